Source: an optimization exercise on an open RTL-to-GDS flow (aim: small area). Production flows keep margins and buffers that such runs may drop.
Function was checked by simulation only, so behaviour that the tests miss may differ from the original.
Order is by start time. A run may have started before the one above it ended, and the first run may already hold edits.
Not every run is shown, and edits may drop behaviour that the tests do not exercise.
No activity file was given, so power comes from the tool's default toggle rates.

===== flow/design.v =====
`timescale 1ns / 1ps
module VGA_800x600at60HZ(
    input  clk,
    input  rst,
    output Hsync, Vsync,
    output reg [11:0] HorizontalCounter, VerticalCounter
    );
    always@(posedge clk)begin
        if(rst)begin
            HorizontalCounter <= 'h0;
            VerticalCounter <= 'h0;
        end
        else if(HorizontalCounter == 'd1056)begin
            HorizontalCounter <= 'h0;
            if(VerticalCounter == 'd628)begin
                VerticalCounter <= 'h0;
            end
            else VerticalCounter <= VerticalCounter + 1;
        end
        else HorizontalCounter <= HorizontalCounter + 1;
    end
    assign Hsync = (HorizontalCounter <= 'd840) | (HorizontalCounter >= 'd968);
    assign Vsync = (VerticalCounter <= 'd601) | (VerticalCounter >= 'd605);
endmodule
	module image_logic(
    input clk,
    input rst,
    input [11:0] Hindex, Vindex,
    input btnU, btnD, btnR, btnL,
    output reg [11:0] pixel_data,
    output [6:0] seg,
    output reg [3:0] an
    );
    localparam [11:0] left_paddle_horizontal_index = 12'd10;
    reg [11:0] left_paddle_vertical_index;
    localparam left_param_width = 12'd10;
    localparam left_param_lenght = 12'd50;
    localparam [11:0] right_paddle_horizontal_index = 12'd730;
    reg [11:0] right_paddle_vertical_index;
    localparam right_param_width = 12'd10;
    localparam right_param_lenght = 12'd50;
    reg [11:0] ball_hi;
    reg [11:0] ball_vi;
    localparam ball_w = 12'd5;
    localparam ball_h = 12'd5;
	reg [3:0] ball_dir;
    wire ball_active = (Hindex >= ball_hi & Hindex < (ball_hi + ball_w)) & (Vindex >= ball_vi & Vindex < (ball_vi + ball_h));
    wire left_paddle_active = (Hindex >= left_paddle_horizontal_index & Hindex <= (left_paddle_horizontal_index + left_param_width)) & (Vindex >= left_paddle_vertical_index & Vindex <= left_paddle_vertical_index + left_param_lenght);
    wire right_paddle_active = (Hindex >= right_paddle_horizontal_index & (Hindex < right_paddle_horizontal_index + right_param_width) & (Vindex >= right_paddle_vertical_index & Vindex <= (right_paddle_vertical_index + right_param_lenght)));
    wire top_hit = ball_vi == 12'd0;
    wire bottom_hit = (ball_vi + ball_h) >= 12'd600;
	wire left_paddle_hit = (((left_paddle_horizontal_index + left_param_width) >= ball_hi) & ((left_paddle_vertical_index <= ball_vi) & ((left_paddle_vertical_index + left_param_lenght) >= ball_vi)));
    wire right_paddle_hit = ((right_paddle_horizontal_index <= ball_hi) & ((right_paddle_vertical_index <= ball_vi) & ((right_paddle_vertical_index + right_param_lenght) >= ball_vi)));     
    wire left_hit = ball_hi == 12'd0;
    wire right_hit = ball_hi == 12'd800;
    always@(*)begin 
        if(left_paddle_active | right_paddle_active | ball_active)begin
            pixel_data = 12'hfff;
        end
        else begin
            pixel_data = 12'h000;
        end
    end
    localparam TICK_BITS = 10;
    reg [TICK_BITS-1:0] tick_div;
    always@(posedge clk)begin
        if(rst) tick_div <= 0;
        else tick_div <= tick_div + 1;
    end
    wire tick = tick_div == {1'b0, {(TICK_BITS-1){1'b1}}};
always@(posedge clk)begin
    if(rst)begin
        left_paddle_vertical_index <= 12'd10;
        right_paddle_vertical_index <= 12'd10;
    end else if(tick)begin
        if(btnU)begin
            if(left_paddle_vertical_index != 0)begin
                left_paddle_vertical_index <= left_paddle_vertical_index - 1;
            end
        end
        else if(btnL)begin
            if(left_paddle_vertical_index <= 12'd550)begin
                left_paddle_vertical_index <= left_paddle_vertical_index + 1;
            end
        end
        if(btnR)begin
            if(right_paddle_vertical_index != 0)begin
                right_paddle_vertical_index <= right_paddle_vertical_index - 1;
            end
        end
        else if(btnD)begin
            if(right_paddle_vertical_index <= 12'd550)begin
                right_paddle_vertical_index <= right_paddle_vertical_index + 1;
            end
        end
    end
end
reg reset;
reg [3:0] score_left;
reg [3:0] score_right;
reg [11:0] ball_hi_mv, ball_vi_mv;
always@(*)begin
    ball_hi_mv = ball_hi;
    ball_vi_mv = ball_vi;
    if (ball_dir[0])
       ball_hi_mv = ball_hi_mv + 1;
    if (ball_dir[1])
       ball_hi_mv = ball_hi_mv - 1;
    if (ball_dir[2])
       ball_vi_mv = ball_vi_mv + 1;
    if (ball_dir[3])
       ball_vi_mv = ball_vi_mv - 1;
end
always@(posedge clk)begin
    if(rst)begin
        ball_hi <= 12'd400;
        ball_vi <= 12'd300;
        ball_dir <= 4'b1010;
        reset <= 0;
        score_left <= 0;
        score_right <= 0;
    end else if(tick)begin
    if(reset)begin
        ball_hi <= 12'd400;
        ball_vi <= 12'd300;
        reset <= 0;
    end else
    begin
        ball_hi <= ball_hi_mv;
        ball_vi <= ball_vi_mv;
        if(left_paddle_hit)begin
            ball_dir[0] <= 1;
            ball_dir[1] <= 0;
            ball_hi <= ball_hi_mv + 1;
       end else
        if(right_paddle_hit)begin
            ball_dir[0] <= 0;
            ball_dir[1] <= 1;
            ball_hi <= ball_hi_mv - 1;
        end else
        if(top_hit)begin
            ball_dir[2] <= 1;
            ball_dir[3] <= 0;
            ball_vi <= ball_vi_mv + 1;
         end else
        if(bottom_hit)begin
            ball_dir[2] <= 0;
            ball_dir[3] <= 1;
            ball_vi <= ball_vi_mv - 1;
         end else
        if(left_hit)begin
            reset <= 1;
            ball_dir[0] <= 1;
            ball_dir[1] <= 0;
            score_right <= score_right + 1;
        end else
        if(right_hit)begin
            reset <= 1;
            ball_dir[0] <= 0;
            ball_dir[1] <= 1;
            score_left <= score_left + 1;
        end
    end
    end
end
reg [9:0] counter;
reg [3:0] sw;
wire [6:0] dekoder [15:0];
assign dekoder[0]  = 7'b1000000;  
assign dekoder[1]  = 7'b1111001;  
assign dekoder[2]  = 7'b0100100;  
assign dekoder[3]  = 7'b0110000;  
assign dekoder[4]  = 7'b0011001;  
assign dekoder[5]  = 7'b0010010;  
assign dekoder[6]  = 7'b0000010;  
assign dekoder[7]  = 7'b1111000;  
assign dekoder[8]  = 7'b0000000;  
assign dekoder[9]  = 7'b0010000;  
assign dekoder[10] = 7'b0001000;  
assign dekoder[11] = 7'b0000011;  
assign dekoder[12] = 7'b0100111;  
assign dekoder[13] = 7'b0100001;  
assign dekoder[14] = 7'b0000110;  
assign dekoder[15] = 7'b0001110;  
assign seg = dekoder[sw];
reg [3:0] sel;
always@(posedge clk)begin
    if(rst)begin
        counter <= 0;
        sel <= 4'b0001;
        sw <= 4'd0;
        an <= 4'b1111;
    end else if(tick)begin
    counter <= counter + 1;
    if (counter[9:8] == 1)begin
       sel <= {sel[2:0], sel[3]};
       if(sel[0])begin
            sw <= score_right;
            an <= 4'b0111;
       end
       if(sel[3])begin
            sw <= score_left;
            an <= 4'b1101;
       end
    end
    end
end
endmodule
`timescale 1ns / 1ps
module vga_top(
    input clk,
    input rst,
    input btnU, btnD, btnL, btnR,
    output [3:0] vgaRed, vgaGreen, vgaBlue,
    output Hsync, Vsync,
    output [6:0] seg,
    output [3:0] an
    );
    wire [11:0] Hindex, Vindex;
    VGA_800x600at60HZ vga_inst(.clk(clk), .rst(rst), .Hsync(Hsync), .Vsync(Vsync), .HorizontalCounter(Hindex), .VerticalCounter(Vindex));
    image_logic image_inst(.seg(seg), .an(an), .clk(clk), .rst(rst), .Hindex(Hindex), .Vindex(Vindex), .btnU(btnU), .btnD(btnD), .btnL(btnL), .btnR(btnR), .pixel_data({vgaBlue, vgaGreen ,vgaRed}));
endmodule

===== flow/run.sh =====
#!/bin/bash
# synth_recipe.tcl (not shown) runs the flow's synth.tcl, then flattens the netlist and writes it again
# the make line also repeats each setting of config.mk as NAME=value (left out here)
make -C /OpenROAD-flow-scripts/flow DESIGN_CONFIG=/design/flow/config.mk WORK_HOME=/design/flow/orfs CLKGATE_MAP_FILE= SYNTH_SCRIPT=/design/flow/synth_recipe.tcl finish

===== flow/config.mk =====
export PLATFORM = sky130hd
export DESIGN_NAME = vga_top
export DESIGN_NICKNAME = vga_top
export VERILOG_FILES = /design/flow/design.v
export SDC_FILE = /design/flow/constraint.sdc
export NUM_CORES = 4
export LEC_CHECK = 0
export CAP_MARGIN = 20
export CORE_MARGIN = 2
export CORE_UTILIZATION = 40
export SLEW_MARGIN = 20

===== flow/constraint.sdc =====
create_clock -name core_clock -period 25.0 [get_ports {clk}]
set_input_delay 5.0000 -clock core_clock [delete_from_list [all_inputs] [get_ports {clk}]]
set_output_delay 5.0000 -clock core_clock [all_outputs]
set_load 0.01 [all_outputs]

==> results of run 1 <==
-- layout make-up --
class	count	area, um^2
fill	3007	16610
multi-input combinational	1273	9027
sequential	115	2302
tap	390	488.0
clock buffer	18	439.2
inverter	112	420.4
timing repair buffer	35	327.8
clock inverter	13	98.84
-- power by group through the flow --
stage / combinational [mW] / clock [mW] / sequential [mW]
after floorplan: 0.0145 / 0 / 0.189
after global placement: 0.0200 / 0 / 0.190
after detailed placement: 0.0202 / 0 / 0.190
after CTS: 0.0203 / 0.238 / 0.186
after global routing: 0.0227 / 0.246 / 0.186
final: 0.0202 / 0.235 / 0.186
-- kinds of logic (layout without fill, tap and decap cells) --
family,count (synthesis),in the layout,synth area share
adder cells (fa/ha/maj),185,185,0.1924
AO/OA/AOI/OAI,371,371,0.2009
multiplexers,14,14,0.01189
AND/OR/NAND/NOR,560,560,0.2363
buffers and inverters,188,178,0.06542
flip-flops,115,115,0.1902
other,1,2,0.0003097
XOR/XNOR,141,141,0.1026
-- sequential cells by signal, summed over array words and instances (netlist names) --
| register | cells |
|---|---|
| image_inst.score_right | 4 |
| image_inst.score_left | 4 |
| image_inst.reset | 1 |
| image_inst.an | 2 |
| image_inst.tick_div | 10 |
| vga_inst.VerticalCounter | 12 |
| image_inst.sw | 4 |
| image_inst.left_paddle_vertical_index | 12 |
| image_inst.right_paddle_vertical_index | 12 |
| image_inst.ball_vi | 12 |
| image_inst.ball_dir | 4 |
| image_inst.counter | 10 |
| vga_inst.HorizontalCounter | 12 |
| image_inst.sel | 4 |
| image_inst.ball_hi | 12 |
-- routing by layer --
layer  GRT usage  vias up
met3     0.02749       34
met4     0.06011        0
met1      0.2983     5243
met5           0        -
met2      0.3543      235
li1            -     5668
-- cells in the mapped netlist (all sizes together), types with 36 or more instances --
library cell	count	area share
a21oi	100	0.042
nor3	53	0.023
clkbuf	40	0.012
xor2	38	0.027
nand4	39	0.020
nand2	104	0.032
nand3	61	0.026
dfxtp	115	0.19
xnor2	103	0.075
buf	36	0.018
ha	183	0.19
o21ai	82	0.034
inv	109	0.034
nor2	149	0.046
-- final timing paths --
kind / startpoint / slack, ps / end / depth (start not counted)
worst max-delay path: image_inst.ball_vi[0]$_SDFFE_PP0P_ / 15190 / vgaRed[3] / 11
worst min register to register: image_inst.an[3]$_SDFFE_PP1P_ / 450 / image_inst.an[3]$_SDFFE_PP1P_ / 2
worst max register to register: image_inst.right_paddle_vertical_index[1]$_SDFFE_PP1P_ / 20880 / image_inst.score_left[3]$_SDFFE_PP0P_ / 14
worst min-delay path: image_inst.an[3]$_SDFFE_PP1P_ / 450 / image_inst.an[3]$_SDFFE_PP1P_ / 2
-- worst max-delay path, cell delays in order, from the launching register on --
cell,delay [ps]
dfxtp_1,660
ha_1,410
o211a_1,260
or3b_1,430
xnor2_1,160
ha_1,200
a211oi_1,260
nand2_1,80
o41ai_1,350
nand3_1,140
o221ai_1,740
clkdlybuf4s50_1,690
==> impl_metrics.ini, run 1 <==
[route]
drt-met1-wl_mm = 16.55
avgViaCountPerCell = 5.716
routed_wl_mm = 33.58
wl_met2_mm = 15.18
drt-initial-drc-count = 958
firstDrtPassIters = 5
wl_met3_mm = 1.365
antenna_left = 0
drc = 0
routed.top_layer = met4
wire_per_inst_um = 17.17
vias = 11180

[clock_tree]
ctsResizeCount = 0
clk_latency_ps = 440
cts-htree-levels = 4
cts_tree = built
clock-root-buffer = clkbuf_16
cts.sinks = 115
numCtsBuffers = 17
cts_setup_buffers = 0
path_clk_slew_ps = 60
cts.hold.buffers_added = 0
cts.path.max_buffers = 2

[final_layout]
stdcell_count = 1956
diodes = 0
synthToLayoutAreaGrowth_pct = 8.237
final_cell_mix = ha_1 (183), nor2_1 (149), dfxtp_1 (115)
drive_above_1_share = 0.04342
finish.utilization = 0.4410
final_area_mm2 = 0.01310
final_common_cell = ha_1
finish.net_count = 1745

[placed_design]
dpl_cell_area_mm2 = 0.01256
port_buffers = 28
routabilityCongestion = 0.8702
dp_cells = 1925
hpwl_mm = 24.91
pre_cts_ws_ps = 15630

[synthesis]
yosys_warnings = 2
synth-edff-count = 0
postSynth.asyncResetShare = 0
ys.flop_type = dfxtp_1
seq_area_frac_synth = 0.1902
avgSynthCellArea_um2 = 7.687
yosys.cell_types.count = 77
ys_ff_latch = 115
netlist_instances = 1575
synth_area_mm2 = 0.01211

[power_and_ir_drop]
peakVddDrop_mv = 0.04038
p_seq_frac = 0.421
swShare = 0.2707
p_per_area_mw_per_mm2 = 33.64
clock_power_share = 0.533
netSwitchingPower_uw = 119.3
power.leakage_nw = 5.251
internal-power_uw = 321.5
p_total_uw = 440.8
p_comb_frac = 0.046

[timing]
slew-limit-headroom = 0.3645
holdWs_ps = 450.8
worst_slack_ps = 15190
setup_violations = 0
hold_violations = 0
worstMarginPinSlew_ps = 944.5
rsz0062_at_grt = no
max_freq_ghz = 0.1019
setup_tns_ps = 0
slew_viol_final = 0
post-route-min-period_ps = 9813
min_period_over_period = 0.3925
skew_ps = 10.70

[grt]
grt_pass1_wl_mm = 54.64
grt_overflow = 0
antenna_found_initial = 0
grt_max_degree = 57
grt_pass1_vias = 10530
globalRouteTotalUtil = 0.2165

[run]
cap_viol_max_count = 0

[floorplanning]
start_util = 0.4074
die_x_um = 178.0
dieArea_mm2 = 0.03167
rows = 63
ioPinCount = 31
core_area_mm2 = 0.02972
die_height_um = 178.0

[critical_path]
cp_max_fo = 16
crit_arrival_ps = 4810
crit_path_end_kind = output port
cp-start-kind = flip-flop
crit_required_ps = 20000
worstSetupPathType = reg2out

[hold_path]
hp-class = reg2reg

[outcome]
status = complete, no violations
==> run 2: changes to the inputs <==
==> flow/design.v (replaced) <==
`timescale 1ns / 1ps
module VGA_800x600at60HZ(
    input  clk,
    input  rst,
    output Hsync, Vsync,
    output reg [10:0] HorizontalCounter,
    output reg [9:0]  VerticalCounter
    );
    function ge12(input [11:0] a, input [11:0] b);
        integer i;
        reg g;
        begin
            g = 1'b1;
            for (i = 0; i < 12; i = i + 1)
                g = (a[i] & ~b[i]) | (~(a[i] ^ b[i]) & g);
            ge12 = g;
        end
    endfunction
    function [11:0] inc12(input [11:0] a);
        integer i;
        reg c;
        begin
            c = 1'b1;
            for (i = 0; i < 12; i = i + 1) begin
                inc12[i] = a[i] ^ c;
                c = c & a[i];
            end
        end
    endfunction
    wire [10:0] H = HorizontalCounter;
    wire [9:0] V = VerticalCounter;
    wire h_end = H[10] & H[5];
    wire v_end = V[9] & V[6] & V[5] & V[4] & V[2];
    wire [11:0] h_inc = inc12({1'b0, H});
    wire [11:0] v_inc = inc12({2'b0, V});
    always@(posedge clk)begin
        if(rst)begin
            HorizontalCounter <= 11'd0;
            VerticalCounter <= 10'd0;
        end
        else if(h_end)begin
            HorizontalCounter <= 11'd0;
            if(v_end)
                VerticalCounter <= 10'd0;
            else
                VerticalCounter <= v_inc[9:0];
        end
        else HorizontalCounter <= h_inc[10:0];
    end
    assign Hsync = ~ge12({1'b0, H}, 12'd841) | ge12({1'b0, H}, 12'd968);
    assign Vsync = ~ge12({2'b0, V}, 12'd602) | ge12({2'b0, V}, 12'd605);
endmodule
module image_logic(
    input clk,
    input rst,
    input [10:0] Hindex,
    input [9:0] Vindex,
    input btnU, btnD, btnR, btnL,
    output pixel,
    output [6:0] seg,
    output [3:0] an
    );
    function ge12(input [11:0] a, input [11:0] b);
        integer i;
        reg g;
        begin
            g = 1'b1;
            for (i = 0; i < 12; i = i + 1)
                g = (a[i] & ~b[i]) | (~(a[i] ^ b[i]) & g);
            ge12 = g;
        end
    endfunction
    function [12:0] sub12(input [11:0] a, input [11:0] b);
        integer i;
        reg br;
        begin
            br = 1'b0;
            for (i = 0; i < 12; i = i + 1) begin
                sub12[i] = a[i] ^ b[i] ^ br;
                br = (~a[i] & b[i]) | (~(a[i] ^ b[i]) & br);
            end
            sub12[12] = br;
        end
    endfunction
    function [11:0] add12(input [11:0] a, input [11:0] b, input ci);
        integer i;
        reg c;
        begin
            c = ci;
            for (i = 0; i < 12; i = i + 1) begin
                add12[i] = a[i] ^ b[i] ^ c;
                c = (a[i] & b[i]) | ((a[i] ^ b[i]) & c);
            end
        end
    endfunction
    function [11:0] step12(input [11:0] a, input up);
        integer i;
        reg c;
        begin
            c = 1'b1;
            for (i = 0; i < 12; i = i + 1) begin
                step12[i] = a[i] ^ c;
                c = c & (a[i] ~^ up);
            end
        end
    endfunction
    reg [19:0] tcnt;
    reg [19:0] tcnt_inc;
    integer k;
    reg tc_c;
    always@(*)begin
        tc_c = 1'b1;
        for (k = 0; k < 20; k = k + 1) begin
            tcnt_inc[k] = tcnt[k] ^ tc_c;
            tc_c = tc_c & tcnt[k];
        end
    end
    always@(posedge clk)begin
        if(rst) tcnt <= 20'd512;
        else tcnt <= tcnt_inc;
    end
    wire tick = &tcnt[9:0];
    wire [9:0] counter = tcnt[19:10];
    reg [9:0] lpad, rpad;
    wire [11:0] lpad_step = step12({2'b0, lpad}, ~btnU);
    wire [11:0] rpad_step = step12({2'b0, rpad}, ~btnR);
    wire lpad_move = btnU ? (lpad != 10'd0) : (btnL & ~ge12({2'b0, lpad}, 12'd551));
    wire rpad_move = btnR ? (rpad != 10'd0) : (btnD & ~ge12({2'b0, rpad}, 12'd551));
    always@(posedge clk)begin
        if(rst)begin
            lpad <= 10'd10;
            rpad <= 10'd10;
        end else if(tick)begin
            if(lpad_move) lpad <= lpad_step[9:0];
            if(rpad_move) rpad <= rpad_step[9:0];
        end
    end
    reg [11:0] ball_hi, ball_vi;
    reg dir_r, dir_d, pend;
    reg [3:0] score_left, score_right;
    wire lwin = ge12({1'b0, Hindex}, 12'd10) & ~ge12({1'b0, Hindex}, 12'd21);
    wire rwin = ge12({1'b0, Hindex}, 12'd730) & ~ge12({1'b0, Hindex}, 12'd740);
    wire pwin = lwin | rwin;
    wire psel = pwin ? Hindex[9] : Hindex[0];
    wire [9:0] pv = psel ? rpad : lpad;
    wire [9:0] xv = pwin ? Vindex : ball_vi[9:0];
    wire [12:0] pd = sub12({2'b0, xv}, {2'b0, pv});
    wire pin = ~pd[12] & ~ge12({2'b0, pd[9:0]}, 12'd51);
    reg lrow, rrow;
    always@(posedge clk)begin
        if(~pwin)begin
            if(Hindex[0]) rrow <= pin & (ball_vi[11:10] == 2'b00);
            else          lrow <= pin & (ball_vi[11:10] == 2'b00);
        end
    end
    wire lhit = ~ge12(ball_hi, 12'd21) & lrow;
    wire rhit = ge12(ball_hi, 12'd730) & rrow;
    wire top_hit = ball_vi == 12'd0;
    wire bottom_hit = ge12(ball_vi, 12'd595) & ~ge12(ball_vi, 12'd4091);
    wire left_hit = ball_hi == 12'd0;
    wire right_hit = ball_hi == 12'd800;
    reg [2:0] dx, dy;
    always@(*)begin
        if(lhit)       dx = dir_r ? 3'd2 : 3'd0;
        else if(rhit)  dx = dir_r ? 3'd0 : 3'b110;
        else           dx = dir_r ? 3'd1 : 3'b111;
        if(lhit | rhit)     dy = dir_d ? 3'd1 : 3'b111;
        else if(top_hit)    dy = dir_d ? 3'd2 : 3'd0;
        else if(bottom_hit) dy = dir_d ? 3'd0 : 3'b110;
        else                dy = dir_d ? 3'd1 : 3'b111;
    end
    wire [11:0] bx_next = add12(ball_hi, {{9{dx[2]}}, dx}, 1'b0);
    wire [11:0] by_next = add12(ball_vi, {{9{dy[2]}}, dy}, 1'b0);
    wire bounce = lhit | rhit | top_hit | bottom_hit;
    wire score = ~bounce & (left_hit | right_hit);
    reg [3:0] sl_inc, sr_inc;
    always@(*)begin
        sl_inc = {score_left[3] ^ (&score_left[2:0]), score_left[2] ^ (&score_left[1:0]),
                  score_left[1] ^ score_left[0], ~score_left[0]};
        sr_inc = {score_right[3] ^ (&score_right[2:0]), score_right[2] ^ (&score_right[1:0]),
                  score_right[1] ^ score_right[0], ~score_right[0]};
    end
    always@(posedge clk)begin
        if(rst)begin
            ball_hi <= 12'd400;
            ball_vi <= 12'd300;
            dir_r <= 1'b0;
            dir_d <= 1'b0;
            pend <= 1'b0;
            score_left <= 4'd0;
            score_right <= 4'd0;
        end else if(tick)begin
            if(pend)begin
                ball_hi <= 12'd400;
                ball_vi <= 12'd300;
                pend <= 1'b0;
            end else begin
                ball_hi <= bx_next;
                ball_vi <= by_next;
                if(lhit) dir_r <= 1'b1;
                else if(rhit) dir_r <= 1'b0;
                else if(score) dir_r <= left_hit;
                if(~lhit & ~rhit)begin
                    if(top_hit) dir_d <= 1'b1;
                    else if(bottom_hit) dir_d <= 1'b0;
                end
                pend <= score;
                if(score & left_hit) score_right <= sr_inc;
                if(score & ~left_hit) score_left <= sl_inc;
            end
        end
    end
    reg [3:0] sw;
    reg upd;
    wire cwin = (counter[9:8] == 2'b01);
    always@(posedge clk)begin
        if(rst)begin
            sw <= 4'd0;
            upd <= 1'b0;
        end else if(tick & cwin)begin
            upd <= 1'b1;
            if(counter[1:0] == 2'd0) sw <= score_right;
            if(counter[1:0] == 2'd3) sw <= score_left;
        end
    end
    wire an_mid = cwin & (counter[1:0] != 2'd0);
    assign an = {~(upd & an_mid), 1'b1, ~(upd & ~an_mid), 1'b1};
    reg [6:0] seg_r;
    always@(*)begin
        case(sw)
            4'h0: seg_r = 7'b1000000;
            4'h1: seg_r = 7'b1111001;
            4'h2: seg_r = 7'b0100100;
            4'h3: seg_r = 7'b0110000;
            4'h4: seg_r = 7'b0011001;
            4'h5: seg_r = 7'b0010010;
            4'h6: seg_r = 7'b0000010;
            4'h7: seg_r = 7'b1111000;
            4'h8: seg_r = 7'b0000000;
            4'h9: seg_r = 7'b0010000;
            4'ha: seg_r = 7'b0001000;
            4'hb: seg_r = 7'b0000011;
            4'hc: seg_r = 7'b0100111;
            4'hd: seg_r = 7'b0100001;
            4'he: seg_r = 7'b0000110;
            default: seg_r = 7'b0001110;
        endcase
    end
    assign seg = seg_r;
    wire [12:0] hb = sub12({1'b0, Hindex}, {1'b0, ball_hi[10:0]});
    wire [12:0] vb = sub12({2'b0, Vindex}, {2'b0, ball_vi[9:0]});
    wire ball_h = ~ball_hi[11] & ~hb[12] & (hb[10:3] == 8'd0) & ~(hb[2] & (hb[1] | hb[0]));
    wire ball_v = (ball_vi[11:10] == 2'b00) & ~vb[12] & (vb[9:3] == 7'd0) & ~(vb[2] & (vb[1] | vb[0]));
    assign pixel = (ball_h & ball_v) | (pwin & pin);
endmodule
`timescale 1ns / 1ps
module vga_top(
    input clk,
    input rst,
    input btnU, btnD, btnL, btnR,
    output [3:0] vgaRed, vgaGreen, vgaBlue,
    output Hsync, Vsync,
    output [6:0] seg,
    output [3:0] an
    );
    wire [10:0] Hindex;
    wire [9:0] Vindex;
    wire pixel;
    VGA_800x600at60HZ vga_inst(.clk(clk), .rst(rst), .Hsync(Hsync), .Vsync(Vsync),
        .HorizontalCounter(Hindex), .VerticalCounter(Vindex));
    image_logic image_inst(.clk(clk), .rst(rst), .Hindex(Hindex), .Vindex(Vindex),
        .btnU(btnU), .btnD(btnD), .btnL(btnL), .btnR(btnR),
        .pixel(pixel), .seg(seg), .an(an));
    assign vgaRed = {4{pixel}};
    assign vgaGreen = {4{pixel}};
    assign vgaBlue = {4{pixel}};
endmodule
==> run 2 against run 1 <==
Compared with the run above:
- clock-buffer cell count shrank 9
- cell count shrank 47%
- critical path type unchanged
- global-route usage shrank 5.1 points
- sequential power shrank 4%
- register-to-register slack lost 2400 ps
- combinational power shrank 35%
- sequential share of layout area grew 9.8 points
- final area shrank 38%
- non-clock buffer count shrank 3
- via count shrank 50%
- power shrank 24%
- core utilization shrank 0.35 points
==> impl_metrics.ini, run 2 <==
[synthesis]
avgSynthCellArea_um2 = 9.358
yosysTopAreaCell = dfxtp_1
netlist_instances = 804
ys_ff_latch = 110
postSynth.asyncResetShare = 0
ys.flop_type = dfxtp_1
synth_area_mm2 = 0.007523
yosysMostFrequentCell = dfxtp_1
yosys_warnings = 2
synthTopCellsByArea = dfxtp_1 (29%), fa_1 (13%), ha_1 (9.3%)
synth_top_cell_area_share = 0.2874
yosys.cell_types.count = 78
seq_area_frac_synth = 0.2954
synth.top_cells.by_count = dfxtp_1 (108), inv_1 (67), nor2_1 (60)
synth-edff-count = 2

[hold_path]
min-delay-start = image_inst.tcnt[0]$_SDFF_PP0_
min_to = image_inst.tcnt[0]$_SDFF_PP0_
hold_depth = 1
hp-class = reg2reg

[grt]
grt_max_degree = 50
antenna_found_initial = 0
grt_pass1_vias = 5494
grt_overflow = 0
grt_pass1_wl_mm = 27.03
globalRouteTotalUtil = 0.1651

[critical_path]
timing.rr.end = image_inst.lrow$_DFFE_PP_
crit_path_end_kind = output port
crit_arrival_ps = 7570
crit_required_ps = 20000
ff2ff_path_depth = 20
worstSetupPathType = reg2out
cp_max_fo = 18
timing.rr.start = vga_inst.HorizontalCounter[5]$_SDFF_PP0_
cp-start-kind = flip-flop
r2r_setup_slack_ps = 18470

[power_and_ir_drop]
p_per_area_mw_per_mm2 = 41.14
swShare = 0.2479
power.leakage_nw = 3.113
internal-power_uw = 251.5
netSwitchingPower_uw = 82.88
p_seq_frac = 0.533
p_comb_frac = 0.039
peakVddDrop_mv = 0.02975
clock_power_share = 0.428

[timing]
setup_tns_ps = 0
holdWs_ps = 441.0
min_period_over_period = 0.5029
post-route-min-period_ps = 12570
max_freq_ghz = 0.07953
worstMarginPinSlew_ps = 1014
skew_ps = 10.53
rsz0062_at_grt = no
slew_viol_final = 0
hold_violations = 0
slew-limit-headroom = 0.3234
setup_violations = 0

[floorplanning]
dieArea_mm2 = 0.01992
rows = 50
start_util = 0.4049
die_x_um = 141.1
core_area_mm2 = 0.01858
die_height_um = 141.1
ioPinCount = 31

[clock_tree]
ctsResizeCount = 0
cts_setup_buffers = 0
cts.sinks = 110
clock-root-buffer = clkbuf_16
cts-htree-levels = 3
cts.path.max_buffers = 2
cts_tree = built
clk_latency_ps = 360
cts.hold.buffers_added = 0
path_clk_slew_ps = 70
numCtsBuffers = 9

[route]
routed_wl_mm = 15.62
drt-initial-drc-count = 284
avgViaCountPerCell = 5.396
vias = 5590
wire_per_inst_um = 15.07
antenna_left = 0
drc = 0
firstDrtPassIters = 5

[final_layout]
reg_top3 = image_inst.tcnt (20), image_inst.ball_hi (12), image_inst.ball_vi (12)
largest_register_ffs = 20
synthToLayoutAreaGrowth_pct = 8.033
diodes = 0
finish.net_count = 907
final_cell_mix = dfxtp_1 (108), inv_1 (67), nor2_1 (60)
top_register = image_inst.tcnt
final_common_cell = dfxtp_1
drive_above_1_share = 0.08105
fillCellCount = 1825

[placed_design]
port_buffers = 28
routabilityCongestion = 0.8331
hpwl_mm = 11.38

[outcome]
status = complete, no violations

[run]
cap_viol_max_count = 0
run 2: worst max path at each step:
stage / startpoint / endpoint / cells past startpoint
final: vga_inst.HorizontalCounter[5]$_SDFF_PP0_ / vgaRed[3] / 21
after detailed placement: vga_inst.HorizontalCounter[5]$_SDFF_PP0_ / vgaRed[3] / 21
after global placement: vga_inst.HorizontalCounter[5]$_SDFF_PP0_ / vgaBlue[2] / 21
after floorplan: vga_inst.HorizontalCounter[0]$_SDFF_PP0_ / vgaBlue[0] / 26
after global routing: vga_inst.HorizontalCounter[5]$_SDFF_PP0_ / vgaBlue[3] / 23
after CTS: vga_inst.HorizontalCounter[5]$_SDFF_PP0_ / vgaRed[3] / 21
run 2: metal layers:
layer  share of wire  up-vias  track usage
met5               0        -            0
met4           0.017        0      0.04947
li1                -     2767            -
met3           0.043       22      0.03363
met1            0.49     2696       0.2280
met2            0.45      105       0.2616
run 2: kinds of logic (layout without fill, tap and decap cells):
group,Yosys count,in the layout,synth area share
AOI/OAI and AO/OA,151,151,0.1483
xor gates and xnor gates,25,25,0.02910
adders and majority gates,104,104,0.2209
buffers and inverters,120,117,0.07268
DFF,110,110,0.2954
muxes,31,31,0.04523
other,1,2,0.0004984
and+or+nand+nor,262,262,0.1879
run 2: power by group through the flow:
stage	Clock, mW	Sequential [mW]	Combinational [mW]
4_1_cts	0.148	0.178	0.0133
2_1_floorplan	0	0.182	0.0104
3_3_place_gp	0	0.182	0.0131
5_1_grt	0.155	0.178	0.0148
6_report	0.143	0.178	0.0131
3_5_place_dp	0	0.182	0.0132
run 2: cell type report:
type                       instances  area (um^2)  area share
tap                              234        292.8     0.03602
timing repair buffer              32        305.3     0.03756
inverter                          69        259.0     0.03187
sequential                       110         2222      0.2734
clock buffer                       9        225.2     0.02771
clock inverter                     7        65.06    0.008005
multi-input combinational        575         4758      0.5854
run 2: metrics by stage:
| step | setup WS [ps] | cells | power, mW | util | cell area, um^2 |
|---|---|---|---|---|---|
| floorplan | 14070 | 805 | 0.1921 | - | 7527 |
| global placement | 13020 | 1020 | 0.1953 | 0.4218 | 7838 |
| detailed placement | 12830 | 1020 | 0.1954 | 0.4218 | 7838 |
| CTS | 12430 | 1036 | 0.3398 | 0.4374 | 8128 |
| global route | 11860 | 1036 | 0.3486 | 0.4374 | 8128 |
| finish | 12430 | 1036 | 0.3344 | 0.4374 | 8128 |
run 2: critical path, cell delays in order, from the launching register on:
cell and delay [ps]:
dfxtp_1 520, inv_1 140, nor4_1 290, o2111ai_1 230
a211oi_4 760, mux2_2 430, fa_1 430, fa_1 370
inv_1 70, fa_1 180, fa_1 170, inv_1 50
fa_1 400, fa_1 410, fa_1 400, fa_1 400
fa_1 430, nor4_1 170, nand2_1 80, a31oi_1 250
a22o_1 410, clkdlybuf4s50_1 620
==> run 3: changes to the inputs <==
--- a/flow/design.v
+++ b/flow/design.v
@@ -7,45 +7,38 @@
     output reg [9:0]  VerticalCounter
     );
-    function ge12(input [11:0] a, input [11:0] b);
-        integer i;
-        reg g;
-        begin
-            g = 1'b1;
-            for (i = 0; i < 12; i = i + 1)
-                g = (a[i] & ~b[i]) | (~(a[i] ^ b[i]) & g);
-            ge12 = g;
-        end
-    endfunction
-    function [11:0] inc12(input [11:0] a);
-        integer i;
-        reg c;
-        begin
-            c = 1'b1;
-            for (i = 0; i < 12; i = i + 1) begin
-                inc12[i] = a[i] ^ c;
-                c = c & a[i];
-            end
-        end
-    endfunction
     wire [10:0] H = HorizontalCounter;
     wire [9:0] V = VerticalCounter;
     wire h_end = H[10] & H[5];
     wire v_end = V[9] & V[6] & V[5] & V[4] & V[2];
-    wire [11:0] h_inc = inc12({1'b0, H});
-    wire [11:0] v_inc = inc12({2'b0, V});
-    always@(posedge clk)begin
-        if(rst)begin
-            HorizontalCounter <= 11'd0;
-            VerticalCounter <= 10'd0;
-        end
-        else if(h_end)begin
-            HorizontalCounter <= 11'd0;
-            if(v_end)
-                VerticalCounter <= 10'd0;
-            else
-                VerticalCounter <= v_inc[9:0];
-        end
-        else HorizontalCounter <= h_inc[10:0];
-    end
+    reg [10:0] h_next;
+    reg [9:0] v_next;
+    reg hc, vc;
+    integer i;
+    always@(*)begin
+        hc = 1'b1;
+        for (i = 0; i < 11; i = i + 1) begin
+            h_next[i] = ~rst & ~h_end & (H[i] ^ hc);
+            hc = hc & H[i];
+        end
+        vc = h_end;
+        for (i = 0; i < 10; i = i + 1) begin
+            v_next[i] = ~rst & ~(h_end & v_end) & (V[i] ^ vc);
+            vc = vc & V[i];
+        end
+    end
+    always@(posedge clk)begin
+        HorizontalCounter <= h_next;
+        VerticalCounter <= v_next;
+    end
+    function ge12(input [11:0] a, input [11:0] b);
+        integer j;
+        reg g;
+        begin
+            g = 1'b1;
+            for (j = 0; j < 12; j = j + 1)
+                g = (a[j] & ~b[j]) | (~(a[j] ^ b[j]) & g);
+            ge12 = g;
+        end
+    endfunction
     assign Hsync = ~ge12({1'b0, H}, 12'd841) | ge12({1'b0, H}, 12'd968);
     assign Vsync = ~ge12({2'b0, V}, 12'd602) | ge12({2'b0, V}, 12'd605);
@@ -83,21 +76,11 @@
         end
     endfunction
-    function [11:0] add12(input [11:0] a, input [11:0] b, input ci);
+    function [11:0] step12(input [11:0] a, input up, input c1, input c2);
         integer i;
         reg c;
         begin
-            c = ci;
-            for (i = 0; i < 12; i = i + 1) begin
-                add12[i] = a[i] ^ b[i] ^ c;
-                c = (a[i] & b[i]) | ((a[i] ^ b[i]) & c);
-            end
-        end
-    endfunction
-    function [11:0] step12(input [11:0] a, input up);
-        integer i;
-        reg c;
-        begin
-            c = 1'b1;
-            for (i = 0; i < 12; i = i + 1) begin
+            step12[0] = a[0] ^ c1;
+            c = c2 | (c1 & (a[0] ~^ up));
+            for (i = 1; i < 12; i = i + 1) begin
                 step12[i] = a[i] ^ c;
                 c = c & (a[i] ~^ up);
@@ -105,33 +88,29 @@
         end
     endfunction
-    reg [19:0] tcnt;
-    reg [19:0] tcnt_inc;
-    integer k;
-    reg tc_c;
-    always@(*)begin
-        tc_c = 1'b1;
-        for (k = 0; k < 20; k = k + 1) begin
-            tcnt_inc[k] = tcnt[k] ^ tc_c;
-            tc_c = tc_c & tcnt[k];
-        end
-    end
-    always@(posedge clk)begin
-        if(rst) tcnt <= 20'd512;
-        else tcnt <= tcnt_inc;
-    end
-    wire tick = &tcnt[9:0];
-    wire [9:0] counter = tcnt[19:10];
+    reg [9:0] dsr;
+    wire dfb = dsr[9] ^ dsr[6] ^ (dsr[8:0] == 9'd0);
+    always@(posedge clk)begin
+        if(rst) dsr <= 10'd0;
+        else dsr <= {dsr[8:0], dfb};
+    end
+    wire tick = (dsr == 10'b0010000100);
+    reg [9:0] counter;
+    wire [11:0] counter_inc = step12({2'b0, counter}, 1'b1, tick, 1'b0);
+    always@(posedge clk)begin
+        if(rst) counter <= 10'd0;
+        else counter <= counter_inc[9:0];
+    end
     reg [9:0] lpad, rpad;
-    wire [11:0] lpad_step = step12({2'b0, lpad}, ~btnU);
-    wire [11:0] rpad_step = step12({2'b0, rpad}, ~btnR);
-    wire lpad_move = btnU ? (lpad != 10'd0) : (btnL & ~ge12({2'b0, lpad}, 12'd551));
-    wire rpad_move = btnR ? (rpad != 10'd0) : (btnD & ~ge12({2'b0, rpad}, 12'd551));
+    wire lpad_move = tick & (btnU ? (lpad != 10'd0) : (btnL & ~ge12({2'b0, lpad}, 12'd551)));
+    wire rpad_move = tick & (btnR ? (rpad != 10'd0) : (btnD & ~ge12({2'b0, rpad}, 12'd551)));
+    wire [11:0] lpad_next = step12({2'b0, lpad}, ~btnU, lpad_move, 1'b0);
+    wire [11:0] rpad_next = step12({2'b0, rpad}, ~btnR, rpad_move, 1'b0);
     always@(posedge clk)begin
         if(rst)begin
             lpad <= 10'd10;
             rpad <= 10'd10;
-        end else if(tick)begin
-            if(lpad_move) lpad <= lpad_step[9:0];
-            if(rpad_move) rpad <= rpad_step[9:0];
+        end else begin
+            lpad <= lpad_next[9:0];
+            rpad <= rpad_next[9:0];
         end
     end
@@ -160,25 +139,16 @@
     wire left_hit = ball_hi == 12'd0;
     wire right_hit = ball_hi == 12'd800;
-    reg [2:0] dx, dy;
-    always@(*)begin
-        if(lhit)       dx = dir_r ? 3'd2 : 3'd0;
-        else if(rhit)  dx = dir_r ? 3'd0 : 3'b110;
-        else           dx = dir_r ? 3'd1 : 3'b111;
-        if(lhit | rhit)     dy = dir_d ? 3'd1 : 3'b111;
-        else if(top_hit)    dy = dir_d ? 3'd2 : 3'd0;
-        else if(bottom_hit) dy = dir_d ? 3'd0 : 3'b110;
-        else                dy = dir_d ? 3'd1 : 3'b111;
-    end
-    wire [11:0] bx_next = add12(ball_hi, {{9{dx[2]}}, dx}, 1'b0);
-    wire [11:0] by_next = add12(ball_vi, {{9{dy[2]}}, dy}, 1'b0);
-    wire bounce = lhit | rhit | top_hit | bottom_hit;
-    wire score = ~bounce & (left_hit | right_hit);
-    reg [3:0] sl_inc, sr_inc;
-    always@(*)begin
-        sl_inc = {score_left[3] ^ (&score_left[2:0]), score_left[2] ^ (&score_left[1:0]),
-                  score_left[1] ^ score_left[0], ~score_left[0]};
-        sr_inc = {score_right[3] ^ (&score_right[2:0]), score_right[2] ^ (&score_right[1:0]),
-                  score_right[1] ^ score_right[0], ~score_right[0]};
-    end
+    wire play = tick & ~pend;
+    wire xhit = lhit | rhit;
+    wire x1 = play & ~xhit;
+    wire x2 = play & ((lhit & dir_r) | (rhit & ~dir_r));
+    wire yb = ~xhit & (top_hit | bottom_hit);
+    wire y1 = play & ~yb;
+    wire y2 = play & ~xhit & ((top_hit & dir_d) | (~top_hit & bottom_hit & ~dir_d));
+    wire [11:0] bx_next = step12(ball_hi, dir_r, x1, x2);
+    wire [11:0] by_next = step12(ball_vi, dir_d, y1, y2);
+    wire score = ~xhit & ~top_hit & ~bottom_hit & (left_hit | right_hit);
+    wire [11:0] sr_next = step12({8'd0, score_right}, 1'b1, play & score & left_hit, 1'b0);
+    wire [11:0] sl_next = step12({8'd0, score_left}, 1'b1, play & score & ~left_hit, 1'b0);
     always@(posedge clk)begin
         if(rst)begin
@@ -190,23 +160,24 @@
             score_left <= 4'd0;
             score_right <= 4'd0;
-        end else if(tick)begin
-            if(pend)begin
+        end else begin
+            if(tick & pend)begin
                 ball_hi <= 12'd400;
                 ball_vi <= 12'd300;
-                pend <= 1'b0;
             end else begin
                 ball_hi <= bx_next;
                 ball_vi <= by_next;
+            end
+            if(play)begin
                 if(lhit) dir_r <= 1'b1;
                 else if(rhit) dir_r <= 1'b0;
                 else if(score) dir_r <= left_hit;
-                if(~lhit & ~rhit)begin
+                if(~xhit)begin
                     if(top_hit) dir_d <= 1'b1;
                     else if(bottom_hit) dir_d <= 1'b0;
                 end
-                pend <= score;
-                if(score & left_hit) score_right <= sr_inc;
-                if(score & ~left_hit) score_left <= sl_inc;
-            end
+            end
+            if(tick) pend <= ~pend & score;
+            score_right <= sr_next[3:0];
+            score_left <= sl_next[3:0];
         end
     end
==> run 3 against run 2 <==
Compared with the run above:
- die area shrank 5.1%
- power decreased by 1.9%
- clock power down 3%
- cell count down 4.5%
- clock-buffer cell count increased by 1
- maximum frequency down 2.8%
- highest routed layer unchanged
==> impl_metrics.ini, run 3 <==
[critical_path]
ff2ff_path_depth = 22
cp-start-kind = flip-flop
crit_path_end_kind = output port
crit_arrival_ps = 7940
worstSetupPathType = reg2out
crit_required_ps = 20000
cp_max_fo = 13

[power_and_ir_drop]
p_per_area_mw_per_mm2 = 42.55
peakVddDrop_mv = 0.03011
p_total_uw = 328.2
power.leakage_nw = 3.013

[route]
avgViaCountPerCell = 5.268
antenna_left = 0
vias = 5210
firstDrtPassIters = 6
wire_per_inst_um = 14.60
routed_wl_mm = 14.44
drt-initial-drc-count = 220
drc = 0

[timing]
skew_ps = 6.495
setup_violations = 0
min_period_over_period = 0.5175
max_freq_ghz = 0.07729
hold_violations = 0
rsz0062_at_grt = no
post-route-min-period_ps = 12940
slew_viol_final = 0
slew-limit-headroom = 0.4055
worstMarginPinSlew_ps = 891.7
holdWs_ps = 485.7
setup_tns_ps = 0

[outcome]
status = complete, no violations

[grt]
globalRouteTotalUtil = 0.1670
grt_pass1_vias = 5207
antenna_found_initial = 0
grt_pass1_wl_mm = 25.18
grt_overflow = 0
grt_max_degree = 70

[synthesis]
synth_area_mm2 = 0.007128
yosys_warnings = 2
yosysMostFrequentCell = dfxtp_1
ys.flop_type = dfxtp_1
synth.top_cells.by_count = dfxtp_1 (108), nor2_1 (54), mux2i_1 (50)
seq_area_frac_synth = 0.3117
synthTopCellsByArea = dfxtp_1 (30%), ha_1 (7.9%), fa_1 (7.9%)
avgSynthCellArea_um2 = 9.269
postSynth.asyncResetShare = 0
netlist_instances = 769
yosysTopAreaCell = dfxtp_1
synth_top_cell_area_share = 0.3033
ys_ff_latch = 110
yosys.cell_types.count = 75
synth-edff-count = 2

[clock_tree]
numCtsBuffers = 9
cts.sinks = 110
ctsResizeCount = 0
cts.path.max_buffers = 2
cts_tree = built
path_clk_slew_ps = 80
cts_setup_buffers = 0
clk_latency_ps = 360
clock-root-buffer = clkbuf_16
cts-htree-levels = 3
cts.hold.buffers_added = 0

[floorplanning]
ioPinCount = 31
die_height_um = 137.5
die_x_um = 137.5
rows = 48
dieArea_mm2 = 0.01890
core_area_mm2 = 0.01736
start_util = 0.4107

[final_layout]
drive_above_1_share = 0.07592
finish.net_count = 838
final_common_cell = dfxtp_1
reg_top3 = image_inst.ball_hi (12), image_inst.ball_vi (12), vga_inst.HorizontalCounter (11)
finish.utilization = 0.4443
multi_input_area_mm2 = 0.004489
ff_latch_area_mm2 = 0.002222
final_cell_mix = dfxtp_1 (108), nor2_1 (54), mux2i_1 (50)
fillCellCount = 1639
synthToLayoutAreaGrowth_pct = 8.197
diodes = 0

[placed_design]
port_buffers = 28
hpwl_mm = 10.68
routabilityCongestion = 0.8257

[run]
cap_viol_max_count = 0

[hold_path]
hp-class = reg2reg
hold_depth = 1
run 3: critical path, cell delays in order (launching register included):
cell and delay [ps]:
dfxtp_1 350, inv_1 120, or3_1 380, a2111oi_0 680, or2_0 770, mux2i_1 300, ha_1 180, inv_1 50
fa_1 380, fa_1 370, inv_1 70, fa_1 180, fa_1 170, inv_1 50, fa_1 380, fa_1 400
fa_1 400, fa_1 390, fa_1 430, nor4_1 170, nand2_1 90, a31oi_1 260, a22o_1 400, clkdlybuf4s50_1 610
run 3: report_power, final:
group          leakage (nW)  switching (mW)  internal, mW
Sequential            0.892        0.000858         0.177
Combinational          1.98         0.00744       0.00402
Clock                 0.141          0.0680        0.0712
run 3: final cells by class:
cell class / instances / area share
Clock inverter: 6 / 0.005678
Tap cell: 225 / 0.03650
Multi-Input combinational cell: 569 / 0.5821
Inverter: 39 / 0.01898
Clock buffer: 10 / 0.03099
Timing Repair Buffer: 30 / 0.03764
Sequential cell: 110 / 0.2881
run 3: layer usage:
layer / GRT usage / wire length [um]
met3: 0.03679 / 353
met1: 0.2161 / 6912
met5: 0 / 0
met4: 0.03780 / 146
met2: 0.2844 / 7022
run 3: cell families after synthesis:
| family | Yosys count | share of synthesized area |
|---|---|---|
| AO/OA/AOI/OAI | 107 | 0.1029 |
| buffers and inverters | 91 | 0.05951 |
| adder cells (fa/ha/maj) | 73 | 0.1576 |
| other | 1 | 0.0005261 |
| flip-flops | 110 | 0.3117 |
| XOR/XNOR | 32 | 0.03932 |
| multiplexers | 67 | 0.09707 |
| AND/OR/NAND/NOR | 288 | 0.2314 |
run 3: worst paths after layout:
path / from / endpoint / slack (ps)
max: vga_inst.HorizontalCounter[4]$_DFF_P_ / vgaRed[2] / 12060
min: image_inst.dsr[1]$_SDFF_PP0_ / image_inst.dsr[2]$_SDFF_PP0_ / 490
max reg2reg: vga_inst.HorizontalCounter[4]$_DFF_P_ / image_inst.lrow$_DFFE_PP_ / 18100
min reg2reg: image_inst.dsr[1]$_SDFF_PP0_ / image_inst.dsr[2]$_SDFF_PP0_ / 490
run 3: through the flow:
stage | std cells | setup slack [ps] | area (um^2)
global route | 989 | 11600 | 7712
finish | 989 | 12060 | 7712
detailed placement | 973 | 12510 | 7426
global placement | 973 | 12790 | 7426
floorplan | 770 | 13960 | 7132
CTS | 989 | 12130 | 7709
==> run 4: changes to the inputs <==
==> flow/flow/run.sh (new file) <==
#!/bin/bash
# Standard synthesis, then an area-oriented re-mapping of the combinational
# logic (registers untouched), then the standard layout steps.
set -euo pipefail
W=$PWD
F=$W/flow
R=$W/orfs/results/$FLOW_PLATFORM/vga_top/base
export LIB=$FLOW_HOME/platforms/$FLOW_PLATFORM/lib/sky130_fd_sc_hd__tt_025C_1v80.lib

bash standard.sh synth > $W/log_synth.txt 2>&1

cp $R/1_2_yosys.v $W/netlist_std.v
export NET_IN=$W/netlist_std.v NET_OUT=$W/netlist_reopt.v STAT_OUT=$W/stat_reopt.txt
export ABC_SCRIPT=$F/reopt.abc
export DONT_USE="$(grep -oE 'sky130_fd_sc_hd__(lpflow_[a-z0-9_]+|probe_p_8|probec_p_8)' $LIB | sort -u | tr '\n' ' ')"
export FF_CELLS="$(grep -oE '^\s*sky130_fd_sc_hd__[a-z0-9_]+' $NET_IN | sort -u | grep -E '__(e?df|sdf|dl)' | tr -d ' ' | tr '\n' ' ')"
if timeout 900 yosys -c $F/reopt.tcl > $W/log_reopt.txt 2>&1 && [ -s $W/netlist_reopt.v ]; then
  cp $W/netlist_reopt.v $R/1_2_yosys.v
  rm -f $R/1_synth.odb $R/1_synth.sdc
  bash standard.sh synth > $W/log_synth2.txt 2>&1
else
  echo "re-mapping failed; keeping the standard netlist" >> $W/log_reopt.txt
fi

bash standard.sh > $W/log_layout.txt 2>&1
==> flow/flow/reopt.abc (new file) <==
strash
&get -n
&deepsyn -T 40
&put
dch -f
amap
topo
==> flow/flow/reopt.tcl (new file) <==
# Re-map the combinational logic of the standard synthesis netlist for area.
# Registers stay as they are: same instances, names and cell types.
yosys read_liberty -ignore_miss_func $::env(LIB)
yosys read_verilog $::env(NET_IN)
yosys hierarchy -top $::env(FLOW_TOP)
set ffs $::env(FF_CELLS)
puts "registers kept: $ffs"
yosys setattr -mod -set keep_hierarchy 1 {*}$ffs
yosys flatten
yosys opt_clean
set du {}
foreach c $::env(DONT_USE) { lappend du -dont_use $c }
yosys abc -liberty $::env(LIB) {*}$du -script $::env(ABC_SCRIPT)
yosys opt_clean -purge
yosys hilomap -singleton -hicell sky130_fd_sc_hd__conb_1 HI -locell sky130_fd_sc_hd__conb_1 LO
yosys insbuf -buf sky130_fd_sc_hd__buf_1 A X
yosys select $::env(FLOW_TOP)
yosys tee -o $::env(STAT_OUT) stat -liberty $::env(LIB)
yosys write_verilog -noattr -nohex -nodec -selected $::env(NET_OUT)
==> flow/standard.sh (new file) <==
#!/bin/bash
# synth_recipe.tcl (not shown) runs the flow's synth.tcl, then flattens the netlist and writes it again
# the make line also repeats each setting of config.mk as NAME=value (left out here)
make -C /OpenROAD-flow-scripts/flow DESIGN_CONFIG=/design/flow/config.mk WORK_HOME=/design/flow/orfs CLKGATE_MAP_FILE= SYNTH_SCRIPT=/design/flow/synth_recipe.tcl "${@:-finish}"
removed: flow/run.sh
==> run 4 against run 3 <==
Compared with the run above:
- still clean on timing, DRC and antenna
- die area down 21%
- critical path depth is 5 lower
- synthesized area is 21% lower
- setup slack better by 2200 ps
- global-route usage rose by 3.6 points
- non-clock buffer count stayed put
- final area decreased by 17%
- combinational power barely moved
- critical endpoint is now vgaRed[0]
- largest power group unchanged
- highest routed layer unchanged
==> impl_metrics.ini, run 4 <==
[floorplanning]
start_util = 0.4069
rows = 43
die_height_um = 122.4
dieArea_mm2 = 0.01497
ioPinCount = 31
core_area_mm2 = 0.01377
die_x_um = 122.4

[critical_path]
path_cells = nor2_1, or3_1, nor3_1, a31oi_1, clkinv_1, nor2_1, nor2_1, clkinv_1, o22ai_1, nand2_1, o21a_1, nand2_1, a21oi_1, a31o_1, o21ai_0, o2111ai_1, o32ai_2, clkdlybuf4s50_1
crit_path_frequent_cell = nor2_1
path_buf_inv = 3
crit_required_ps = 20000
worstSetupPathType = reg2out
crit_family = compound AO/OA/AOI/OAI gates
cp-start-kind = flip-flop
slowest_delay_ps = 670
crit_arrival_ps = 5710
cp_max_fo = 12
crit_path_top_delay_cell = clkdlybuf4s50_1
crit_path_end_kind = output port

[clock_tree]
cts.sinks = 110
cts_setup_buffers = 0
path_clk_slew_ps = 80
numCtsBuffers = 9
cts.hold.buffers_added = 0
clk_latency_ps = 360
clock-root-buffer = clkbuf_16
cts.path.max_buffers = 2
cts_tree = built
ctsResizeCount = 0
cts-htree-levels = 3

[timing]
setup_violations = 0
slew_viol_final = 0
rsz0062_at_grt = no
min_period_over_period = 0.4285
worstMarginPinSlew_ps = 1104
holdWs_ps = 417.2
setup_tns_ps = 0
hold_violations = 0
slew-limit-headroom = 0.2608
max_freq_ghz = 0.09335
post-route-min-period_ps = 10710
skew_ps = 11.00

[placed_design]
hpwl_mm = 11.00
port_buffers = 28
routabilityCongestion = 0.9229
dpl_cell_area_mm2 = 0.006075

[final_layout]
finish.net_count = 828
final_common_cell = nor2_1
final_cell_mix = nor2_1 (179), clkinv_1 (111), dfxtp_1 (108)
final_area_mm2 = 0.006387
synthToLayoutAreaGrowth_pct = 13.98
drive_above_1_share = 0.02418
reg_top3 = image_inst.ball_hi (12), image_inst.ball_vi (12), vga_inst.HorizontalCounter (11)
diodes = 0

[synthesis]
netlist_instances = 793
yosys_warnings = 2
synth_area_mm2 = 0.005604
avgSynthCellArea_um2 = 7.067

[grt]
grt_pass1_wl_mm = 24.15
gr-max-usage-layer = met2
grt_max_degree = 53
grt_overflow = 0
globalRouteTotalUtil = 0.2025
grt_use_met2 = 0.3243
use_met3 = 0.04926
antenna_found_initial = 0
met1_usage = 0.2634
grt_pass1_vias = 5045

[route]
wire_per_inst_um = 14.48
drt-initial-drc-count = 361
antenna_left = 0
vias = 5565
avgViaCountPerCell = 5.526
drc = 0
firstDrtPassIters = 5
routed_wl_mm = 14.58

[run]
cap_viol_max_count = 0

[power_and_ir_drop]
power.leakage_nw = 2.083
peakVddDrop_mv = 0.03700
p_per_area_mw_per_mm2 = 52.33

[hold_path]
hp-class = reg2reg

[outcome]
status = complete, no violations
==> run 4: area by class of cell <==
cell class | instances | area, um^2
clock inverters | 7 | 80.08
flip-flops and latches | 110 | 2222
multi-input cells | 560 | 2928
fillers | 1400 | 7386
clock buffers | 9 | 225.2
inverters | 111 | 416.7
well taps | 180 | 225.2
repair buffers | 30 | 290.3
==> run 4: routing by layer <==
metal	vias up	share of wire	wire, um
li1	2885	-	-
met1	2516	0.47	6866
met2	134	0.45	6630
met3	30	0.048	702
met4	0	0.026	379
met5	-	0	0
==> run 4: worst min-delay path: cells and delay by family (launching register included) <==
kind / cells / cell delay [ps]
buffers and inverters: 1 / 50
flip-flops: 1 / 310
AND/OR/NAND/NOR: 1 / 30
==> run 4: final timing paths <==
check | startpoint | to | slack [ps] | cells after the start
hold reg to reg | image_inst.dsr[4]$_SDFF_PP0_ | image_inst.dsr[5]$_SDFF_PP0_ | 420 | 2
setup / recovery | vga_inst.HorizontalCounter[4]$_DFF_P_ | vgaRed[0] | 14290 | 18
hold / removal | image_inst.dsr[4]$_SDFF_PP0_ | image_inst.dsr[5]$_SDFF_PP0_ | 420 | 2
setup reg to reg | vga_inst.HorizontalCounter[4]$_DFF_P_ | image_inst.lrow$_DFFE_PP_ | 20390 | 17
==> run 4: metrics by stage <==
step	setup WS (ps)	power, mW	instances	utilization
global placement	14790	0.1928	991	0.4410
CTS	14080	0.3392	1007	0.4632
finish	14290	0.3343	1007	0.4638
global route	13760	0.3471	1007	0.4638
detailed placement	14490	0.1931	991	0.4410
floorplan	16020	0.1882	794	-
==> run 4: report_power, final <==
group          total (mW)  switching (mW)  internal (mW)
registers           0.178        0.000907          0.177
clock network       0.145          0.0741         0.0712
logic              0.0113         0.00763        0.00365
total               0.334          0.0826          0.252
==> run 5: changes to the inputs <==
--- a/flow/design.v
+++ b/flow/design.v
@@ -197,26 +197,12 @@
     wire an_mid = cwin & (counter[1:0] != 2'd0);
     assign an = {~(upd & an_mid), 1'b1, ~(upd & ~an_mid), 1'b1};
-    reg [6:0] seg_r;
-    always@(*)begin
-        case(sw)
-            4'h0: seg_r = 7'b1000000;
-            4'h1: seg_r = 7'b1111001;
-            4'h2: seg_r = 7'b0100100;
-            4'h3: seg_r = 7'b0110000;
-            4'h4: seg_r = 7'b0011001;
-            4'h5: seg_r = 7'b0010010;
-            4'h6: seg_r = 7'b0000010;
-            4'h7: seg_r = 7'b1111000;
-            4'h8: seg_r = 7'b0000000;
-            4'h9: seg_r = 7'b0010000;
-            4'ha: seg_r = 7'b0001000;
-            4'hb: seg_r = 7'b0000011;
-            4'hc: seg_r = 7'b0100111;
-            4'hd: seg_r = 7'b0100001;
-            4'he: seg_r = 7'b0000110;
-            default: seg_r = 7'b0001110;
-        endcase
-    end
-    assign seg = seg_r;
+    wire [15:0] dec = 16'd1 << sw;
+    assign seg[0] = |(dec & 16'h3812);
+    assign seg[1] = |(dec & 16'hd860);
+    assign seg[2] = |(dec & 16'hd004);
+    assign seg[3] = |(dec & 16'h8492);
+    assign seg[4] = |(dec & 16'h02ba);
+    assign seg[5] = |(dec & 16'h308e);
+    assign seg[6] = |(dec & 16'h0083);
     wire [12:0] hb = sub12({1'b0, Hindex}, {1'b0, ball_hi[10:0]});
     wire [12:0] vb = sub12({2'b0, Vindex}, {2'b0, ball_vi[9:0]});
--- a/flow/flow/run.sh
+++ b/flow/flow/run.sh
@@ -23,3 +23,6 @@
 fi
 
+# Smallest buffer on each port; a clock tree of smaller buffers without dummy loads.
+export BUFFER_PORTS_ARGS="-buffer_cell sky130_fd_sc_hd__buf_1"
+export CTS_ARGS="-sink_clustering_enable -repair_clock_nets -dont_use_dummy_load -buf_list sky130_fd_sc_hd__clkbuf_4 -root_buf sky130_fd_sc_hd__clkbuf_8 -sink_clustering_size 8"
 bash standard.sh > $W/log_layout.txt 2>&1
==> run 5 against run 4 <==
Compared with the run above:
- still clean
- critical path type unchanged
- routed wire length is 0.21% lower
- setup slack better by 580 ps
- critical path depth is 1 lower
- cell count is 0.79% lower
- highest routed layer unchanged
- register-to-register slack worse by 130 ps
- sequential power is 7% lower
==> impl_metrics.ini, run 5 <==
[outcome]
status = complete, no violations

[grt]
grt_max_degree = 45
globalRouteTotalUtil = 0.2041
grt_pass1_vias = 4865
grt_overflow = 0
antenna_found_initial = 0
met1_usage = 0.2803
grt_pass1_wl_mm = 23.94
use_met3 = 0.04464
gr-max-usage-layer = met2
grt_use_met2 = 0.3251

[clock_tree]
cts-htree-levels = 3
numCtsBuffers = 9
cts.hold.buffers_added = 0
ctsResizeCount = 0
cts_setup_buffers = 0
cts_tree = built
cts.sinks = 103
clk_latency_ps = 390
cts.path.max_buffers = 2
path_clk_slew_ps = 100
clock-root-buffer = clkbuf_8

[critical_path]
worstSetupPathType = reg2out
crit_path_frequent_cell = clkinv_1
crit_path_top_delay_cell = o22ai_1
crit_arrival_ps = 5130
path_cells = clkinv_1, a21oi_1, a32oi_1, nor4_1, nor2_1, nor2_1, clkinv_1, o22ai_1, nor2b_1, clkinv_1, nand2_1, o32ai_1, nor3_1, a221oi_1, or4b_1, o22ai_1, buf_1
timing.rr.start = image_inst.dsr[8]$_SDFF_PP0_
crit_required_ps = 20000
crit_family = compound AO/OA/AOI/OAI gates
crit_path_end_kind = output port
r2r_setup_slack_ps = 20260
cp-start-kind = flip-flop
cp_max_fo = 12
slowest_delay_ps = 590
startpoint = vga_inst.HorizontalCounter[3]$_DFF_P_
path_buf_inv = 4

[timing]
post-route-min-period_ps = 10130
rsz0062_at_grt = no
worst_slack_ps = 14870
worstMarginPinSlew_ps = 857.7
slew-limit-headroom = 0.4261
max_freq_ghz = 0.09874
hold_violations = 0
skew_ps = 33.92
setup_tns_ps = 0
slew_viol_final = 0
holdWs_ps = 447.5
min_period_over_period = 0.4051
setup_violations = 0

[synthesis]
yosys_warnings = 2
synth_area_mm2 = 0.005519
netlist_instances = 796
avgSynthCellArea_um2 = 6.933

[final_layout]
synthToLayoutAreaGrowth_pct = 7.617
final_common_cell = nor2_1
diodes = 0
finish.net_count = 831
final_area_mm2 = 0.005939
stdcell_count = 999
final_cell_mix = nor2_1 (186), clkinv_1 (101), dfxtp_1 (101)
drive_above_1_share = 0.01458
reg_top3 = image_inst.ball_hi (12), image_inst.ball_vi (12), vga_inst.HorizontalCounter (11)
finish.utilization = 0.4450

[power_and_ir_drop]
peakVddDrop_mv = 0.02887
power.leakage_nw = 1.911
p_per_area_mw_per_mm2 = 44.20
p_total_uw = 262.5

[placed_design]
routabilityCongestion = 0.9252
dp_cells = 990
pre_cts_ws_ps = 15360
port_buffers = 28
hpwl_mm = 11.03
dpl_cell_area_mm2 = 0.005816

[floorplanning]
rows = 42
die_height_um = 121.5
dieArea_mm2 = 0.01475
die_x_um = 121.5
core_area_mm2 = 0.01335
start_util = 0.4135
ioPinCount = 31

[route]
firstDrtPassIters = 4
drc = 0
drt-initial-drc-count = 330
antenna_left = 0
routed_wl_mm = 14.55
wire_per_inst_um = 14.56
avgViaCountPerCell = 5.511
vias = 5505

[hold_path]
min-delay-start = image_inst.dsr[7]$_SDFF_PP0_
hp-class = reg2reg

[run]
cap_viol_max_count = 0
-- run 5: cell type report --
type / instances / area [um^2]
inverter: 101 / 379.1
tap: 176 / 220.2
sequential: 103 / 2082
clock buffer: 9 / 123.9
timing repair buffer: 30 / 121.4
fill: 1392 / 7408
multi-input combinational: 580 / 3013
-- run 5: path summary, 6_finish.rpt --
path | endpoint | cells past startpoint
worst max-delay path | vgaGreen[3] | 17
worst min-delay path | image_inst.dsr[8]$_SDFF_PP0_ | 2
worst max register to register | image_inst.ball_vi[11]$_SDFF_PP0_ | 20
worst min register to register | image_inst.dsr[8]$_SDFF_PP0_ | 2
-- run 5: worst register-to-register path, stage by stage, from the launching register on --
cell and delay [ps]:
dfxtp_1 320, or4_1 510, nor3_1 230, nand3_1 320, nor3_1 400, clkinv_1 170
nor2b_1 170, nor2_1 120, or3_1 370, or2_0 240, nand2_1 120, clkinv_1 100
nor3_1 240, nand2_1 120, o32ai_1 270, clkinv_1 170, a21oi_1 250, clkinv_1 120
nor2_1 130, nor2_1 50, a211oi_1 190
-- run 5: routing by layer --
layer	part of all wire	vias up
met4	0.014	0
met1	0.49	2491
met5	0	-
li1	-	2882
met3	0.044	17
met2	0.45	115
-- run 5: power breakdown --
part           total, mW  internal (mW)  switching [mW]  leakage, nW
registers          0.166          0.166        0.000670        0.836
logic             0.0107        0.00313         0.00756         1.01
clock network     0.0856         0.0324          0.0532       0.0647
total              0.263          0.201          0.0614         1.91
==> run 6: changes to the inputs <==
--- a/flow/flow/run.sh
+++ b/flow/flow/run.sh
@@ -25,4 +25,4 @@
 # Smallest buffer on each port; a clock tree of smaller buffers without dummy loads.
 export BUFFER_PORTS_ARGS="-buffer_cell sky130_fd_sc_hd__buf_1"
-export CTS_ARGS="-sink_clustering_enable -repair_clock_nets -dont_use_dummy_load -buf_list sky130_fd_sc_hd__clkbuf_4 -root_buf sky130_fd_sc_hd__clkbuf_8 -sink_clustering_size 8"
+export CTS_ARGS="-sink_clustering_enable -repair_clock_nets -dont_use_dummy_load -buf_list sky130_fd_sc_hd__clkbuf_8 -root_buf sky130_fd_sc_hd__clkbuf_8"
 bash standard.sh > $W/log_layout.txt 2>&1
==> run 6 against run 5 <==
Compared with the run above:
- sequential cell count is the same
- worst hold slack is the same
- critical path depth is the same
- setup slack is the same
- power is the same
- highest routed layer unchanged
==> impl_metrics.ini, run 6 <==
[route]
routed.top_layer = met4
drt-met1-wl_mm = 7.126
drt-initial-drc-count = 330
wire_per_inst_um = 14.56
vias = 5505
routed_wl_mm = 14.55
wl_met2_mm = 6.582
drc = 0
wl_met3_um = 637
avgViaCountPerCell = 5.511
antenna_left = 0
firstDrtPassIters = 4

[floorplanning]
die_x_um = 121.5
rows = 42
ioPinCount = 31
die_height_um = 121.5
start_util = 0.4135
dieArea_mm2 = 0.01475
core_area_mm2 = 0.01335

[final_layout]
final_area_mm2 = 0.005939
drive_above_1_share = 0.01458
diodes = 0
finish.net_count = 831
final_cell_mix = nor2_1 (186), clkinv_1 (101), dfxtp_1 (101)
final_common_cell = nor2_1
stdcell_count = 999
synthToLayoutAreaGrowth_pct = 7.617
reg_top3 = image_inst.ball_hi (12), image_inst.ball_vi (12), vga_inst.HorizontalCounter (11)

[placed_design]
port_buffers = 28
dpl_cell_area_mm2 = 0.005816
dp_cells = 990
hpwl_mm = 11.03
routabilityCongestion = 0.9252

[critical_path]
crit_path_end_kind = output port
cp_max_fo = 12
worstSetupPathType = reg2out
crit_arrival_ps = 5130
cp-start-kind = flip-flop
crit_required_ps = 20000

[grt]
grt_pass1_wl_mm = 23.94
grt_pass1_vias = 4865
grt_max_degree = 45
antenna_found_initial = 0
globalRouteTotalUtil = 0.2041
grt_overflow = 0

[power_and_ir_drop]
peakVddDrop_mv = 0.02887
p_per_area_mw_per_mm2 = 44.20
power.leakage_nw = 1.911
p_total_uw = 262.5

[clock_tree]
cts_tree = built
clk_latency_ps = 390
cts.sinks = 103
numCtsBuffers = 9
clock-root-buffer = clkbuf_8
cts-htree-levels = 3
path_clk_slew_ps = 100
cts.path.max_buffers = 2
cts_setup_buffers = 0
ctsResizeCount = 0
cts.hold.buffers_added = 0

[timing]
rsz0062_at_grt = no
slew_viol_final = 0
setup_violations = 0
holdWs_ps = 447.5
setup_tns_ps = 0
skew_ps = 33.92
worstMarginPinSlew_ps = 857.7
min_period_over_period = 0.4051
hold_violations = 0
max_freq_ghz = 0.09874
post-route-min-period_ps = 10130
slew-limit-headroom = 0.4261

[synthesis]
synth_area_mm2 = 0.005519
netlist_instances = 796
avgSynthCellArea_um2 = 6.933
yosys_warnings = 2

[run]
cap_viol_max_count = 0

[hold_path]
hp-class = reg2reg

[outcome]
status = complete, no violations
==> run 6: cell counts in the layout (fill, tap and decap cells not counted) <==
Identical to the previous run, type by type.
==> run 6: path summary, 6_finish.rpt <==
| path | from | end | slack, ps | cells past startpoint |
|---|---|---|---|---|
| setup / recovery | vga_inst.HorizontalCounter[3]$_DFF_P_ | vgaGreen[3] | 14870 | 17 |
| setup reg to reg | image_inst.dsr[8]$_SDFF_PP0_ | image_inst.ball_vi[11]$_SDFF_PP0_ | 20260 | 20 |
| hold reg to reg | image_inst.dsr[7]$_SDFF_PP0_ | image_inst.dsr[8]$_SDFF_PP0_ | 450 | 2 |
| hold / removal | image_inst.dsr[7]$_SDFF_PP0_ | image_inst.dsr[8]$_SDFF_PP0_ | 450 | 2 |
==> run 6: routing by layer <==
layer / vias to the layer above / global-route usage
met5: - / 0
met4: 0 / 0.05244
met3: 17 / 0.04464
met2: 115 / 0.3251
met1: 2491 / 0.2803
li1: 2882 / -
==> run 6: critical path, stage by stage (launching register included) <==
cell and delay, ps:
dfxtp_1 370, clkinv_1 200, a21oi_1 290, a32oi_1 90, nor4_1 310, nor2_1 70, nor2_1 570, clkinv_1 440
o22ai_1 250, nor2b_1 90, clkinv_1 60, nand2_1 50, o32ai_1 280, nor3_1 90, a221oi_1 240, or4b_1 540
o22ai_1 590, buf_1 210
==> run 6: per-stage QoR <==
stage | setup WS, ps | util
after detailed placement | 15360 | 0.4357
final | 14870 | 0.4450
after CTS | 14930 | 0.4450
after global routing | 14320 | 0.4450
after global placement | 15530 | 0.4357
after floorplan | 16070 | -
==> run 6: cell type report <==
class,count,area (um^2)
fill,1392,7408
multi-input combinational,580,3013
sequential,103,2082
inverter,101,379.1
tap,176,220.2
clock buffer,9,123.9
timing repair buffer,30,121.4
==> run 6: report_power, final <==
group / switching (mW) / leakage, nW / internal (mW) / total, mW
clock: 0.0532 / 0.0647 / 0.0324 / 0.0856
sequential: 0.000670 / 0.836 / 0.166 / 0.166
combinational: 0.00756 / 1.01 / 0.00313 / 0.0107
total: 0.0614 / 1.91 / 0.201 / 0.263
==> run 7: changes to the inputs <==
--- a/flow/design.v
+++ b/flow/design.v
@@ -102,6 +102,6 @@
     end
     reg [9:0] lpad, rpad;
-    wire lpad_move = tick & (btnU ? (lpad != 10'd0) : (btnL & ~ge12({2'b0, lpad}, 12'd551)));
-    wire rpad_move = tick & (btnR ? (rpad != 10'd0) : (btnD & ~ge12({2'b0, rpad}, 12'd551)));
+    wire lpad_move = tick & (btnU ? (lpad != 10'd0) : (btnL & (lpad != 10'd551)));
+    wire rpad_move = tick & (btnR ? (rpad != 10'd0) : (btnD & (rpad != 10'd551)));
     wire [11:0] lpad_next = step12({2'b0, lpad}, ~btnU, lpad_move, 1'b0);
     wire [11:0] rpad_next = step12({2'b0, rpad}, ~btnR, rpad_move, 1'b0);
==> run 7 against run 6 <==
Compared with the run above:
- sequential power about the same
- clock skew fell by 6.1 ps
- synthesized area down 0.32%
- global-route usage barely moved
- final area about the same
- sequential share of layout area is essentially flat
- cell count is 1.3% lower
- via count rose by 0.94%
- highest routed layer unchanged
==> impl_metrics.ini, run 7 <==
[critical_path]
slowest_delay_ps = 630
crit_path_frequent_cell = nor2_1
startpoint = vga_inst.HorizontalCounter[2]$_DFF_P_
path_cells = o21ai_0, nor2_1, o2111ai_1, o21ai_0, buf_4, o21ai_1, clkinv_1, o22ai_1, and2_0, a211oi_1, a21boi_0, or2_0, o21ai_0, nor2_1, nor2_1, nor2_1, or3b_1, o22ai_1, buf_1
timing.rr.start = vga_inst.HorizontalCounter[2]$_DFF_P_
worstSetupPathType = reg2out
crit_arrival_ps = 5490
cp-start-kind = flip-flop
crit_required_ps = 20000
crit_path_top_delay_cell = o21ai_1
cp_max_fo = 13
crit_path_end_kind = output port

[synthesis]
avgSynthCellArea_um2 = 7.044
synth_area_mm2 = 0.005502
netlist_instances = 781
yosys_warnings = 2

[timing]
worstMarginPinSlew_ps = 788.8
setup_tns_ps = 0
setup_violations = 0
slew_viol_final = 0
min_period_over_period = 0.4195
rsz0062_at_grt = no
post-route-min-period_ps = 10490
holdWs_ps = 422.0
hold_violations = 0
skew_ps = 27.83
slew-limit-headroom = 0.4706
max_freq_ghz = 0.09534

[floorplanning]
core_area_mm2 = 0.01335
rows = 42
dieArea_mm2 = 0.01471
ioPinCount = 31
die_height_um = 121.3
start_util = 0.4122
die_x_um = 121.3

[final_layout]
drive_above_1_share = 0.01728
synthToLayoutAreaGrowth_pct = 7.914
diodes = 0
final_cell_mix = nor2_1 (173), clkinv_1 (107), dfxtp_1 (101)
fillCellCount = 1350
finish.net_count = 818
final_common_cell = nor2_1
reg_top3 = image_inst.ball_hi (12), image_inst.ball_vi (12), vga_inst.HorizontalCounter (11)

[placed_design]
hpwl_mm = 10.91
routabilityCongestion = 0.9541
port_buffers = 28

[outcome]
status = complete, no violations

[route]
wire_per_inst_um = 14.67
antenna_left = 0
drt-initial-drc-count = 362
firstDrtPassIters = 5
routed_wl_mm = 14.46
drc = 0
avgViaCountPerCell = 5.636
vias = 5557

[grt]
antenna_found_initial = 0
grt_use_met2 = 0.3357
grt_overflow = 0
globalRouteTotalUtil = 0.2043
use_met3 = 0.04840
gr-max-usage-layer = met2
grt_max_degree = 47
grt_pass1_wl_mm = 24.00
met1_usage = 0.2519
grt_pass1_vias = 5137

[clock_tree]
cts.path.max_buffers = 2
cts_tree = built
clk_latency_ps = 390
path_clk_slew_ps = 100
cts.sinks = 103
cts_setup_buffers = 0
clock-root-buffer = clkbuf_8
cts.hold.buffers_added = 0
cts-htree-levels = 3
numCtsBuffers = 9
ctsResizeCount = 0

[power_and_ir_drop]
peakVddDrop_mv = 0.02655
p_per_area_mw_per_mm2 = 44.30
power.leakage_nw = 1.898

[run]
cap_viol_max_count = 0

[hold_path]
min-delay-start = image_inst.dsr[8]$_SDFF_PP0_
hp-class = reg2reg
run 7: final timing paths:
kind	to	slack [ps]	depth (start not counted)
worst max-delay path	vgaBlue[2]	14510	19
worst max register to register	image_inst.lrow$_DFFE_PP_	20280	18
worst min register to register	image_inst.dsr[9]$_SDFF_PP0_	420	2
worst min-delay path	image_inst.dsr[9]$_SDFF_PP0_	420	2
run 7: critical path, delay by kind of cell, from the launching register on:
family / cells / cell delay, ps
AOI/OAI and AO/OA: 9 / 2690
buffers and inverters: 3 / 870
and+or+nand+nor: 7 / 1180
DFF: 1 / 380
run 7: layout make-up:
class	count	area, um^2	share of cell area
clock buffer	9	123.9	0.02086
timing repair buffer	32	136.4	0.02297
inverter	107	401.6	0.06765
sequential	103	2082	0.3507
multi-input combinational	559	2973	0.5007
tap	176	220.2	0.03709
run 7: metrics by stage:
| step | std cells | util | setup slack, ps | total power, mW | area, um^2 |
|---|---|---|---|---|---|
| 2_1_floorplan | 782 | - | 15130 | 0.1778 | 5505 |
| 3_3_place_gp | 977 | 0.4355 | 14810 | 0.1819 | 5813 |
| 3_5_place_dp | 977 | 0.4355 | 14480 | 0.1823 | 5813 |
| 4_1_cts | 986 | 0.4448 | 14060 | 0.2669 | 5937 |
| 5_1_grt | 986 | 0.4448 | 13850 | 0.2743 | 5937 |
| 6_report | 986 | 0.4448 | 14510 | 0.2630 | 5937 |
run 7: power breakdown:
| group | internal [mW] | switching, mW |
|---|---|---|
| clock network | 0.0324 | 0.0519 |
| registers | 0.166 | 0.00100 |
| logic | 0.00364 | 0.00825 |
| total | 0.202 | 0.0611 |
run 7: layer usage:
metal,routed length [um],vias to the layer above
met5,0,-
met4,525,0
met3,629,45
met2,6758,160
met1,6551,2505
li1,-,2847
==> run 8: changes to the inputs <==
--- a/flow/flow/run.sh
+++ b/flow/flow/run.sh
@@ -15,5 +15,5 @@
 export DONT_USE="$(grep -oE 'sky130_fd_sc_hd__(lpflow_[a-z0-9_]+|probe_p_8|probec_p_8)' $LIB | sort -u | tr '\n' ' ')"
 export FF_CELLS="$(grep -oE '^\s*sky130_fd_sc_hd__[a-z0-9_]+' $NET_IN | sort -u | grep -E '__(e?df|sdf|dl)' | tr -d ' ' | tr '\n' ' ')"
-if timeout 900 yosys -c $F/reopt.tcl > $W/log_reopt.txt 2>&1 && [ -s $W/netlist_reopt.v ]; then
+if timeout 1500 yosys -c $F/reopt.tcl > $W/log_reopt.txt 2>&1 && [ -s $W/netlist_reopt.v ]; then
   cp $W/netlist_reopt.v $R/1_2_yosys.v
   rm -f $R/1_synth.odb $R/1_synth.sdc
==> flow/flow/reopt.abc (replaced) <==
strash
&get -n
&deepsyn -T 400
&put
dch -f
amap
topo
==> run 8 against run 7 <==
Compared with the run above:
- critical path type unchanged
- register-to-register slack got worse by 60 ps
- highest routed layer unchanged
- via count decreased by 0.16%
- synthesized area decreased by 1.6%
==> impl_metrics.ini, run 8 <==
[floorplanning]
die_x_um = 120.3
start_util = 0.4086
ioPinCount = 31
die_height_um = 120.3
rows = 42
dieArea_mm2 = 0.01447
core_area_mm2 = 0.01324

[synthesis]
yosys_warnings = 2
netlist_instances = 776
avgSynthCellArea_um2 = 6.974
synth_area_mm2 = 0.005411

[clock_tree]
cts-htree-levels = 3
cts_tree = built
clk_latency_ps = 380
ctsResizeCount = 0
path_clk_slew_ps = 90
cts.path.max_buffers = 2
numCtsBuffers = 9
clock-root-buffer = clkbuf_8
cts.sinks = 103
cts_setup_buffers = 0
cts.hold.buffers_added = 0

[timing]
max_freq_ghz = 0.09487
setup_violations = 0
slew-limit-headroom = 0.4579
slew_viol_final = 0
rsz0062_at_grt = no
skew_ps = 27.30
hold_violations = 0
worstMarginPinSlew_ps = 810.2
post-route-min-period_ps = 10540
min_period_over_period = 0.4216
setup_tns_ps = 0

[final_layout]
fillCellCount = 1406
reg_top3 = image_inst.ball_hi (12), image_inst.ball_vi (12), vga_inst.HorizontalCounter (11)
diodes = 0
ff_latch_area_mm2 = 0.002082
synthToLayoutAreaGrowth_pct = 7.769
multi_input_area_mm2 = 0.002909
final_cell_mix = nor2_1 (193), dfxtp_1 (101), clkinv_1 (100)
final_area_mm2 = 0.005832
final_common_cell = nor2_1
finish.net_count = 811
drive_above_1_share = 0.01494

[hold_path]
hp-class = reg2reg
min-delay-start = image_inst.dsr[4]$_SDFF_PP0_

[critical_path]
crit_required_ps = 20000
worstSetupPathType = reg2out
cp-start-kind = flip-flop
timing.rr.start = vga_inst.HorizontalCounter[2]$_DFF_P_
crit_path_end_kind = output port
cp_max_fo = 14
startpoint = vga_inst.HorizontalCounter[2]$_DFF_P_
crit_arrival_ps = 5540

[power_and_ir_drop]
clock_power_share = 0.321
p_per_area_mw_per_mm2 = 45.37
peakVddDrop_mv = 0.02239
power.leakage_nw = 1.923
p_comb_frac = 0.047
swShare = 0.2360
internal-power_uw = 202.2
p_seq_frac = 0.631
netSwitchingPower_uw = 62.43

[outcome]
status = complete, no violations

[grt]
grt_pass1_vias = 5146
antenna_found_initial = 0
grt_pass1_wl_mm = 24.53
grt_max_degree = 44
grt_overflow = 0
globalRouteTotalUtil = 0.2113

[route]
drc = 0
wire_per_inst_um = 14.96
drt-initial-drc-count = 375
antenna_left = 0
routed_wl_mm = 14.64
firstDrtPassIters = 5
vias = 5548
avgViaCountPerCell = 5.667

[placed_design]
routabilityCongestion = 0.9508
hpwl_mm = 11.16
dpl_cell_area_mm2 = 0.005708
port_buffers = 28

[run]
cap_viol_max_count = 0
[run 8: worst paths after layout]
check                                      end  slack, ps  depth (start not counted)
setup / recovery                   vgaGreen[0]      14460                         19
hold / removal    image_inst.dsr[5]$_SDFF_PP0_        420                          2
setup reg to reg     image_inst.rrow$_DFFE_PP_      20220                         18
hold reg to reg   image_inst.dsr[5]$_SDFF_PP0_        420                          2
[run 8: layout make-up]
class / count / area share
multi-input cells: 561 / 0.4988
flip-flops and latches: 103 / 0.3570
inverters: 100 / 0.06436
repair buffers: 30 / 0.02081
well taps: 176 / 0.03776
clock buffers: 9 / 0.02124
[run 8: critical path, stage by stage, from the launching register on]
cell	delay (ps)
dfxtp_1	360
o21ai_0	290
clkinv_1	150
a32oi_1	200
nor3_1	100
nor2_1	650
clkinv_1	490
nor2_1	250
nor2_1	190
clkinv_1	220
o22ai_1	110
nand2_1	130
o21ai_0	150
a21oi_1	230
a21boi_0	290
a22oi_1	160
a21boi_0	190
o2111ai_1	170
o22ai_1	620
buf_1	220
[run 8: per-stage QoR]
| stage | utilization | total power [mW] | hold slack [ps] | cells | worst slack, ps |
|---|---|---|---|---|---|
| 2_1_floorplan | - | 0.1786 | 397.5 | 777 | 15840 |
| 3_3_place_gp | 0.4310 | 0.1827 | 408.0 | 970 | 15420 |
| 3_5_place_dp | 0.4310 | 0.1831 | 409.8 | 970 | 14950 |
| 4_1_cts | 0.4404 | 0.2682 | 422.7 | 979 | 14530 |
| 5_1_grt | 0.4404 | 0.2764 | 447.0 | 979 | 13860 |
| 6_report | 0.4404 | 0.2646 | 419.9 | 979 | 14460 |
[run 8: power groups by stage]
| stage | combinational [mW] | sequential [mW] | clock (mW) |
|---|---|---|---|
| floorplan | 0.00811 | 0.170 | 0 |
| global placement | 0.0119 | 0.171 | 0 |
| detailed placement | 0.0124 | 0.171 | 0 |
| CTS | 0.0124 | 0.167 | 0.0888 |
| global route | 0.0140 | 0.167 | 0.0951 |
| finish | 0.0125 | 0.167 | 0.0850 |
[run 8: layer usage]
layer  GRT usage  share of wire
met5           0              0
met4     0.09012          0.029
met3     0.04151          0.060
met2      0.3445           0.46
met1      0.2730           0.45
==> run 9: changes to the inputs <==
==> flow/flow/run.sh (replaced) <==
#!/bin/bash
# Standard synthesis, then an area-oriented re-mapping of the combinational
# logic (registers untouched), then the standard layout steps.
set -euo pipefail
W=$PWD
F=$W/flow
R=$W/orfs/results/$FLOW_PLATFORM/vga_top/base
export LIB=$FLOW_HOME/platforms/$FLOW_PLATFORM/lib/sky130_fd_sc_hd__tt_025C_1v80.lib

bash standard.sh synth > $W/log_synth.txt 2>&1

cp $R/1_2_yosys.v $W/netlist_std.v
export NET_IN=$W/netlist_std.v
export DONT_USE="$(grep -oE 'sky130_fd_sc_hd__(lpflow_[a-z0-9_]+|probe_p_8|probec_p_8)' $LIB | sort -u | tr '\n' ' ')"
export FF_CELLS="$(grep -oE '^\s*sky130_fd_sc_hd__[a-z0-9_]+' $NET_IN | sort -u | grep -E '__(e?df|sdf|dl)' | tr -d ' ' | tr '\n' ' ')"

# Three re-mappings with different ABC seeds, in parallel; keep the smallest.
for s in 0 1 2; do
  ( NET_OUT=$W/netlist_reopt$s.v STAT_OUT=$W/stat_reopt$s.txt ABC_SCRIPT=$F/reopt$s.abc \
      timeout 1200 yosys -c $F/reopt.tcl > $W/log_reopt$s.txt 2>&1 || true ) &
done
wait
best=""; best_area=""
for s in 0 1 2; do
  if [ -s $W/netlist_reopt$s.v ] && [ -s $W/stat_reopt$s.txt ]; then
    a=$(grep "Chip area for module" $W/stat_reopt$s.txt | head -1 | awk '{print $NF}')
    echo "seed $s area $a" >> $W/log_reopt_pick.txt
    if [ -z "$best" ] || awk "BEGIN{exit !($a < $best_area)}"; then best=$s; best_area=$a; fi
  fi
done
if [ -n "$best" ]; then
  echo "picked seed $best ($best_area)" >> $W/log_reopt_pick.txt
  cp $W/netlist_reopt$best.v $R/1_2_yosys.v
  rm -f $R/1_synth.odb $R/1_synth.sdc
  bash standard.sh synth > $W/log_synth2.txt 2>&1
else
  echo "re-mapping failed; keeping the standard netlist" >> $W/log_reopt_pick.txt
fi

# Smallest buffer on each port; a clock tree of clkbuf_8 without dummy loads.
export BUFFER_PORTS_ARGS="-buffer_cell sky130_fd_sc_hd__buf_1"
export CTS_ARGS="-sink_clustering_enable -repair_clock_nets -dont_use_dummy_load -buf_list sky130_fd_sc_hd__clkbuf_8 -root_buf sky130_fd_sc_hd__clkbuf_8"
bash standard.sh > $W/log_layout.txt 2>&1
--- a/flow/flow/reopt.tcl
+++ b/flow/flow/reopt.tcl
@@ -11,5 +11,5 @@
 set du {}
 foreach c $::env(DONT_USE) { lappend du -dont_use $c }
-yosys abc -liberty $::env(LIB) {*}$du -script $::env(ABC_SCRIPT)
+yosys abc -liberty $::env(LIB) {*}$du -script $::env(ABC_SCRIPT) $::env(FLOW_TOP)
 yosys opt_clean -purge
 yosys hilomap -singleton -hicell sky130_fd_sc_hd__conb_1 HI -locell sky130_fd_sc_hd__conb_1 LO
==> flow/flow/reopt0.abc (new file) <==
strash
&get -n
&deepsyn -T 400 -S 0
&put
dch -f
amap
topo
==> flow/flow/reopt1.abc (new file) <==
strash
&get -n
&deepsyn -T 400 -S 1
&put
dch -f
amap
topo
==> flow/flow/reopt2.abc (new file) <==
strash
&get -n
&deepsyn -T 400 -S 2
&put
dch -f
amap
topo
removed: flow/flow/reopt.abc
==> run 9 against run 8 <==
Compared with the run above:
- setup slack worse by 110 ps
- clock-buffer cell count unchanged
- still clean on timing, DRC and antenna
- clock skew down 3.0 ps
- largest power group unchanged
- die area fell by 0.27%
- register-to-register slack got worse by 290 ps
- clock power increased by 3.6%
==> impl_metrics.ini, run 9 <==
[outcome]
status = complete, no violations

[placed_design]
hpwl_mm = 10.98
routabilityCongestion = 0.9518
dp_cells = 955
port_buffers = 28

[critical_path]
cp-start-kind = flip-flop
crit_arrival_ps = 5650
crit_path_top_delay_cell = nor2_1
crit_required_ps = 20000
slowest_delay_ps = 570
crit_family = simple AND/OR/NAND/NOR gates
path_cells = nor2_1, or3_1, nor3_1, a31oi_2, clkinv_1, nor2_1, nor2_1, clkinv_1, o22ai_1, nand2_1, o21ai_0, a21oi_1, o21a_1, nand2b_1, a31oi_1, a31oi_1, or4_1, o32ai_2, buf_1
crit_path_end_kind = output port
cp_max_fo = 13
path_buf_inv = 3
worstSetupPathType = reg2out
crit_path_frequent_cell = nor2_1
ff2ff_path_depth = 18
crit_cells = 19

[clock_tree]
clk_latency_ps = 400
cts_setup_buffers = 0
numCtsBuffers = 9
clock-root-buffer = clkbuf_8
cts-htree-levels = 3
ctsResizeCount = 0
path_clk_slew_ps = 100
cts.hold.buffers_added = 0
cts.sinks = 103
cts.path.max_buffers = 2
cts_tree = built

[grt]
grt_overflow = 0
antenna_found_initial = 0
grt_pass1_vias = 5148
grt_max_degree = 52
globalRouteTotalUtil = 0.2130
grt_pass1_wl_mm = 24.63

[power_and_ir_drop]
peakVddDrop_mv = 0.02130
power.leakage_nw = 1.873
p_per_area_mw_per_mm2 = 45.60

[route]
drc = 0
antenna_left = 0
wire_per_inst_um = 15.14
drt-initial-drc-count = 374
firstDrtPassIters = 6
routed_wl_mm = 14.60
avgViaCountPerCell = 5.743
vias = 5536

[floorplanning]
die_x_um = 120.2
die_height_um = 120.2
dieArea_mm2 = 0.01444
start_util = 0.4091
core_area_mm2 = 0.01319
ioPinCount = 31
rows = 42

[run]
cap_viol_max_count = 0

[timing]
post-route-min-period_ps = 10650
setup_violations = 0
min_period_over_period = 0.4260
skew_ps = 24.32
setup_tns_ps = 0
slew_viol_final = 0
hold_violations = 0
max_freq_ghz = 0.09390
worstMarginPinSlew_ps = 736.7
rsz0062_at_grt = no
slew-limit-headroom = 0.5071

[final_layout]
multi_input_area_mm2 = 0.002882
stdcell_count = 964
diodes = 0
drive_above_1_share = 0.01777
reg_top3 = image_inst.ball_hi (12), image_inst.ball_vi (12), vga_inst.HorizontalCounter (11)
final_cell_mix = nor2_1 (168), clkinv_1 (107), dfxtp_1 (101)
finish.utilization = 0.4420
final_common_cell = nor2_1
synthToLayoutAreaGrowth_pct = 8.045
fillCellCount = 1380
ff_latch_area_mm2 = 0.002082
finish.net_count = 796

[synthesis]
synth_area_mm2 = 0.005396
netlist_instances = 761
yosys_warnings = 2
avgSynthCellArea_um2 = 7.091

[hold_path]
hp-class = reg2reg
hold_depth = 2
run 9: where the power goes:
part	total, mW	internal (mW)	switching, mW
registers	0.167	0.166	0.00100
logic	0.0111	0.00343	0.00769
clock network	0.0881	0.0325	0.0556
run 9: path summary, 6_finish.rpt:
check / startpoint / to / slack (ps)
setup / recovery: vga_inst.HorizontalCounter[4]$_DFF_P_ / vgaRed[0] / 14350
hold / removal: image_inst.dsr[3]$_SDFF_PP0_ / image_inst.dsr[4]$_SDFF_PP0_ / 420
setup reg to reg: vga_inst.HorizontalCounter[4]$_DFF_P_ / image_inst.rrow$_DFFE_PP_ / 19930
hold reg to reg: image_inst.dsr[3]$_SDFF_PP0_ / image_inst.dsr[4]$_SDFF_PP0_ / 420
run 9: stage by stage:
step                area, um^2  hold WS (ps)  setup slack (ps)  total power, mW
CTS                       5817         426.5             14220           0.2679
floorplan                 5400         397.5             15580           0.1771
global placement          5693         408.9             14980           0.1812
finish                    5831         421.2             14350           0.2659
detailed placement        5693         414.2             14650           0.1815
global route              5831         452.4             13960           0.2766
run 9: final cells by class:
type                       count  share of cell area
clock buffer                   9             0.02124
inverter                     107             0.06888
multi-input combinational    539              0.4942
sequential                   103              0.3571
tap                          176             0.03777
timing repair buffer          30             0.02082
run 9: per-layer routing:
layer / track usage / vias up / part of all wire
met5: 0 / - / 0
met3: 0.04943 / 28 / 0.054
met2: 0.3388 / 166 / 0.45
met4: 0.08088 / 0 / 0.021
met1: 0.2804 / 2569 / 0.47
li1: - / 2773 / -
run 9: worst min-delay path, cell delays in order, from the launching register on:
cell and delay (ps):
dfxtp_1 310, clkinv_1 50, nor2_1 30
==> run 10: changes to the inputs <==
--- a/flow/flow/run.sh
+++ b/flow/flow/run.sh
@@ -15,12 +15,12 @@
 export FF_CELLS="$(grep -oE '^\s*sky130_fd_sc_hd__[a-z0-9_]+' $NET_IN | sort -u | grep -E '__(e?df|sdf|dl)' | tr -d ' ' | tr '\n' ' ')"
 
-# Three re-mappings with different ABC seeds, in parallel; keep the smallest.
-for s in 0 1 2; do
+# Four re-mappings with different ABC seeds, in parallel; keep the smallest.
+for s in 0 1 2 3; do
   ( NET_OUT=$W/netlist_reopt$s.v STAT_OUT=$W/stat_reopt$s.txt ABC_SCRIPT=$F/reopt$s.abc \
-      timeout 1200 yosys -c $F/reopt.tcl > $W/log_reopt$s.txt 2>&1 || true ) &
+      timeout 1500 yosys -c $F/reopt.tcl > $W/log_reopt$s.txt 2>&1 || true ) &
 done
 wait
 best=""; best_area=""
-for s in 0 1 2; do
+for s in 0 1 2 3; do
   if [ -s $W/netlist_reopt$s.v ] && [ -s $W/stat_reopt$s.txt ]; then
     a=$(grep "Chip area for module" $W/stat_reopt$s.txt | head -1 | awk '{print $NF}')
==> flow/flow/reopt0.abc (replaced) <==
strash
&get -n
&deepsyn -T 600 -S 0
&put
dch -f
amap
topo
==> flow/flow/reopt1.abc (replaced) <==
strash
&get -n
&deepsyn -T 600 -S 1
&put
dch -f
amap
topo
==> flow/flow/reopt2.abc (replaced) <==
strash
&get -n
&deepsyn -T 600 -S 2
&put
dch -f
amap
topo
==> flow/flow/reopt3.abc (new file) <==
strash
&get -n
&deepsyn -T 600 -S 3
&put
dch -f
amap
topo
==> run 10 against run 9 <==
Compared with the run above:
- still clean on timing, DRC and antenna
- die area is 0.27% higher
- clock skew is 3.0 ps higher
- synthesized area is 0.28% higher
- synthesized cell count is 2.0% higher
- via count is 0.22% higher
- final area hardly changed
- sequential power hardly changed
- sequential cell count stayed put
==> impl_metrics.ini, run 10 <==
[outcome]
status = complete, no violations

[final_layout]
final_common_cell = nor2_1
final_cell_mix = nor2_1 (193), dfxtp_1 (101), clkinv_1 (100)
final_area_mm2 = 0.005832
synthToLayoutAreaGrowth_pct = 7.769
reg_top3 = image_inst.ball_hi (12), image_inst.ball_vi (12), vga_inst.HorizontalCounter (11)
drive_above_1_share = 0.01494
finish.net_count = 811
diodes = 0
fillCellCount = 1406

[critical_path]
timing.rr.start = vga_inst.HorizontalCounter[2]$_DFF_P_
cp-start-kind = flip-flop
ff2ff_path_depth = 18
cp-endpoint = vgaGreen[0]
crit_arrival_ps = 5540
timing.rr.end = image_inst.rrow$_DFFE_PP_
cp_max_fo = 14
crit_path_end_kind = output port
r2r_setup_slack_ps = 20220
crit_required_ps = 20000
worstSetupPathType = reg2out
startpoint = vga_inst.HorizontalCounter[2]$_DFF_P_

[clock_tree]
cts.hold.buffers_added = 0
cts.sinks = 103
numCtsBuffers = 9
clock-root-buffer = clkbuf_8
ctsResizeCount = 0
path_clk_slew_ps = 90
cts.path.max_buffers = 2
cts_tree = built
clk_latency_ps = 380
cts-htree-levels = 3
cts_setup_buffers = 0

[timing]
min_period_over_period = 0.4216
hold_violations = 0
slew_viol_final = 0
max_freq_ghz = 0.09487
setup_tns_ps = 0
post-route-min-period_ps = 10540
skew_ps = 27.30
setup_violations = 0
rsz0062_at_grt = no
worstMarginPinSlew_ps = 810.2
slew-limit-headroom = 0.4579

[route]
wire_per_inst_um = 14.96
drt-initial-drc-count = 375
drc = 0
antenna_left = 0
vias = 5548
firstDrtPassIters = 5
avgViaCountPerCell = 5.667
routed_wl_mm = 14.64

[floorplanning]
die_x_um = 120.3
ioPinCount = 31
rows = 42
core_area_mm2 = 0.01324
dieArea_mm2 = 0.01447
die_height_um = 120.3
start_util = 0.4086

[grt]
antenna_found_initial = 0
grt_pass1_wl_mm = 24.53
grt_max_degree = 44
grt_pass1_vias = 5146
globalRouteTotalUtil = 0.2113
grt_overflow = 0

[power_and_ir_drop]
peakVddDrop_mv = 0.02239
p_per_area_mw_per_mm2 = 45.37
power.leakage_nw = 1.923

[synthesis]
avgSynthCellArea_um2 = 6.974
netlist_instances = 776
yosys_warnings = 2
synth_area_mm2 = 0.005411

[run]
cap_viol_max_count = 0

[placed_design]
dpl_cell_area_mm2 = 0.005708
hpwl_mm = 11.16
port_buffers = 28
routabilityCongestion = 0.9508

[hold_path]
hp-class = reg2reg
==> run 10: power breakdown <==
part / switching [mW] / internal (mW) / leakage (nW) / total [mW]
Sequential: 0.00109 / 0.166 / 0.836 / 0.167
Clock: 0.0526 / 0.0324 / 0.0647 / 0.0850
Combinational: 0.00874 / 0.00380 / 1.02 / 0.0125
==> run 10: per-stage QoR <==
stage,hold slack (ps),worst slack [ps],utilization,power (mW),cells
floorplan,397.5,15840,-,0.1786,777
global placement,408.0,15420,0.4310,0.1827,970
detailed placement,409.8,14950,0.4310,0.1831,970
CTS,422.7,14530,0.4404,0.2682,979
global route,447.0,13860,0.4404,0.2764,979
finish,419.9,14460,0.4404,0.2646,979
==> run 10: how the worst min path moves through the flow <==
stage	start	end	slack (ps)	cells after the start
finish	image_inst.dsr[4]$_SDFF_PP0_	image_inst.dsr[5]$_SDFF_PP0_	420	2
floorplan	image_inst.dsr[4]$_SDFF_PP0_	image_inst.dsr[5]$_SDFF_PP0_	400	2
global route	image_inst.dsr[3]$_SDFF_PP0_	image_inst.dsr[4]$_SDFF_PP0_	450	2
detailed placement	image_inst.dsr[4]$_SDFF_PP0_	image_inst.dsr[5]$_SDFF_PP0_	410	2
global placement	image_inst.dsr[4]$_SDFF_PP0_	image_inst.dsr[5]$_SDFF_PP0_	410	2
CTS	image_inst.dsr[4]$_SDFF_PP0_	image_inst.dsr[5]$_SDFF_PP0_	420	2
==> run 10: area by class of cell <==
cell class	instances	area (um^2)	share of cell area
repair buffers	30	121.4	0.02081
well taps	176	220.2	0.03776
flip-flops and latches	103	2082	0.3570
inverters	100	375.4	0.06436
multi-input cells	561	2909	0.4988
clock buffers	9	123.9	0.02124
==> run 10: critical path, cell delays in order (launching register included) <==
cell,delay [ps]
dfxtp_1,360
o21ai_0,290
clkinv_1,150
a32oi_1,200
nor3_1,100
nor2_1,650
clkinv_1,490
nor2_1,250
nor2_1,190
clkinv_1,220
o22ai_1,110
nand2_1,130
o21ai_0,150
a21oi_1,230
a21boi_0,290
a22oi_1,160
a21boi_0,190
o2111ai_1,170
o22ai_1,620
buf_1,220
==> run 10: routing by layer <==
layer	track usage	vias up	share of wire
met3	0.04151	36	0.060
met2	0.3445	176	0.46
met4	0.09012	0	0.029
li1	-	2814	-
met5	0	-	0
met1	0.2730	2522	0.45

## what the ideal ports hide
Ports are ideal in the flow. The routed layouts listed here were re-timed in OpenROAD. Step 1 sets driving cells, clkbuf_16 on the clock port and buf_2 on the other inputs (assumed; they add their load-dependent delay and slew). Step 2 also shifts input and output timing later by t, the mid clock arrival at the registers, as if the neighbouring blocks saw the same clock. Three values: no drivers, after step 1, after step 2; two values: the first two.
run | t, ns | setup slack, ns | worst hold slack (ns)
run 1 | 0.488 | 15.187 / 15.135 / 15.623 | 0.451 / 0.451 / 0.451
run 2 | 0.397 | 12.426 / 12.385 / 12.781 | 0.441 / 0.441 / 0.441
run 3 | 0.397 | 12.062 / 12.021 / 12.418 | 0.486 / 0.486 / 0.486
run 4 | 0.398 | 14.288 / 14.249 / 14.647 | 0.417 / 0.417 / 0.417
run 5 | 0.414 | 14.872 / 14.836 / 15.250 | 0.447 / 0.447 / 0.447
run 6 | 0.414 | 14.872 / 14.836 / 15.250 | 0.447 / 0.447 / 0.447
run 7 | 0.411 | 14.512 / 14.476 / 14.887 | 0.422 / 0.422 / 0.422
run 8 | 0.404 | 14.460 / 14.425 / 14.830 | 0.420 / 0.420 / 0.420
run 9 | 0.424 | 14.351 / 14.314 / 14.738 | 0.421 / 0.421 / 0.421
run 10 | 0.404 | 14.460 / 14.425 / 14.830 | 0.420 / 0.420 / 0.420
After both steps every run listed still meets setup and hold.
